Context: an optimization exercise on an open-source flow, tuned for small area and a short achievable clock period. The choices shown serve that exercise and are no tape-out recipe. In this exercise RTL edits were held to simulation tests only and were not proved equivalent to the original. The runs stand in the order in which they began. Some may have run side by side, so a run need not build on the results above it, and the first need not be the original design. Not every run is shown, and edits may drop behaviour that the tests do not exercise. Power is estimated from default activity; no workload was simulated.

===== flow/run.sh =====
#!/bin/bash
# synth_recipe.tcl (not shown) runs the flow's synth.tcl, then flattens the netlist and writes it again
# the make line also repeats each setting of config.mk as NAME=value (left out here)
make -C /OpenROAD-flow-scripts/flow DESIGN_CONFIG=/design/flow/config.mk WORK_HOME=/design/flow/orfs CLKGATE_MAP_FILE= SYNTH_SCRIPT=/design/flow/synth_recipe.tcl finish

===== flow/config.mk =====
export PLATFORM = sky130hd
export DESIGN_NAME = minisys_cpu
export DESIGN_NICKNAME = minisys_cpu
export VERILOG_FILES = /design/flow/design.v
export SDC_FILE = /design/flow/constraint.sdc
export NUM_CORES = 4
export LEC_CHECK = 0
export CAP_MARGIN = 20
export CORE_MARGIN = 2
export CORE_UTILIZATION = 35
export SLEW_MARGIN = 20

===== flow/constraint.sdc =====
create_clock -name core_clock -period 18.0 [get_ports {clk}]
set_input_delay 3.6000 -clock core_clock [delete_from_list [all_inputs] [get_ports {clk}]]
set_output_delay 3.6000 -clock core_clock [all_outputs]
set_load 0.01 [all_outputs]

===== flow/design.v =====
`timescale 1ns / 1ps
module control32(Opcode, Function_opcode, Jr, RegDST, ALUSrc, RegWrite, MemWrite, Branch, nBranch, Jmp, Jal, I_format, Sftmd, ALUOp,
                Alu_resultHigh,MemorIOtoReg,MemRead,IORead, IOWrite);
    input[5:0]   Opcode;             
    input[5:0]   Function_opcode;  	 
    output       Jr;         	  
    output       RegDST;           
    output       ALUSrc;           
    output       RegWrite;   	   
    output       MemWrite;        
    output       Branch;         
    output       nBranch;        
    output       Jmp;             
    output       Jal;             
    output       I_format;       
    output       Sftmd;          
    output[1:0]  ALUOp;         
    input[21:0] Alu_resultHigh;  
    output MemorIOtoReg;  
    output MemRead;  
    output IORead;  
    output IOWrite;  
wire R_format;
assign R_format = (Opcode == 6'b000000)? 1'b1 : 1'b0;
assign Jmp = (Opcode == 6'b000010)? 1'b1 : 1'b0;
assign Jr = ((Opcode == 6'b000000)&&(Function_opcode == 6'b001000))? 1'b1 : 1'b0;
assign Jal = (Opcode == 6'b000011)? 1'b1 : 1'b0;
assign Branch = (Opcode == 6'b000100)? 1'b1 : 1'b0;
assign nBranch = (Opcode == 6'b000101)? 1'b1 : 1'b0;
assign RegDST = R_format;
assign I_format = (Opcode[5:3]==3'b001)? 1'b1 : 1'b0;
assign ALUSrc = I_format||Opcode == 6'b100011||Opcode == 6'b101011;  
assign Sftmd =  (((Function_opcode==6'b000000)||(Function_opcode==6'b000010)
||(Function_opcode==6'b000011)||(Function_opcode==6'b000100)
||(Function_opcode==6'b000110)||(Function_opcode==6'b000111))
&& R_format)? 1'b1:1'b0;
assign ALUOp = {(R_format||I_format),(Branch||nBranch)};
assign RegWrite = (R_format||MemorIOtoReg||Jal||I_format)&&!(Jr); 
assign MemWrite = (Opcode == 6'b101011 && (Alu_resultHigh[21:0] != 22'h3FFFFF)) ? 1'b1:1'b0;        
assign MemRead = (Opcode == 6'b100011 && Alu_resultHigh[21:0] != 22'h3FFFFF) ? 1'b1:1'b0;           
assign IORead = (Opcode == 6'b100011 && Alu_resultHigh[21:0] == 22'h3FFFFF) ? 1'b1:1'b0;            
assign IOWrite =(Opcode == 6'b101011 && Alu_resultHigh[21:0] == 22'h3FFFFF) ? 1'b1:1'b0;            
assign MemorIOtoReg = IORead || MemRead;   
endmodule
`timescale 1ns / 1ps
module decode32(read_data_1,read_data_2,Instruction,mem_data,ALU_result,
                 Jal,RegWrite,MemtoReg,RegDst,Sign_extend,clock,reset,opcplus4);
    output[31:0] read_data_1;
    output[31:0] read_data_2;
    input[31:0]  Instruction;
    input[31:0]  mem_data;               
    input[31:0]  ALU_result;
    input        Jal;
    input        RegWrite;
    input        MemtoReg;               
    input        RegDst;
    output[31:0] Sign_extend;
    input        clock,reset;
    input[31:0]  opcplus4;               
reg [31:0] register[0:31];
wire [5:0] op = Instruction[31:26];
wire [4:0]rs,rt;
assign rs = Instruction[25:21];
assign rt = Instruction[20:16];
assign read_data_1 = register[rs];
assign read_data_2 = register[rt];
wire sign;
assign sign = Instruction[15];
assign Sign_extend[31:0] = ((op==6'b001100)      
                          ||(op==6'b001101)      
                          ||(op==6'b001110)      
                          ||(op==6'b001011)      
                          ||(op==6'b001001))?{{16{1'b0}},Instruction[15:0]}:{{16{sign}},Instruction[15:0]};   
reg [4:0] write_addrass;
always @(*) begin
    if(Jal) write_addrass = 5'b11111;
    else if(RegDst) write_addrass = Instruction[15:11];
    else write_addrass = Instruction[20:16];
end
integer i;
always @(posedge clock) begin
    if(reset==1) begin
        for(i=0;i<32;i=i+1)
            register[i] <= 32'b0;
    end
    else if(RegWrite && (write_addrass != 5'b00000)) begin
        if(Jal) register[write_addrass] <= opcplus4;
        else if(MemtoReg) register[write_addrass] <= mem_data;
        else register[write_addrass] <= ALU_result;
    end
end
endmodule
`timescale 1ns / 1ps
module executs32(Read_data_1,Read_data_2,Sign_extend,Function_opcode,Exe_opcode,ALUOp,
                 Shamt,ALUSrc,I_format,Zero,Jr,Sftmd,ALU_Result,Addr_Result,PC_plus_4
                 );
    input[31:0]  Read_data_1;		 
    input[31:0]  Read_data_2;		 
    input[31:0]  Sign_extend;		 
    input[5:0]   Function_opcode;  	 
    input[5:0]   Exe_opcode;  		 
    input[1:0]   ALUOp;              
    input[4:0]   Shamt;              
    input  		 Sftmd;             
    input        ALUSrc;             
    input        I_format;           
    input        Jr;                
    output       Zero;               
    output reg [31:0] ALU_Result;         
    output[31:0] Addr_Result;		 
    input[31:0]  PC_plus_4;          
wire[31:0] Ainput,Binput;  
wire[3:0] Exe_code;  
wire[2:0] ALU_ctl;  
wire[2:0] Sftm;  
reg[31:0] Shift_Result;  
reg[31:0] ALU_output_mux;  
wire[32:0] Branch_Addr;  
assign Ainput = Read_data_1;
assign Binput = (ALUSrc == 0) ? Read_data_2 : Sign_extend[31:0];
wire signed [31:0] s_A,s_B ;
assign s_A = Ainput;
assign s_B = Binput;
assign Exe_code = (I_format==0) ? Function_opcode[3:0] :{1'b0,Exe_opcode[2:0]};
assign ALU_ctl[0] = (Exe_code[0] | Exe_code[3]) & ALUOp[1];
assign ALU_ctl[1] = ((!Exe_code[2]) | (!ALUOp[1]));
assign ALU_ctl[2] = (Exe_code[1] & ALUOp[1]) | ALUOp[0];
always @(*) begin
    case (ALU_ctl)
        3'b000: ALU_output_mux = Ainput&Binput ; 
        3'b001: ALU_output_mux = Ainput|Binput; 
        3'b010: ALU_output_mux = s_A + s_B; 
        3'b011: ALU_output_mux = Ainput+Binput; 
        3'b100: ALU_output_mux = Ainput^Binput; 
        3'b101: ALU_output_mux = ~(Ainput|Binput); 
        3'b110: ALU_output_mux = s_A-s_B; 
        3'b111: begin
            if(Function_opcode==6'b101010) ALU_output_mux = s_A-s_B;  
            else ALU_output_mux = Ainput - Binput; 
        end  
        default: ALU_output_mux = 32'h0000_0000;
    endcase
end
assign Sftm = Function_opcode[2:0];
always @* begin  
if(Sftmd)
case(Sftm[2:0])
3'b000:Shift_Result = Binput << Shamt;  
3'b010:Shift_Result = Binput >> Shamt;  
3'b100:Shift_Result = Binput << Ainput;  
3'b110:Shift_Result = Binput >> Ainput;  
3'b011:Shift_Result = s_B >>> Shamt;  
3'b111:Shift_Result = s_B >>> Ainput;  
default:Shift_Result = Binput;
endcase
else
Shift_Result = Binput;
end
always @* begin
if( ((ALU_ctl==3'b111) && (Exe_code[3]==1)) ||((ALU_ctl[2:1]==2'b11) && (I_format==1)) )
ALU_Result = {31'b0,ALU_output_mux[31]};
else if((ALU_ctl==3'b101) && (I_format==1))
ALU_Result[31:0]= {Sign_extend[15:0],16'b0};
else if(Sftmd==1)
ALU_Result = Shift_Result ;
else  
ALU_Result = ALU_output_mux[31:0];
end
assign Zero = (ALU_output_mux == 32'b0) ? 1'b1 : 1'b0;
assign Branch_Addr = PC_plus_4+(Sign_extend<<2);  
assign Addr_Result = Branch_Addr[31:0];
endmodule
`timescale 1ns / 1ps
module Ifetc32(Instruction_i,rom_adr_o,Instruction,branch_base_addr,Addr_result,Read_data_1,Branch,nBranch,Jmp,Jal,Jr,Zero,clock,reset,link_addr);
    input[31:0]  Instruction_i;          
    output[13:0] rom_adr_o;              
    output[31:0] Instruction;            
    output[31:0] branch_base_addr;       
    input[31:0]  Addr_result;            
    input[31:0]  Read_data_1;            
    input        Branch;
    input        nBranch;
    input        Jmp;
    input        Jal;
    input        Jr;
    input        Zero;
    input        clock,reset;            
    output[31:0] link_addr;              
reg[31:0] PC, Next_PC;
assign branch_base_addr = PC + 4;
assign link_addr = PC + 4;
assign rom_adr_o = PC[15:2];
assign Instruction = Instruction_i;
always @* begin
if(((Branch == 1) && (Zero == 1 )) || ((nBranch == 1) && (Zero == 0)))  
    Next_PC = Addr_result;
else if(Jr == 1)
    Next_PC = Read_data_1;
else Next_PC = PC+4;
end
always @(posedge clock) begin
    if(reset == 1)
        PC <= 32'h0000_0000;
    else begin
        if((Jal == 1) || (Jmp == 1)) PC <= {PC[31:28],Instruction[25:0],2'b00};
        else PC <= Next_PC;
    end
end
endmodule
`timescale 1ns / 1ps
module MemOrIO( mRead, mWrite, ioRead, ioWrite,addr_in, addr_out, m_rdata,
                io_rdata, r_wdata, r_rdata, write_data, LEDCtrl, SwitchCtrl,SegmentCtrl,keyboardCtrl);
input mRead;              
input mWrite;             
input ioRead;             
input ioWrite;            
input[31:0] addr_in;      
output[31:0] addr_out;    
input[31:0] m_rdata;      
input[15:0] io_rdata;     
output[31:0] r_wdata;     
input[31:0] r_rdata;      
output[31:0] write_data;  
output LEDCtrl;           
output SwitchCtrl;        
output SegmentCtrl;
output keyboardCtrl;
assign addr_out = addr_in;
assign r_wdata = (mRead ) ? m_rdata: {16'b0,io_rdata} ;
assign LEDCtrl = (ioWrite) ? 1'b1: 1'b0;
assign SwitchCtrl = (ioRead) ? 1'b1: 1'b0;
assign keyboardCtrl = (ioRead) ? 1'b1: 1'b0;
assign SegmentCtrl = LEDCtrl;
assign write_data = r_rdata;
endmodule
`timescale 1ns / 1ps
module IO(SwitchCtrl,LedCtrl,SegmentCtrl,keyboardCtrl,clk,rst,IORead,IOWrite,addr,switch,
        Led_data,keyboard_read_data,SegmentData,io_data,led,Segment_num);
    input SwitchCtrl;
    input LedCtrl;
    input SegmentCtrl;
    input keyboardCtrl;
    input clk;
    input rst;
    input IORead;
    input IOWrite;
    input[1:0] addr;
    input [23:0] switch;
    input[15:0] Led_data;
    input [15:0]keyboard_read_data;
    input [7:0] SegmentData;
    output reg [15:0] io_data;
    output reg [23:0] led;
    output reg [31:0] Segment_num;
    reg [15:0] io_data_q;
    always @(*) begin
        io_data = io_data_q;
        if(IORead) begin
            if(addr==2'b00)
                io_data = switch[15:0];
            else if(addr==2'b10)
                io_data = { 8'h00, switch[23:16] };
            else if(addr==2'b11)
                io_data = keyboard_read_data;
        end
    end
    always@(posedge clk) begin
        if(rst)
            io_data_q <= 0;
        else
            io_data_q <= io_data;
    end
     always@(posedge clk) begin
        if(rst) begin
            led <= 0;
        end
		else if(LedCtrl) begin
			if(addr == 2'b00)
				led[23:0] <= { led[23:16], Led_data[15:0] };
			else if(addr == 2'b10 )
				led[23:0] <= { Led_data[7:0], led[15:0] };
			else
				led <= led;
        end
		else begin
            led <= 0;
        end
    end
    always@(posedge clk) begin
        if(rst) begin
            Segment_num <= 0;
        end
		else if(SegmentCtrl ) begin
			if(addr == 2'b00)
                if(switch[23:21] == 3'b000) Segment_num[31:0] <= {8'b0,Segment_num[23:16],Led_data[15:0]};
                else if (switch[23:21] == 3'b001) Segment_num[31:0] <= {4'b0001,4'b0,Segment_num[23:16],Led_data[15:0]};
                else if (switch[23:21] == 3'b010) Segment_num[31:0] <= {4'b0010,4'b0,Segment_num[23:16],Led_data[15:0]};
                else if (switch[23:21] == 3'b011) Segment_num[31:0] <= {4'b0011,4'b0,Segment_num[23:16],Led_data[15:0]};
                else if (switch[23:21] == 3'b100) Segment_num[31:0] <= {4'b0100,4'b0,Segment_num[23:16],Led_data[15:0]};
                else if (switch[23:21] == 3'b101) Segment_num[31:0] <= {4'b0101,4'b0,Segment_num[23:16],Led_data[15:0]};
                else if (switch[23:21] == 3'b110) Segment_num[31:0] <= {4'b0110,4'b0,Segment_num[23:16],Led_data[15:0]};
                else if (switch[23:21] == 3'b111) Segment_num[31:0] <= {4'b0111,4'b0,Segment_num[23:16],Led_data[15:0]};
                else Segment_num[31:0] <= {8'b0,Segment_num[23:16],Led_data[15:0]};
			else if(addr == 2'b11)
				if(switch[23:21] == 3'b00) Segment_num[31:0] <= {4'b0,SegmentData[7:0],Segment_num[15:0]};
                else if (switch[23:21] == 3'b001) Segment_num[31:0] <= {4'b0001,SegmentData[7:0],Segment_num[15:0]};
                else if (switch[23:21] == 3'b010) Segment_num[31:0] <= {4'b0010,SegmentData[7:0],Segment_num[15:0]};
                else if (switch[23:21] == 3'b011) Segment_num[31:0] <= {4'b0011,SegmentData[7:0],Segment_num[15:0]};
                else if (switch[23:21] == 3'b100) Segment_num[31:0] <= {4'b0100,SegmentData[7:0],Segment_num[15:0]};
                else if (switch[23:21] == 3'b101) Segment_num[31:0] <= {4'b0101,SegmentData[7:0],Segment_num[15:0]};
                else if (switch[23:21] == 3'b110) Segment_num[31:0] <= {4'b0110,SegmentData[7:0],Segment_num[15:0]};
                else if (switch[23:21] == 3'b111) Segment_num[31:0] <= {4'b0111,SegmentData[7:0],Segment_num[15:0]};
                else Segment_num[31:0] <= {4'b0,SegmentData[7:0],Segment_num[23:0]};
        end
		else begin
            Segment_num[31:0] <= Segment_num;
        end
    end
endmodule
`timescale 1ns / 1ps
module minisys_cpu(
    input         clk,
    input         rst,           
    output [13:0] imem_addr,     
    input  [31:0] imem_data,     
    output [13:0] dmem_addr,     
    output        dmem_we,       
    output        dmem_re,       
    output [31:0] dmem_wdata,    
    input  [31:0] dmem_rdata,    
    input  [23:0] switch_i,      
    input  [15:0] kbd_i,         
    output [23:0] led,           
    output [31:0] seg_num        
);
wire [31:0] Instruction;
    wire[5:0]   Opcode = Instruction[31:26];
    wire[5:0]   Function_opcode = Instruction[5:0];
    wire       Jr;
    wire       RegDST;
    wire       ALUSrc;
    wire       RegWrite;
    wire       MemWrite;
    wire       Branch;
    wire       nBranch;
    wire       Jmp;
    wire       Jal;
    wire       I_format;
    wire       Sftmd;
    wire[1:0]  ALUOp;
    wire[31:0]  ALU_result;
    wire MemorIOtoReg;
    wire MemRead;
    wire IORead;
    wire IOWrite;
control32 contorller(.Opcode(Opcode),.Function_opcode(Function_opcode),.Jr(Jr),.RegDST(RegDST),.ALUSrc(ALUSrc),.RegWrite(RegWrite),.MemWrite(MemWrite),.Branch(Branch),.nBranch(nBranch)
                    ,.Jmp(Jmp),.Jal(Jal),.I_format(I_format),.Sftmd(Sftmd),.ALUOp(ALUOp),.Alu_resultHigh(ALU_result[31:10]),.MemorIOtoReg(MemorIOtoReg),.MemRead(MemRead)
                    ,.IORead(IORead),.IOWrite(IOWrite));
    wire[31:0] read_data_1;
    wire[31:0] read_data_2;
    wire[31:0] mem_data;
    wire[31:0] Sign_extend;
    wire[31:0] opcplus4;
    wire clock = clk;
decode32 decoder(.read_data_1(read_data_1),.read_data_2(read_data_2),.Instruction(Instruction),.mem_data(mem_data),.ALU_result(ALU_result),.Jal(Jal),.RegWrite(RegWrite)
                ,.MemtoReg(MemorIOtoReg),.RegDst(RegDST),.Sign_extend(Sign_extend),.clock(clock),.reset(rst),.opcplus4(opcplus4));
wire Zero;
wire [31:0] PC_plus_4;
wire [31:0] Addr_Result;
wire [4:0]  Shamt = Instruction[10:6];
executs32 ALU(.Read_data_1(read_data_1),.Read_data_2(read_data_2),.Sign_extend(Sign_extend),.Function_opcode(Function_opcode),.Exe_opcode(Opcode),
            .ALUOp(ALUOp),.Shamt(Shamt),.Sftmd(Sftmd),.ALUSrc(ALUSrc),.I_format(I_format),.Jr(Jr),.Zero(Zero),.ALU_Result(ALU_result),.Addr_Result(Addr_Result),
            .PC_plus_4(PC_plus_4));
Ifetc32 ifetc(.Instruction_i(imem_data),.rom_adr_o(imem_addr),.Instruction(Instruction),.branch_base_addr(PC_plus_4),.Addr_result(Addr_Result),.Read_data_1(read_data_1),.Branch(Branch),.nBranch(nBranch),.Jmp(Jmp),
            .Jal(Jal),.Jr(Jr),.Zero(Zero),.clock(clock),.reset(rst),.link_addr(opcplus4));
wire [31:0] addr_out;
wire [31:0] write_data;
wire  LEDCtrl ;
wire  SwitchCtrl;
wire  SegmentCtrl;
wire  keyboardCtrl;
wire [15:0]io_data;
MemOrIO memoryIO(
    .mRead(MemRead),
    .mWrite(MemWrite),
    .ioRead(IORead),
    .ioWrite(IOWrite),
    .addr_in(ALU_result),
    .addr_out(addr_out),
    .m_rdata(dmem_rdata),
    .io_rdata(io_data),
    .r_wdata(mem_data),
    .r_rdata(read_data_2),
    .write_data(write_data),
    .LEDCtrl(LEDCtrl),
    .SwitchCtrl(SwitchCtrl),
    .SegmentCtrl(SegmentCtrl),
    .keyboardCtrl(keyboardCtrl));
assign dmem_addr  = addr_out[15:2];
assign dmem_we    = MemWrite;
assign dmem_re    = MemRead;
assign dmem_wdata = write_data;
IO io(
    .SwitchCtrl(SwitchCtrl),
    .LedCtrl(LEDCtrl),
    .SegmentCtrl(SegmentCtrl),
    .keyboardCtrl(keyboardCtrl),
    .clk(clock),
    .rst(rst),
    .IORead(IORead),
    .IOWrite(IOWrite),
    .addr(addr_out[1:0]),
    .switch(switch_i),
    .Led_data(write_data[15:0]),
    .keyboard_read_data(kbd_i),
    .SegmentData(write_data[7:0]),
    .io_data(io_data),
    .led(led),
    .Segment_num(seg_num));
endmodule

==> key figures, run 1 <==
Run status
  • Outcome: timing/DRC/antenna clean

Timing
  • TNS Setup: 0 ns
  • Slew margin rel.: 15.5%
  • Tmin final: 16.82 ns
  • Fin. Hold Viols: 0
  • Worst-Margin Slew: 1.26 ns
  • Post-route clock period utilization: 93.4%
  • Worst Clk Skew: 0.0653 ns
  • Pins Over Slew Limit: 0
  • Final setup vio count: 0
  • Unrepaired setup endpoints after global routing: false
  • Max Fclk: 59.5 MHz

Worst setup path
  • RR Startpoint: decoder.register[31][1]
  • Worst EP required: 14.40 ns
  • Reg-to-reg critical path endpoint: decoder.register[31][2]
  • Critical-path top delay cell: clkdlybuf4s50_1
  • Crit path buf inv count: 4
  • CP endpoint: dmem_re
  • Worst Setup Start Kind: primary input
  • CP Capture Type: primary output
  • Most frequent CP cell: a21oi_1
  • Crit path launch: imem_data[18]
  • R2R depth: 30
  • Worst path depth: 25
  • Worst path top cell family by delay: compound AO/OA/AOI/OAI gates
  • Max stage delay on crit path: 0.99 ns
  • Reg-to-reg slack, setup: 7.59 ns
  • Data arrival, critical path: 13.22 ns
  • Crit-path max FO: 32
  • WS Path Type: primary input to primary output

Detailed routing
  • ANT nets after route: 0
  • Routed via count: 67400
  • # DRC: 0
  • Final WL: 372 mm
  • 1st-iter DRT viols: 10500
  • Vias per cell: 6.58
  • 1st-pass router iterations: 8
  • Wire length per cell: 36.3 um

Finish
  • # fillers: 20500
  • Layout area overhead: 13.5%
  • Commonest non-fill, non-tap cell in the layout: nor2_1
  • Fin nets: 7533
  • Fin area: 85100 um2
  • Layout cell share with drive strength beyond 1: 14.3%
  • Most frequent cells in the layout: nor2_1 (1107), edfxtp_1 (1024), mux2i_1 (945)

Synthesis
  • FFs w/ async S/R, synth: 0%
  • Syn Area/Cell: 10.3 um2
  • Seq/Total Area, Yosys: 43.8%
  • Most area-consuming cells after synthesis: edfxtp_1 (41%), mux2i_1 (13%), mux4_2 (6.1%), nor2_1 (5.6%), a22oi_1 (3.5%)
  • Dominant cell type by area after synthesis: edfxtp_1
  • Synth warn: 4
  • Prevailing post-synth register cell: edfxtp_1
  • Number of flops mapped to enable cells by yosys: 1024
  • Seq cells post-synth: 1128
  • Netlist Area Pre-Place: 75000 um2
  • Yosys cell types: 109
  • Post-synthesis cell count: 7313
  • Share of the synthesized area in the top cell type: 41.0%

Clock network
  • Clk Latency, worst-skew pair: 0.85 ns
  • Gates resized, CTS repair: 0
  • Num CTS Buffers: 131
  • Cts hold-fix bufs: 0
  • Cell chosen for the clock root: clkbuf_16
  • Setup Buffers After CTS: 0
  • Clock Sinks: 1128
  • CTS H-tree lvls: 4
  • Worst-path clk slew: 0.05 ns
  • CTS tree: yes
  • CTS Buffer Depth: 3

Pwr
  • Overall power: 7.92 mW
  • Pwr Density: 93.0 nW/um2
  • Leak: 30.8 nW
  • Max VDD drop: 0.105 mV

Floorplanning
  • Core ar.: 213000 um2
  • Die area: 218000 um2
  • Die Y: 467 um
  • Starting Density: 35.3%
  • Rows: 169
  • Chip width: 467 um
  • Ports: 224

GRT
  • Largest net degree at the start of global routing: 113
  • First-pass GRT wire length: 507 mm
  • All-Layer GR Usage: 33.0%
  • Vias in the first global route: 63600
  • Initial antenna violation count: 21
  • Grt total ovfl: 0

Worst hold path
  • Hold WC Path Type: flop to flop
  • Hold path depth: 2

Placement
  • DP HPWL: 252 mm
  • Final weighted congestion in routability-driven placement: 1.07
  • DP Area: 80800 um2
  • Buffers on Ports: 223

Run
  • Max-Cap Viols: 0
[how the worst min path moves through the flow]
stage	start	endpoint	slack (ns)
finish	io.io_data_q[8]	io.io_data_q[8]	0.45
global route	io.io_data_q[14]	io.io_data_q[14]	0.47
CTS	io.io_data_q[8]	io.io_data_q[8]	0.45
detailed placement	io.io_data_q[8]	io.io_data_q[8]	0.44
global placement	io.io_data_q[3]	io.io_data_q[3]	0.44
floorplan	io.io_data_q[10]	io.io_data_q[10]	0.43
[per-layer routing]
metal | part of all wire [%] | GRT usage [%] | up-vias
met5 | 0.10 | 0.329 | -
met2 | 43 | 48.9 | 5291
li1 | - | - | 27500
met3 | 13 | 9.64 | 1156
met4 | 7.3 | 20.7 | 18
met1 | 37 | 41.9 | 33400
[report_power, final]
part / total [mW] / switching (mW) / internal [mW]
Sequential: 3.00 / 0.0539 / 2.94
Clock: 2.72 / 1.19 / 1.54
Combinational: 2.20 / 1.50 / 0.701
[logic make-up (layout without fill, tap and decap cells)]
group / after synthesis / count (layout) / synth area share (%)
buf+inv: 835 / 893 / 5.03
mux: 1197 / 1197 / 19.4
simple gates: 2302 / 2302 / 13.9
compound gates: 1656 / 1656 / 14.9
flops: 1128 / 1128 / 43.8
fa+ha+maj: 127 / 127 / 2.14
xor+xnor: 67 / 67 / 0.782
other cells: 1 / 46 / 0.00500
[cell usage after synthesis, types with 34 or more instances]
library cell	instances
xnor2_1	50
ha_1	123
a211oi_1	87
nor2_2	92
o22ai_1	45
edfxtp_1	1024
o211ai_1	85
nor3_1	152
a21o_1	42
buf_2	84
a22oi_1	345
o21ai_0	189
inv_1	137
mux2_2	45
nand2_1	440
buf_1	62
nand3_1	141
dfxtp_1	104
mux2i_1	949
mux4_2	202
nor2b_1	64
nor2_1	1115
and3_1	34
nor4_1	40
buf_4	83
nand2b_1	43
a31oi_1	41
a21oi_1	444
clkbuf_1	426
[final cells by class]
cell class                      instances  area [um2]  area share, %
Tap cell                             2821        3530           4.15
Clock inverter                         75         796          0.935
Multi-Input combinational cell       5381       39400           46.3
Clock buffer                          159        3450           4.05
Antenna cell                           14        35.0         0.0412
Timing Repair Buffer                  510        4550           5.34
Inverter                              149         559          0.657
Sequential cell                      1128       32800           38.6
[tightest hold or removal path: stages (launching register included)]
cell and delay, ns:
dfxtp_1 0.30, nand2_1 0.05, a21oi_1 0.05
[per-stage QoR]
stage / hold slack, ns / setup slack (ns) / std cells / utilization [%]
floorplan: 0.431 / 3.20 / 7344 / -
global placement: 0.439 / 1.72 / 9986 / 38.0
detailed placement: 0.443 / 1.53 / 9986 / 38.0
CTS: 0.450 / 1.50 / 10200 / 40.0
global route: 0.468 / 1.13 / 10200 / 40.0
finish: 0.450 / 1.18 / 10200 / 40.1
[state kept, by name (all words and copies together), names as in the netlist, named ones only]
| name | count |
|---|---|
| decoder.register | 1024 |
| ifetc.PC | 30 |
| io.Segment_num | 32 |
| io.io_data_q | 16 |
| io.led | 24 |
==> inputs of run 2 (changes only) <==
==> flow/design.v (replaced) <==
`timescale 1ns / 1ps
module rf_aoi222(input a1, input a2, input b1, input b2, input c1, input c2, output y);
    assign y = ~((a1 & a2) | (b1 & b2) | (c1 & c2));
endmodule
module rf_nand2(input a, input b, output y);
    assign y = ~(a & b);
endmodule
module rf_join11(input [10:0] g, output yn);
    assign yn = &g;
endmodule
module rf_rbit(input [31:1] sel, input [31:1] d, output yn);
    wire [10:0] g;
    genvar j;
    generate for (j = 0; j < 10; j = j + 1) begin : T
        rf_aoi222 u(.a1(sel[3*j+1]), .a2(d[3*j+1]), .b1(sel[3*j+2]), .b2(d[3*j+2]),
                    .c1(sel[3*j+3]), .c2(d[3*j+3]), .y(g[j]));
    end endgenerate
    rf_nand2 u31(.a(sel[31]), .b(d[31]), .y(g[10]));
    rf_join11 uj(.g(g), .yn(yn));
endmodule
module rf_wdec(input [4:0] n, input wen, input rst, output [31:1] en);
    genvar i;
    generate for (i = 1; i < 32; i = i + 1) begin : D
        assign en[i] = (wen && n == i) || rst;
    end endgenerate
endmodule
module wb_nand4(input a, input b, input c, input d, output y);
    assign y = ~(a & b & c & d);
endmodule
module wb_bit9(input [8:0] s, input [8:0] d, input fill_n, output y);
    wire [2:0] g;
    genvar j;
    generate for (j = 0; j < 3; j = j + 1) begin : T
        rf_aoi222 u(.a1(s[3*j]), .a2(d[3*j]), .b1(s[3*j+1]), .b2(d[3*j+1]),
                    .c1(s[3*j+2]), .c2(d[3*j+2]), .y(g[j]));
    end endgenerate
    wb_nand4 uj(.a(g[0]), .b(g[1]), .c(g[2]), .d(fill_n), .y(y));
endmodule
module wb_mux(input [31:0] sum, input [31:0] g, input [31:0] p, input [31:0] pgn,
              input [31:0] shr, input [31:0] shl, input [15:0] imm, input [31:0] mem,
              input [15:0] io, input [31:0] pc4,
              input s_arith, input s_slt, input s_g, input s_p, input s_n,
              input s_srl, input s_sll, input fill_n, input s_lui,
              input s_mem, input s_io, input s_jal, output [31:0] wd);
    genvar b;
    generate for (b = 0; b < 32; b = b + 1) begin : B
        if (b == 0) begin : Z
            assign wd[0] = (s_arith & sum[0]) | (s_slt & sum[31]) | (s_g & g[0]) | (s_p & p[0])
                         | (s_n & pgn[0]) | (s_srl & shr[0]) | (s_sll & shl[0]) | ~fill_n
                         | (s_mem & mem[0]) | (s_io & io[0]) | (s_jal & pc4[0]);
        end else if (b < 16) begin : L
            wb_bit9 u(.s({s_arith, s_g, s_p, s_n, s_srl, s_sll, s_mem, s_io, s_jal}),
                      .d({sum[b], g[b], p[b], pgn[b], shr[b], shl[b], mem[b], io[b], pc4[b]}),
                      .fill_n(fill_n), .y(wd[b]));
        end else begin : H
            wb_bit9 u(.s({s_arith, s_g, s_p, s_n, s_srl, s_sll, s_mem, s_lui, s_jal}),
                      .d({sum[b], g[b], p[b], pgn[b], shr[b], shl[b], mem[b], imm[b-16], pc4[b]}),
                      .fill_n(fill_n), .y(wd[b]));
        end
    end endgenerate
endmodule
module rf_dec(input [4:0] n, output [31:1] sel);
    genvar i;
    generate for (i = 1; i < 32; i = i + 1) begin : D
        assign sel[i] = (n == i);
    end endgenerate
endmodule
module mem_addr(input [15:0] p, input [15:0] g, output [15:0] sum, output c10);
    wire [15:0] pp [0:4];
    wire [15:0] gg [0:4];
    assign gg[0] = g;
    assign pp[0] = p;
    genvar l, m;
    generate for (l = 0; l < 4; l = l + 1) begin : L
        for (m = 0; m < 16; m = m + 1) begin : M
            if ((m >> l) & 1) begin : C
                localparam integer J = ((m >> l) << l) - 1;
                assign gg[l+1][m] = gg[l][m] | (pp[l][m] & gg[l][J]);
                assign pp[l+1][m] = pp[l][m] & pp[l][J];
            end else begin : N
                assign gg[l+1][m] = gg[l][m];
                assign pp[l+1][m] = pp[l][m];
            end
        end
    end endgenerate
    assign sum = p ^ {gg[4][14:0], 1'b0};
    assign c10 = gg[4][9];
endmodule
module mem_strobe(input [21:0] rh, input [21:0] s, input [21:0] si, input c10,
                  input is_sw, input is_lw, output we, output re, output is_io);
    wire io0 = &(rh ^ s);
    wire io1 = &(rh ^ si);
    assign is_io = c10 ? io1 : io0;
    assign we = is_sw & ~is_io;
    assign re = is_lw & ~is_io;
endmodule
module sh_mux2i(input a, input b, input s, output y);
    assign y = ~(s ? b : a);
endmodule
module minisys_cpu(
    input         clk,
    input         rst,           
    output [13:0] imem_addr,     
    input  [31:0] imem_data,     
    output [13:0] dmem_addr,     
    output        dmem_we,       
    output        dmem_re,       
    output [31:0] dmem_wdata,    
    input  [31:0] dmem_rdata,    
    input  [23:0] switch_i,      
    input  [15:0] kbd_i,         
    output [23:0] led,           
    output [31:0] seg_num        
);
    wire [31:0] ins = imem_data;
    wire [5:0]  op  = ins[31:26];
    wire [5:0]  fn  = ins[5:0];
    wire [4:0]  rs  = ins[25:21];
    wire [4:0]  rt  = ins[20:16];
    wire [4:0]  rd  = ins[15:11];
    wire [4:0]  sh  = ins[10:6];
    wire [15:0] imm = ins[15:0];
    wire is_lw   = op[5] & ~op[3];
    wire is_sw   = op[5] &  op[3];
    wire is_i    = ~op[5] & op[3];                  
    wire is_r    = ~op[5] & ~op[3] & ~op[2] & ~op[1];
    wire is_br   = ~op[5] & ~op[3] &  op[2];        
    wire is_jmp  = ~op[5] & ~op[3] & ~op[2] & op[1];  
    wire is_jal  = is_jmp & op[0];
    wire is_jr   = is_r & ~fn[5] & fn[3];
    wire zext    = is_i & (op[2] | op[0]);
    wire [31:0] ext = {{16{imm[15] & ~zext}}, imm};
    wire [31:0] sext = {{16{imm[15]}}, imm};
    reg  [31:0] pc;
    reg  [15:0] io_q;
    reg  [23:0] led_q;
    reg  [15:0] seg_lo;
    reg  [7:0]  seg_mid;
    reg  [2:0]  seg_a;      
    reg  [2:0]  seg_b;      
    wire        wen;
    wire [4:0]  wa;
    wire [31:1] sel_a, sel_b, en_w;
    wire [31:0] wdr;
    wire [31:0] rbits [1:31];
    rf_dec dec_a(.n(rs), .sel(sel_a));
    rf_dec dec_b(.n(rt), .sel(sel_b));
    rf_wdec dec_w(.n(wa), .wen(wen), .rst(rst), .en(en_w));
    genvar g, b;
    generate for (g = 1; g < 32; g = g + 1) begin : R
        reg [31:0] q;
        always @(posedge clk) begin
            if (en_w[g]) q <= wdr;
        end
        assign rbits[g] = q;
    end endgenerate
    wire [31:0] ra_n, rb_n;
    wire [31:0] ra = ~ra_n;
    wire [31:0] rb = ~rb_n;
    generate for (b = 0; b < 32; b = b + 1) begin : P
        wire [31:1] col;
        for (g = 1; g < 32; g = g + 1) begin : C
            assign col[g] = rbits[g][b];
        end
        rf_rbit pa(.sel(sel_a), .d(col), .yn(ra_n[b]));
        rf_rbit pb(.sel(sel_b), .d(col), .yn(rb_n[b]));
    end endgenerate
    wire [31:0] bop   = is_r ? rb : ext;
    wire        sub   = is_r ? (fn[3] | (fn[1] & ~fn[2])) : (is_i & op[1] & ~op[2]);
    wire [31:0] bx    = bop ^ {32{sub}};
    wire [31:0] p     = ra ^ bx;
    wire [31:0] gn    = ra & bx;
    wire [31:0] pg [0:5];
    wire [31:0] gg [0:5];
    assign gg[0] = {gn[31:1], gn[0] | (p[0] & sub)};
    assign pg[0] = p;
    genvar l, m;
    generate for (l = 0; l < 5; l = l + 1) begin : L
        for (m = 0; m < 32; m = m + 1) begin : M
            if ((m >> l) & 1) begin : C
                localparam integer J = ((m >> l) << l) - 1;
                assign gg[l+1][m] = gg[l][m] | (pg[l][m] & gg[l][J]);
                assign pg[l+1][m] = pg[l][m] & pg[l][J];
            end else begin : N
                assign gg[l+1][m] = gg[l][m];
                assign pg[l+1][m] = pg[l][m];
            end
        end
    end endgenerate
    wire [31:0] cy    = gg[5];                     
    wire [31:0] sum   = p ^ {cy[30:0], sub};
    wire        sh_var   = fn[2];
    wire        sh_left  = ~fn[1];
    wire        sh_fill  = fn[0] & rb[31];
    wire [4:0]  sh_amt   = sh_var ? ra[4:0] : sh;
    wire        sh_big   = sh_var & (|ra[31:5]);
    wire [31:0] sx [0:5];
    wire [31:0] sh_r, sh_out;
    genvar q;
    generate for (q = 0; q < 32; q = q + 1) begin : SH
        sh_mux2i ui(.a(rb[q]), .b(rb[31-q]), .s(sh_left), .y(sx[0][q]));
        for (l = 0; l < 5; l = l + 1) begin : S
            if (q + (1 << l) < 32) begin : M
                sh_mux2i u(.a(sx[l][q]), .b(sx[l][q + (1 << l)]), .s(sh_amt[l]), .y(sx[l+1][q]));
            end else begin : F
                sh_mux2i u(.a(sx[l][q]), .b(l % 2 ? sh_fill : ~sh_fill), .s(sh_amt[l]), .y(sx[l+1][q]));
            end
        end
        assign sh_out[q] = sx[5][31-q];
    end endgenerate
    assign sh_r = sx[5];
    wire [15:0] ap = ra[15:0] ^ imm;
    wire [15:0] ag = ra[15:0] & imm;
    wire [15:0] addr;
    wire        c10;
    mem_addr mad(.p(ap), .g(ag), .sum(addr), .c10(c10));
    wire [21:0] inc  = sext[31:10] + 22'd1;
    wire        is_io;
    wire [1:0] ioa = addr[1:0];
    wire io_rd = is_lw & is_io;
    wire io_wr = is_sw & is_io;
    mem_strobe mst(.rh(ra[31:10]), .s(sext[31:10]), .si(inc), .c10(c10),
                   .is_sw(is_sw), .is_lw(is_lw), .we(dmem_we), .re(dmem_re), .is_io(is_io));
    wire mem_rd = is_lw & ~is_io;
    assign dmem_addr = addr[15:2];
    assign dmem_wdata = rb;
    reg [15:0] io_data;
    always @(*) begin
        io_data = io_q;
        if (io_rd) begin
            case (ioa)
                2'b00: io_data = switch_i[15:0];
                2'b10: io_data = {8'h00, switch_i[23:16]};
                2'b11: io_data = kbd_i;
                default: io_data = io_q;
            endcase
        end
    end
    wire eq = (ra == rb);
    wire taken = is_br & (eq ^ op[0]);
    wire [29:0] boff = taken ? sext[29:0] : 30'b0;
    wire [29:0] pcw  = pc[31:2] + boff + 30'd1;
    wire [31:0] pcn  = {pcw, pc[1:0]};           
    wire [31:0] pc4  = pcn;                      
    reg [31:0] npc;
    always @(*) begin
        if (is_jmp)      npc = {pc[31:28], ins[25:0], 2'b00};
        else if (is_jr)  npc = ra;
        else             npc = pcn;
    end
    assign imem_addr = pc[15:2];
    wire [1:0] lop   = is_r ? fn[1:0] : op[1:0];
    wire r_arith = is_r & fn[5] & ~fn[2] & ~fn[3];
    wire r_slt   = is_r & fn[5] & fn[3];
    wire r_logic = is_r & fn[5] & fn[2];
    wire r_shift = is_r & ~fn[5];
    wire i_arith = is_i & ~op[2] & ~op[1];
    wire i_slt   = is_i & ~op[2] & op[1];
    wire i_logic = is_i & op[2] & ~(op[1] & op[0]);
    wire i_lui   = is_i & op[2] & op[1] & op[0];
    wire is_log  = r_logic | i_logic;
    wire nr      = ~rst;
    wire s_arith = nr & (r_arith | i_arith);
    wire s_slt   = nr & (r_slt | i_slt);
    wire s_g     = nr & is_log & ~lop[1];              
    wire s_p     = nr & is_log & (lop[1] ^ lop[0]);    
    wire s_n     = nr & is_log & lop[1] & lop[0];      
    wire s_srl   = nr & r_shift & ~sh_left & ~sh_big;
    wire s_sll   = nr & r_shift & sh_left & ~sh_big;
    wire s_fill  = nr & r_shift & sh_big & sh_fill;
    wire s_lui   = nr & i_lui;
    wire s_mem   = nr & is_lw & mem_rd;
    wire s_io    = nr & is_lw & ~mem_rd;
    wire s_jal   = nr & is_jal;
    wb_mux wbm(.sum(sum), .g(gn), .p(p), .pgn(~(p | gn)), .shr(sh_r), .shl(sh_out), .imm(imm),
               .mem(dmem_rdata), .io(io_data), .pc4(pc4),
               .s_arith(s_arith), .s_slt(s_slt), .s_g(s_g), .s_p(s_p), .s_n(s_n),
               .s_srl(s_srl), .s_sll(s_sll), .fill_n(~s_fill), .s_lui(s_lui),
               .s_mem(s_mem), .s_io(s_io), .s_jal(s_jal), .wd(wdr));
    assign wen = (is_r & ~is_jr) | is_i | is_lw | is_jal;
    assign wa  = is_jal ? 5'd31 : (is_r ? rd : rt);
    always @(posedge clk) begin
        if (rst) begin
            pc    <= 32'b0;
            io_q  <= 16'b0;
            led_q <= 24'b0;
            seg_lo <= 16'b0;
            seg_mid <= 8'b0;
            seg_a <= 3'b0;
            seg_b <= 3'b0;
        end else begin
            pc <= npc;
            io_q <= io_data;
            if (io_wr) begin
                if (ioa == 2'b00) led_q[15:0] <= rb[15:0];
                else if (ioa == 2'b10) led_q[23:16] <= rb[7:0];
            end else
                led_q <= 24'b0;
            if (io_wr && ioa == 2'b00) begin
                seg_lo <= rb[15:0];
                seg_a  <= switch_i[23:21];
                seg_b  <= 3'b0;
            end else if (io_wr && ioa == 2'b11) begin
                seg_mid <= rb[7:0];
                seg_a  <= 3'b0;
                seg_b  <= switch_i[23:21];
            end
        end
    end
    assign led = led_q;
    assign seg_num = {1'b0, seg_a, 1'b0, seg_b, seg_mid, seg_lo};
endmodule
==> flow/flow/run.sh (new file) <==
#!/bin/bash
# Layout flow: the standard ORFS flow (standard.sh), with
#  - port buffers of sky130_fd_sc_hd__buf_1 instead of the default delay buffer
#  - a larger setup slack margin for ORFS's timing repair, so that it keeps
#    improving paths past the (loose) clock constraint
#  - global routing that keeps more wires off met1/met2 (flow/fastroute.tcl)
# The SDC, clock period and every other setting are the standard flow's.
set -uo pipefail
here=$(pwd)
export SETUP_SLACK_MARGIN=7
export BUFFER_PORTS_ARGS="-buffer_cell sky130_fd_sc_hd__buf_1"
export FASTROUTE_TCL="$here/flow/fastroute.tcl"
bash standard.sh > standard_flow.log 2>&1
status=$?
cp -f orfs/logs/sky130hd/minisys_cpu/base/*.log . 2>/dev/null || true
exit $status
==> flow/flow/fastroute.tcl (new file) <==
# Global routing layers for sky130hd, as the platform's fastroute.tcl, but
# with less of met1 and met2 offered to the global router so that fewer
# wires are left to fight over the cell pins there.
set_global_routing_layer_adjustment met1 0.5
set_global_routing_layer_adjustment met2 0.35
set_global_routing_layer_adjustment met3-$::env(MAX_ROUTING_LAYER) 0.2

set_routing_layers -clock $::env(MIN_CLK_ROUTING_LAYER)-$::env(MAX_ROUTING_LAYER)
set_routing_layers -signal $::env(MIN_ROUTING_LAYER)-$::env(MAX_ROUTING_LAYER)
==> flow/standard.sh (new file) <==
#!/bin/bash
# synth_recipe.tcl (not shown) runs the flow's synth.tcl, then flattens the netlist and writes it again
# the make line also repeats each setting of config.mk as NAME=value (left out here)
make -C /OpenROAD-flow-scripts/flow DESIGN_CONFIG=/design/flow/config.mk WORK_HOME=/design/flow/orfs CLKGATE_MAP_FILE= SYNTH_SCRIPT=/design/flow/synth_recipe.tcl "${@:-finish}"
--- a/flow/config.mk
+++ b/flow/config.mk
@@ -7,5 +7,9 @@
 export LEC_CHECK = 0
 export CAP_MARGIN = 20
 export CORE_MARGIN = 2
-export CORE_UTILIZATION = 35
+export CORE_UTILIZATION = 50
+export CTS_CLUSTER_DIAMETER = 100
+export CTS_CLUSTER_SIZE = 30
 export SLEW_MARGIN = 20
+export SYNTH_HIERARCHICAL = 1
+export SYNTH_MINIMUM_KEEP_SIZE = 0
removed: flow/run.sh
==> run 2 against run 1 <==
Via count fell by 36%. Maximum frequency rose by 46%. Sequential cell count fell by 34. Sequential share of layout area rose by 13 points. Setup slack improved by 5.3 ns. Final area fell by 28%. Clock skew fell by 0.023 ns. Critical endpoint is now dmem_we. Largest power group unchanged.
==> key figures, run 2 <==
Run
  • Max-Cap Viols: 0 (unchanged)

Pwr
  • Leak: 22.0 nW (was 30.8 nW)
  • Clock share of power: 23.2% (was 34.3%)
  • Overall power: 5.80 mW (was 7.92 mW)
  • Pint: 3.97 mW (was 5.18 mW)
  • Combinational Power Share: 23.0% (was 27.8%)
  • Pwr Density: 93.9 nW/um2 (was 93.0 nW/um2)
  • Net switching power: 1.83 mW (was 2.74 mW)
  • Reg power frac: 53.7% (was 37.8%)
  • Sw frac: 31.6% (was 34.6%)
  • Max VDD drop: 0.0813 mV (was 0.105 mV)

Worst setup path
  • CP endpoint: dmem_we (was dmem_re)
  • R2R depth: 29 (was 30)
  • CP Capture Type: primary output (unchanged)
  • Critical-path top delay cell: nand4_1 (was clkdlybuf4s50_1)
  • WS Path Type: primary input to primary output (unchanged)
  • Crit path buf inv count: 6 (was 4)
  • Worst path depth: 21 (was 25)
  • Reg-to-reg slack, setup: 10.32 ns (was 7.59 ns)
  • Worst Setup Start Kind: primary input (unchanged)
  • Reg-to-reg critical path endpoint: R[19].q[28] (was decoder.register[31][2])
  • Worst path top cell family by delay: simple AND/OR/NAND/NOR gates (was compound AO/OA/AOI/OAI gates)
  • CP Cell Sequence: buf_1, buf_6, nand2b_4, nor2_4, buf_12, a222oi_1, nand4_1, nor3_2, buf_4, inv_4, ha_4, ha_4, o211a_4, o211ai_4, a31o_4, nand2b_4, nand4_1, nor2_1, a22oi_2, and2_4, buf_6
  • Worst EP required: 14.40 ns (about the same)
  • Crit path launch: imem_data[24] (was imem_data[18])
  • Crit-path max FO: 9 (was 32)
  • RR Startpoint: R[13].q[4] (was decoder.register[31][1])
  • Data arrival, critical path: 7.93 ns (was 13.22 ns)
  • Max stage delay on crit path: 0.60 ns (was 0.99 ns)

Placement
  • DP Area: 56900 um2 (was 80800 um2)
  • Final weighted congestion in routability-driven placement: 1.02 (was 1.07)
  • DP HPWL: 136 mm (was 252 mm)
  • Pre-CTS setup slack: 5.03 ns (was 1.53 ns)
  • Buffers on Ports: 220 (was 223)

Finish
  • Layout cell share with drive strength beyond 1: 17.3% (was 14.3%)
  • Largest register by flop count: R.q (was decoder.register)
  • Final core utilization: 58.9% (was 40.1%)
  • Largest register FFs: 992 (was 1024)
  • Most frequent cells in the layout: edfxtp_1 (992), a222oi_1 (742), buf_4 (273) (was nor2_1 (1107), edfxtp_1 (1024), mux2i_1 (945))
  • Fin nets: 4602 (was 7533)
  • # fillers: 8500 (was 20500)
  • Layout area overhead: 17.2% (was 13.5%)
  • Fin area: 61700 um2 (was 85100 um2)
  • Largest regs: R.q (992), pc (32), led_q (24) (was decoder.register (1024), io.Segment_num (32), ifetc.PC (30))
  • Commonest non-fill, non-tap cell in the layout: edfxtp_1 (was nor2_1)

Synthesis
  • Most area-consuming cells after synthesis: edfxtp_1 (57%), a222oi_1 (14%), mux2i_1 (3.9%), dfxtp_1 (3.9%), ha_1 (2.7%) (was edfxtp_1 (41%), mux2i_1 (13%), mux4_2 (6.1%), nor2_1 (5.6%), a22oi_1 (3.5%))
  • Synth warn: 8 (was 4)
  • Share of the synthesized area in the top cell type: 56.6% (was 41.0%)
  • Dominant cell type by area after synthesis: edfxtp_1 (unchanged)
  • FFs w/ async S/R, synth: 0% (unchanged)
  • List of most frequent post-synthesis cells: edfxtp_1 (992), a222oi_1 (742), nor2_1 (208), mux2i_1 (207), nand4_1 (182) (was nor2_1 (1115), edfxtp_1 (1024), mux2i_1 (949), a21oi_1 (444), nand2_1 (440))
  • Yosys cell types: 81 (was 109)
  • Seq/Total Area, Yosys: 60.4% (was 43.8%)
  • Prevailing post-synth register cell: edfxtp_1 (unchanged)
  • Seq cells post-synth: 1094 (was 1128)
  • Post-synthesis cell count: 3828 (was 7313)
  • Syn Area/Cell: 13.8 um2 (was 10.3 um2)
  • Count leader, synth: edfxtp_1 (was nor2_1)
  • Number of flops mapped to enable cells by yosys: 992 (was 1024)
  • Netlist Area Pre-Place: 52700 um2 (was 75000 um2)

Detailed routing
  • # DRC: 0 (unchanged)
  • ANT nets after route: 0 (unchanged)
  • Vias per cell: 7.40 (was 6.58)
  • 1st-pass router iterations: 10 (was 8)
  • Final WL: 223 mm (was 372 mm)
  • Wire length per cell: 38.6 um (was 36.3 um)
  • 1st-iter DRT viols: 6536 (was 10500)
  • Routed via count: 42800 (was 67400)

Floorplanning
  • Core ar.: 105000 um2 (was 213000 um2)
  • Starting Density: 50.2% (was 35.3%)
  • Chip width: 329 um (was 467 um)
  • Die Y: 329 um (was 467 um)
  • Rows: 119 (was 169)
  • Die area: 108000 um2 (was 218000 um2)
  • Ports: 224 (unchanged)

Clock network
  • CTS tree: yes (unchanged)
  • CTS H-tree lvls: 2 (was 4)
  • Clk Latency, worst-skew pair: 0.70 ns (was 0.85 ns)
  • Worst-path clk slew: 0.11 ns (was 0.05 ns)
  • Cell chosen for the clock root: clkbuf_16 (unchanged)
  • CTS Buffer Depth: 3 (unchanged)
  • Clock Sinks: 1094 (was 1128)
  • Num CTS Buffers: 47 (was 131)

Worst hold path
  • Hold WC Path Type: flop to flop (unchanged)

Timing
  • Pins Over Slew Limit: 0 (unchanged)
  • Slew margin rel.: 23.1% (was 15.5%)
  • Worst Clk Skew: 0.0421 ns (was 0.0653 ns)
  • Max Fclk: 86.7 MHz (was 59.5 MHz)
  • Worst-Margin Slew: 1.15 ns (was 1.26 ns)
  • Post-route clock period utilization: 64.1% (was 93.4%)
  • TNS Setup: 0 ns (unchanged)
  • Tmin final: 11.53 ns (was 16.82 ns)
  • Unrepaired setup endpoints after global routing: true (was false)
  • Fin. Hold Viols: 0 (unchanged)
  • PnR worst setup slack: 6.47 ns (was 1.18 ns)
  • Final setup vio count: 0 (unchanged)

GRT
  • Grt total ovfl: 0 (unchanged)
  • Initial antenna violation count: 6 (was 21)
  • Largest net degree at the start of global routing: 59 (was 113)
  • First-pass GRT wire length: 300 mm (was 507 mm)
  • All-Layer GR Usage: 47.9% (was 33.0%)
  • Vias in the first global route: 42100 (was 63600)

Run status
  • Outcome: timing/DRC/antenna clean (unchanged)
run 2: cell count changes after synthesis, moves of 282 or more:
cell | previous run | this run
a21oi_1 | 444 | 92
a22oi_1 | 345 | 8
a222oi_1 | 7 | 742
nand2_1 | 440 | 158
clkbuf_1 | 426 | 72
nor2_1 | 1115 | 208
mux2i_1 | 949 | 207
run 2: stage by stage:
stage	hold WS (ns)	cells
floorplan	0.473	3829
detailed placement	0.446	5523
finish	0.469	5787
global route	0.493	5782
global placement	0.437	5523
CTS	0.471	5686
run 2: power groups by stage:
| stage | Sequential, mW | Clock (mW) | Combinational, mW |
|---|---|---|---|
| floorplan | 3.15 | 0 | 0.675 |
| global placement | 3.15 | 0 | 1.15 |
| detailed placement | 3.17 | 0 | 1.15 |
| CTS | 3.11 | 1.35 | 1.23 |
| global route | 3.14 | 1.43 | 1.39 |
| finish | 3.11 | 1.35 | 1.33 |
run 2: final cells by class:
cell class / instances / area, um2 / share of cell area [%]
sequential: 1094 / 31800 / 51.6
inverter: 138 / 524 / 0.850
clock buffer: 53 / 1240 / 2.01
antenna: 6 / 15.0 / 0.0243
clock inverter: 10 / 221 / 0.359
multi-input combinational: 2495 / 21300 / 34.5
tap: 1391 / 1740 / 2.82
timing repair buffer: 600 / 4820 / 7.81
run 2: worst register-to-register path, delay by kind of cell (launching register included):
kind | cells | cell delay, ns
AOI/OAI and AO/OA | 6 | 1.89
DFF | 1 | 0.40
buffers and inverters | 8 | 1.32
xor gates and xnor gates | 2 | 0.20
adders and majority gates | 2 | 0.56
and+or+nand+nor | 11 | 3.07
run 2: cell families (layout without fill, tap and decap cells):
logic type	after synthesis	count (layout)	synth area share (%)
xor+xnor	171	171	2.86
other cells	1	8	0.00712
buf+inv	240	801	1.91
fa+ha+maj	120	120	2.94
flops	1094	1094	60.4
mux	216	216	4.13
simple gates	879	879	9.07
compound gates	1107	1107	18.7
run 2: worst min-delay path by stage:
stage | start | endpoint | depth (start not counted)
after floorplan | pc[29] | pc[29] | 2
after global placement | seg_lo[2] | seg_lo[2] | 2
after detailed placement | seg_lo[2] | seg_lo[2] | 2
after CTS | seg_lo[2] | seg_lo[2] | 2
after global routing | seg_lo[11] | seg_lo[11] | 2
final | seg_lo[2] | seg_lo[2] | 2
run 2: timing repair:
| item | in CTS | in global routing |
|---|---|---|
| setup buffers | 92 | 77 |
| hold buffers | 0 | 0 |
| endpoints found under the setup margin | 899 | 477 |
| gates cloned | 8 | 18 |
| pin swaps | 106 | 120 |
| resized for setup | 162 | 145 |
run 2: routing by layer:
layer | routed length [um] | global-route usage (%) | share of wire, % | up-vias
li1 | - | - | - | 17900
met1 | 72600 | 66.8 | 33 | 20800
met2 | 89000 | 66.3 | 40 | 3314
met3 | 40800 | 26.7 | 18 | 816
met4 | 20900 | 32.6 | 9.3 | 10
met5 | 60 | 0 | 0.027 | -
run 2: modules after synthesis (local to each module, per instance), a selection:
module,area (um2),cells,times used,flops+latches
rf_dec,218,46,2,0
mem_strobe,508,64,1,0
rf_join11,27.5,4,64,0
wb_nand4,6.26,1,31,0
sh_mux2i,10.0,1,192,0
rf_aoi222,10.0,1,733,0
==> inputs of run 3 (changes only) <==
--- a/flow/design.v
+++ b/flow/design.v
@@ -5,8 +5,11 @@
 module rf_nand2(input a, input b, output y);
     assign y = ~(a & b);
 endmodule
-module rf_join11(input [10:0] g, output yn);
-    assign yn = &g;
+module rf_join11(input [10:0] g, output [2:0] h);
+    assign h = {~&g[10:8], ~&g[7:4], ~&g[3:0]};
+endmodule
+module rf_nor3(input [2:0] h, output yn);
+    assign yn = ~|h;
 endmodule
 module rf_rbit(input [31:1] sel, input [31:1] d, output yn);
     wire [10:0] g;
@@ -16,7 +19,22 @@
                     .c1(sel[3*j+3]), .c2(d[3*j+3]), .y(g[j]));
     end endgenerate
     rf_nand2 u31(.a(sel[31]), .b(d[31]), .y(g[10]));
-    rf_join11 uj(.g(g), .yn(yn));
+    wire [2:0] h;
+    rf_join11 uj(.g(g), .h(h));
+    rf_nor3 un(.h(h), .yn(yn));
+endmodule
+module rf_rbit2(input [31:1] sel, input [31:1] d, output yn, output yn2);
+    wire [10:0] g;
+    genvar j;
+    generate for (j = 0; j < 10; j = j + 1) begin : T
+        rf_aoi222 u(.a1(sel[3*j+1]), .a2(d[3*j+1]), .b1(sel[3*j+2]), .b2(d[3*j+2]),
+                    .c1(sel[3*j+3]), .c2(d[3*j+3]), .y(g[j]));
+    end endgenerate
+    rf_nand2 u31(.a(sel[31]), .b(d[31]), .y(g[10]));
+    wire [2:0] h;
+    rf_join11 uj(.g(g), .h(h));
+    rf_nor3 un(.h(h), .yn(yn));
+    rf_nor3 un2(.h(h), .yn(yn2));
 endmodule
 module rf_wdec(input [4:0] n, input wen, input rst, output [31:1] en);
     genvar i;
@@ -65,34 +83,179 @@
         assign sel[i] = (n == i);
     end endgenerate
 endmodule
-module mem_addr(input [15:0] p, input [15:0] g, output [15:0] sum, output c10);
-    wire [15:0] pp [0:4];
-    wire [15:0] gg [0:4];
-    assign gg[0] = g;
-    assign pp[0] = p;
-    genvar l, m;
-    generate for (l = 0; l < 4; l = l + 1) begin : L
-        for (m = 0; m < 16; m = m + 1) begin : M
-            if ((m >> l) & 1) begin : C
-                localparam integer J = ((m >> l) << l) - 1;
-                assign gg[l+1][m] = gg[l][m] | (pp[l][m] & gg[l][J]);
-                assign pp[l+1][m] = pp[l][m] & pp[l][J];
-            end else begin : N
-                assign gg[l+1][m] = gg[l][m];
-                assign pp[l+1][m] = pp[l][m];
-            end
-        end
-    end endgenerate
-    assign sum = p ^ {gg[4][14:0], 1'b0};
-    assign c10 = gg[4][9];
-endmodule
+module mem_addr(input [15:0] rn, input [15:0] imm, output [15:0] sum, output c10);
+    wire [15:0] G0, P0;
+    wire [15:0] G1, P1;
+    wire [15:0] G2, P2;
+    wire [15:0] G3, P3;
+    wire [15:0] G4, P4;
+    ma_xnor2 x0(.a(rn[0]), .b(imm[0]), .y(P0[0]));
+    ma_andn a0(.an(rn[0]), .b(imm[0]), .y(G0[0]));
+    ma_xnor2 x1(.a(rn[1]), .b(imm[1]), .y(P0[1]));
+    ma_andn a1(.an(rn[1]), .b(imm[1]), .y(G0[1]));
+    ma_xnor2 x2(.a(rn[2]), .b(imm[2]), .y(P0[2]));
+    ma_andn a2(.an(rn[2]), .b(imm[2]), .y(G0[2]));
+    ma_xnor2 x3(.a(rn[3]), .b(imm[3]), .y(P0[3]));
+    ma_andn a3(.an(rn[3]), .b(imm[3]), .y(G0[3]));
+    ma_xnor2 x4(.a(rn[4]), .b(imm[4]), .y(P0[4]));
+    ma_andn a4(.an(rn[4]), .b(imm[4]), .y(G0[4]));
+    ma_xnor2 x5(.a(rn[5]), .b(imm[5]), .y(P0[5]));
+    ma_andn a5(.an(rn[5]), .b(imm[5]), .y(G0[5]));
+    ma_xnor2 x6(.a(rn[6]), .b(imm[6]), .y(P0[6]));
+    ma_andn a6(.an(rn[6]), .b(imm[6]), .y(G0[6]));
+    ma_xnor2 x7(.a(rn[7]), .b(imm[7]), .y(P0[7]));
+    ma_andn a7(.an(rn[7]), .b(imm[7]), .y(G0[7]));
+    ma_xnor2 x8(.a(rn[8]), .b(imm[8]), .y(P0[8]));
+    ma_andn a8(.an(rn[8]), .b(imm[8]), .y(G0[8]));
+    ma_xnor2 x9(.a(rn[9]), .b(imm[9]), .y(P0[9]));
+    ma_andn a9(.an(rn[9]), .b(imm[9]), .y(G0[9]));
+    ma_xnor2 x10(.a(rn[10]), .b(imm[10]), .y(P0[10]));
+    ma_andn a10(.an(rn[10]), .b(imm[10]), .y(G0[10]));
+    ma_xnor2 x11(.a(rn[11]), .b(imm[11]), .y(P0[11]));
+    ma_andn a11(.an(rn[11]), .b(imm[11]), .y(G0[11]));
+    ma_xnor2 x12(.a(rn[12]), .b(imm[12]), .y(P0[12]));
+    ma_andn a12(.an(rn[12]), .b(imm[12]), .y(G0[12]));
+    ma_xnor2 x13(.a(rn[13]), .b(imm[13]), .y(P0[13]));
+    ma_andn a13(.an(rn[13]), .b(imm[13]), .y(G0[13]));
+    ma_xnor2 x14(.a(rn[14]), .b(imm[14]), .y(P0[14]));
+    ma_andn a14(.an(rn[14]), .b(imm[14]), .y(G0[14]));
+    ma_xnor2 x15(.a(rn[15]), .b(imm[15]), .y(P0[15]));
+    ma_andn a15(.an(rn[15]), .b(imm[15]), .y(G0[15]));
+    ma_inv gi0_0(.a(G0[0]), .y(G1[0]));
+    ma_a21oi g0_1(.a1(P0[1]), .a2(G0[0]), .b1(G0[1]), .y(G1[1]));
+    ma_inv gi0_2(.a(G0[2]), .y(G1[2]));
+    ma_inv pi0_2(.a(P0[2]), .y(P1[2]));
+    ma_a21oi g0_3(.a1(P0[3]), .a2(G0[2]), .b1(G0[3]), .y(G1[3]));
+    ma_nand2 p0_3(.a(P0[3]), .b(P0[2]), .y(P1[3]));
+    ma_inv gi0_4(.a(G0[4]), .y(G1[4]));
+    ma_inv pi0_4(.a(P0[4]), .y(P1[4]));
+    ma_a21oi g0_5(.a1(P0[5]), .a2(G0[4]), .b1(G0[5]), .y(G1[5]));
+    ma_nand2 p0_5(.a(P0[5]), .b(P0[4]), .y(P1[5]));
+    ma_inv gi0_6(.a(G0[6]), .y(G1[6]));
+    ma_inv pi0_6(.a(P0[6]), .y(P1[6]));
+    ma_a21oi g0_7(.a1(P0[7]), .a2(G0[6]), .b1(G0[7]), .y(G1[7]));
+    ma_nand2 p0_7(.a(P0[7]), .b(P0[6]), .y(P1[7]));
+    ma_inv gi0_8(.a(G0[8]), .y(G1[8]));
+    ma_inv pi0_8(.a(P0[8]), .y(P1[8]));
+    ma_a21oi g0_9(.a1(P0[9]), .a2(G0[8]), .b1(G0[9]), .y(G1[9]));
+    ma_nand2 p0_9(.a(P0[9]), .b(P0[8]), .y(P1[9]));
+    ma_inv gi0_10(.a(G0[10]), .y(G1[10]));
+    ma_inv pi0_10(.a(P0[10]), .y(P1[10]));
+    ma_a21oi g0_11(.a1(P0[11]), .a2(G0[10]), .b1(G0[11]), .y(G1[11]));
+    ma_nand2 p0_11(.a(P0[11]), .b(P0[10]), .y(P1[11]));
+    ma_inv gi0_12(.a(G0[12]), .y(G1[12]));
+    ma_inv pi0_12(.a(P0[12]), .y(P1[12]));
+    ma_a21oi g0_13(.a1(P0[13]), .a2(G0[12]), .b1(G0[13]), .y(G1[13]));
+    ma_nand2 p0_13(.a(P0[13]), .b(P0[12]), .y(P1[13]));
+    ma_inv gi0_14(.a(G0[14]), .y(G1[14]));
+    ma_inv pi0_14(.a(P0[14]), .y(P1[14]));
+    ma_a21oi g0_15(.a1(P0[15]), .a2(G0[14]), .b1(G0[15]), .y(G1[15]));
+    ma_nand2 p0_15(.a(P0[15]), .b(P0[14]), .y(P1[15]));
+    ma_inv gi1_0(.a(G1[0]), .y(G2[0]));
+    ma_inv gi1_1(.a(G1[1]), .y(G2[1]));
+    ma_o21ai g1_2(.a1(P1[2]), .a2(G1[1]), .b1(G1[2]), .y(G2[2]));
+    ma_o21ai g1_3(.a1(P1[3]), .a2(G1[1]), .b1(G1[3]), .y(G2[3]));
+    ma_inv gi1_4(.a(G1[4]), .y(G2[4]));
+    ma_inv pi1_4(.a(P1[4]), .y(P2[4]));
+    ma_inv gi1_5(.a(G1[5]), .y(G2[5]));
+    ma_inv pi1_5(.a(P1[5]), .y(P2[5]));
+    ma_o21ai g1_6(.a1(P1[6]), .a2(G1[5]), .b1(G1[6]), .y(G2[6]));
+    ma_nor2 p1_6(.a(P1[6]), .b(P1[5]), .y(P2[6]));
+    ma_o21ai g1_7(.a1(P1[7]), .a2(G1[5]), .b1(G1[7]), .y(G2[7]));
+    ma_nor2 p1_7(.a(P1[7]), .b(P1[5]), .y(P2[7]));
+    ma_inv gi1_8(.a(G1[8]), .y(G2[8]));
+    ma_inv pi1_8(.a(P1[8]), .y(P2[8]));
+    ma_inv gi1_9(.a(G1[9]), .y(G2[9]));
+    ma_inv pi1_9(.a(P1[9]), .y(P2[9]));
+    ma_o21ai g1_10(.a1(P1[10]), .a2(G1[9]), .b1(G1[10]), .y(G2[10]));
+    ma_nor2 p1_10(.a(P1[10]), .b(P1[9]), .y(P2[10]));
+    ma_o21ai g1_11(.a1(P1[11]), .a2(G1[9]), .b1(G1[11]), .y(G2[11]));
+    ma_nor2 p1_11(.a(P1[11]), .b(P1[9]), .y(P2[11]));
+    ma_inv gi1_12(.a(G1[12]), .y(G2[12]));
+    ma_inv pi1_12(.a(P1[12]), .y(P2[12]));
+    ma_inv gi1_13(.a(G1[13]), .y(G2[13]));
+    ma_inv pi1_13(.a(P1[13]), .y(P2[13]));
+    ma_o21ai g1_14(.a1(P1[14]), .a2(G1[13]), .b1(G1[14]), .y(G2[14]));
+    ma_nor2 p1_14(.a(P1[14]), .b(P1[13]), .y(P2[14]));
+    ma_o21ai g1_15(.a1(P1[15]), .a2(G1[13]), .b1(G1[15]), .y(G2[15]));
+    ma_nor2 p1_15(.a(P1[15]), .b(P1[13]), .y(P2[15]));
+    ma_inv gi2_0(.a(G2[0]), .y(G3[0]));
+    ma_inv gi2_1(.a(G2[1]), .y(G3[1]));
+    ma_inv gi2_2(.a(G2[2]), .y(G3[2]));
+    ma_inv gi2_3(.a(G2[3]), .y(G3[3]));
+    ma_a21oi g2_4(.a1(P2[4]), .a2(G2[3]), .b1(G2[4]), .y(G3[4]));
+    ma_a21oi g2_5(.a1(P2[5]), .a2(G2[3]), .b1(G2[5]), .y(G3[5]));
+    ma_a21oi g2_6(.a1(P2[6]), .a2(G2[3]), .b1(G2[6]), .y(G3[6]));
+    ma_a21oi g2_7(.a1(P2[7]), .a2(G2[3]), .b1(G2[7]), .y(G3[7]));
+    ma_inv gi2_8(.a(G2[8]), .y(G3[8]));
+    ma_inv pi2_8(.a(P2[8]), .y(P3[8]));
+    ma_inv gi2_9(.a(G2[9]), .y(G3[9]));
+    ma_inv pi2_9(.a(P2[9]), .y(P3[9]));
+    ma_inv gi2_10(.a(G2[10]), .y(G3[10]));
+    ma_inv pi2_10(.a(P2[10]), .y(P3[10]));
+    ma_inv gi2_11(.a(G2[11]), .y(G3[11]));
+    ma_inv pi2_11(.a(P2[11]), .y(P3[11]));
+    ma_a21oi g2_12(.a1(P2[12]), .a2(G2[11]), .b1(G2[12]), .y(G3[12]));
+    ma_nand2 p2_12(.a(P2[12]), .b(P2[11]), .y(P3[12]));
+    ma_a21oi g2_13(.a1(P2[13]), .a2(G2[11]), .b1(G2[13]), .y(G3[13]));
+    ma_nand2 p2_13(.a(P2[13]), .b(P2[11]), .y(P3[13]));
+    ma_a21oi g2_14(.a1(P2[14]), .a2(G2[11]), .b1(G2[14]), .y(G3[14]));
+    ma_nand2 p2_14(.a(P2[14]), .b(P2[11]), .y(P3[14]));
+    ma_a21oi g2_15(.a1(P2[15]), .a2(G2[11]), .b1(G2[15]), .y(G3[15]));
+    ma_nand2 p2_15(.a(P2[15]), .b(P2[11]), .y(P3[15]));
+    ma_inv gi3_0(.a(G3[0]), .y(G4[0]));
+    ma_inv gi3_1(.a(G3[1]), .y(G4[1]));
+    ma_inv gi3_2(.a(G3[2]), .y(G4[2]));
+    ma_inv gi3_3(.a(G3[3]), .y(G4[3]));
+    ma_inv gi3_4(.a(G3[4]), .y(G4[4]));
+    ma_inv gi3_5(.a(G3[5]), .y(G4[5]));
+    ma_inv gi3_6(.a(G3[6]), .y(G4[6]));
+    ma_inv gi3_7(.a(G3[7]), .y(G4[7]));
+    ma_o21ai g3_8(.a1(P3[8]), .a2(G3[7]), .b1(G3[8]), .y(G4[8]));
+    ma_o21ai g3_9(.a1(P3[9]), .a2(G3[7]), .b1(G3[9]), .y(G4[9]));
+    ma_o21ai g3_10(.a1(P3[10]), .a2(G3[7]), .b1(G3[10]), .y(G4[10]));
+    ma_o21ai g3_11(.a1(P3[11]), .a2(G3[7]), .b1(G3[11]), .y(G4[11]));
+    ma_o21ai g3_12(.a1(P3[12]), .a2(G3[7]), .b1(G3[12]), .y(G4[12]));
+    ma_o21ai g3_13(.a1(P3[13]), .a2(G3[7]), .b1(G3[13]), .y(G4[13]));
+    ma_o21ai g3_14(.a1(P3[14]), .a2(G3[7]), .b1(G3[14]), .y(G4[14]));
+    ma_o21ai g3_15(.a1(P3[15]), .a2(G3[7]), .b1(G3[15]), .y(G4[15]));
+    assign sum[0] = P0[0];
+    ma_xor2 s1(.a(P0[1]), .b(G4[0]), .y(sum[1]));
+    ma_xor2 s2(.a(P0[2]), .b(G4[1]), .y(sum[2]));
+    ma_xor2 s3(.a(P0[3]), .b(G4[2]), .y(sum[3]));
+    ma_xor2 s4(.a(P0[4]), .b(G4[3]), .y(sum[4]));
+    ma_xor2 s5(.a(P0[5]), .b(G4[4]), .y(sum[5]));
+    ma_xor2 s6(.a(P0[6]), .b(G4[5]), .y(sum[6]));
+    ma_xor2 s7(.a(P0[7]), .b(G4[6]), .y(sum[7]));
+    ma_xor2 s8(.a(P0[8]), .b(G4[7]), .y(sum[8]));
+    ma_xor2 s9(.a(P0[9]), .b(G4[8]), .y(sum[9]));
+    ma_xor2 s10(.a(P0[10]), .b(G4[9]), .y(sum[10]));
+    ma_xor2 s11(.a(P0[11]), .b(G4[10]), .y(sum[11]));
+    ma_xor2 s12(.a(P0[12]), .b(G4[11]), .y(sum[12]));
+    ma_xor2 s13(.a(P0[13]), .b(G4[12]), .y(sum[13]));
+    ma_xor2 s14(.a(P0[14]), .b(G4[13]), .y(sum[14]));
+    ma_xor2 s15(.a(P0[15]), .b(G4[14]), .y(sum[15]));
+    assign c10 = G4[9];
+endmodule
+module ma_xnor2(input a, input b, output y);  assign y = ~(a ^ b);        endmodule
+module ma_xor2(input a, input b, output y);   assign y = a ^ b;           endmodule
+module ma_andn(input an, input b, output y);  assign y = ~an & b;         endmodule
+module ma_a21oi(input a1, input a2, input b1, output y); assign y = ~((a1 & a2) | b1); endmodule
+module ma_o21ai(input a1, input a2, input b1, output y); assign y = ~((a1 | a2) & b1); endmodule
+module ma_nand2(input a, input b, output y);  assign y = ~(a & b);        endmodule
+module ma_nor2(input a, input b, output y);   assign y = ~(a | b);        endmodule
+module ma_inv(input a, output y);             assign y = ~a;              endmodule
 module mem_strobe(input [21:0] rh, input [21:0] s, input [21:0] si, input c10,
                   input is_sw, input is_lw, output we, output re, output is_io);
     wire io0 = &(rh ^ s);
     wire io1 = &(rh ^ si);
+    wire we0_n = ~(is_sw & ~io0);
+    wire we1_n = ~(is_sw & ~io1);
+    wire re0_n = ~(is_lw & ~io0);
+    wire re1_n = ~(is_lw & ~io1);
+    sh_mux2i mw(.a(we0_n), .b(we1_n), .s(c10), .y(we));
+    sh_mux2i mr(.a(re0_n), .b(re1_n), .s(c10), .y(re));
     assign is_io = c10 ? io1 : io0;
-    assign we = is_sw & ~is_io;
-    assign re = is_lw & ~is_io;
 endmodule
 module sh_mux2i(input a, input b, input s, output y);
     assign y = ~(s ? b : a);
@@ -154,18 +317,19 @@
         end
         assign rbits[g] = q;
     end endgenerate
-    wire [31:0] ra_n, rb_n;
+    wire [31:0] ra_n, rb_n, rm_n;
     wire [31:0] ra = ~ra_n;
+    wire [31:0] rm = ~rm_n;                     
     wire [31:0] rb = ~rb_n;
     generate for (b = 0; b < 32; b = b + 1) begin : P
         wire [31:1] col;
         for (g = 1; g < 32; g = g + 1) begin : C
             assign col[g] = rbits[g][b];
         end
-        rf_rbit pa(.sel(sel_a), .d(col), .yn(ra_n[b]));
+        rf_rbit2 pa(.sel(sel_a), .d(col), .yn(ra_n[b]), .yn2(rm_n[b]));
         rf_rbit pb(.sel(sel_b), .d(col), .yn(rb_n[b]));
     end endgenerate
-    wire [31:0] bop   = is_r ? rb : ext;
+    wire [31:0] bop   = (is_r | is_br) ? rb : ext;    
     wire        sub   = is_r ? (fn[3] | (fn[1] & ~fn[2])) : (is_i & op[1] & ~op[2]);
     wire [31:0] bx    = bop ^ {32{sub}};
     wire [31:0] p     = ra ^ bx;
@@ -209,17 +373,15 @@
         assign sh_out[q] = sx[5][31-q];
     end endgenerate
     assign sh_r = sx[5];
-    wire [15:0] ap = ra[15:0] ^ imm;
-    wire [15:0] ag = ra[15:0] & imm;
     wire [15:0] addr;
     wire        c10;
-    mem_addr mad(.p(ap), .g(ag), .sum(addr), .c10(c10));
+    mem_addr mad(.rn(rm_n[15:0]), .imm(imm), .sum(addr), .c10(c10));
     wire [21:0] inc  = sext[31:10] + 22'd1;
     wire        is_io;
     wire [1:0] ioa = addr[1:0];
     wire io_rd = is_lw & is_io;
     wire io_wr = is_sw & is_io;
-    mem_strobe mst(.rh(ra[31:10]), .s(sext[31:10]), .si(inc), .c10(c10),
+    mem_strobe mst(.rh(rm[31:10]), .s(sext[31:10]), .si(inc), .c10(c10),
                    .is_sw(is_sw), .is_lw(is_lw), .we(dmem_we), .re(dmem_re), .is_io(is_io));
     wire mem_rd = is_lw & ~is_io;
     assign dmem_addr = addr[15:2];
@@ -236,12 +398,12 @@
             endcase
         end
     end
-    wire eq = (ra == rb);
+    wire eq = ~|p;                                  
     wire taken = is_br & (eq ^ op[0]);
-    wire [29:0] boff = taken ? sext[29:0] : 30'b0;
-    wire [29:0] pcw  = pc[31:2] + boff + 30'd1;
-    wire [31:0] pcn  = {pcw, pc[1:0]};           
-    wire [31:0] pc4  = pcn;                      
+    wire [29:0] pc4w = pc[31:2] + 30'd1;
+    wire [29:0] pcbw = pc4w + sext[29:0];
+    wire [31:0] pc4  = {pc4w, pc[1:0]};
+    wire [31:0] pcn  = taken ? {pcbw, pc[1:0]} : pc4;
     reg [31:0] npc;
     always @(*) begin
         if (is_jmp)      npc = {pc[31:28], ins[25:0], 2'b00};
--- a/flow/config.mk
+++ b/flow/config.mk
@@ -6,10 +6,13 @@
 export NUM_CORES = 4
 export LEC_CHECK = 0
 export CAP_MARGIN = 20
+export CELL_PAD_IN_SITES_DETAIL_PLACEMENT = 1
+export CELL_PAD_IN_SITES_GLOBAL_PLACEMENT = 1
 export CORE_MARGIN = 2
-export CORE_UTILIZATION = 50
+export CORE_UTILIZATION = 45
 export CTS_CLUSTER_DIAMETER = 100
 export CTS_CLUSTER_SIZE = 30
 export SLEW_MARGIN = 20
 export SYNTH_HIERARCHICAL = 1
 export SYNTH_MINIMUM_KEEP_SIZE = 0
+export TNS_END_PERCENT = 5
==> run 3 against run 2 <==
Still clean on timing, DRC and antenna. Register-to-register slack improved by 0.92 ns. Non-clock buffer count fell by 134. Count of clock-buffer cells in the layout rose by 6. Critical path type unchanged. Critical endpoint is now dmem_wdata[2]. Largest cell class unchanged.
==> key figures, run 3 <==
Clock network
  • Worst-path clk slew: 0.11 ns (about the same)
  • Num CTS Buffers: 48 (was 47)
  • Cts hold-fix bufs: 0 (unchanged)
  • Clk Latency, worst-skew pair: 0.72 ns (was 0.70 ns)
  • CTS Buffer Depth: 3 (unchanged)
  • CTS tree: yes (unchanged)
  • Clock Sinks: 1094 (unchanged)
  • CTS H-tree lvls: 2 (unchanged)
  • Cell chosen for the clock root: clkbuf_16 (unchanged)

Pwr
  • Reg power frac: 53.1% (was 53.7%)
  • Leak: 21.6 nW (was 22.0 nW)
  • Clock share of power: 23.9% (was 23.2%)
  • Max VDD drop: 0.0864 mV (was 0.0813 mV)
  • Sw frac: 32.4% (was 31.6%)
  • Pint: 3.97 mW (about the same)
  • Combinational Power Share: 23.0% (about the same)
  • Pwr Density: 96.7 nW/um2 (was 93.9 nW/um2)
  • Net switching power: 1.90 mW (was 1.83 mW)

GRT
  • Largest net degree at the start of global routing: 48 (was 59)
  • Grt met1 use: 65.2% (was 66.8%)
  • GRT met2 Usage: 67.1% (was 66.3%)
  • Gr busiest metal: met2 (was met1)
  • Vias in the first global route: 44400 (was 42100)
  • Grt total ovfl: 0 (unchanged)
  • Routing usage on met3: 21.4% (was 26.7%)
  • First-pass GRT wire length: 328 mm (was 300 mm)
  • Initial antenna violation count: 3 (was 6)
  • All-Layer GR Usage: 46.5% (was 47.9%)

Detailed routing
  • 1st-iter DRT viols: 5815 (was 6536)
  • Vias per cell: 7.23 (was 7.40)
  • ANT nets after route: 0 (unchanged)
  • 1st-pass router iterations: 12 (was 10)
  • Wire length per cell: 39.9 um (was 38.6 um)
  • # DRC: 0 (unchanged)
  • Final WL: 238 mm (was 223 mm)
  • Routed via count: 43100 (was 42800)

Timing
  • Smallest hold slack: 0.469 ns (about the same)
  • Worst Clk Skew: 0.0524 ns (was 0.0421 ns)
  • TNS Setup: 0 ns (unchanged)
  • Max Fclk: 89.3 MHz (was 86.7 MHz)
  • Pins Over Slew Limit: 0 (unchanged)
  • Final setup vio count: 0 (unchanged)
  • Unrepaired setup endpoints after global routing: true (unchanged)
  • Tmin final: 11.20 ns (was 11.53 ns)
  • Fin. Hold Viols: 0 (unchanged)
  • Post-route clock period utilization: 62.2% (was 64.1%)
  • Slew margin rel.: 18.2% (was 23.1%)
  • PnR worst setup slack: 6.80 ns (was 6.47 ns)
  • Worst-Margin Slew: 1.22 ns (was 1.15 ns)

Floorplanning
  • Chip width: 350 um (was 329 um)
  • Starting Density: 45.5% (was 50.2%)
  • Ports: 224 (unchanged)
  • Die area: 122000 um2 (was 108000 um2)
  • Rows: 126 (was 119)
  • Core ar.: 118000 um2 (was 105000 um2)
  • Die Y: 350 um (was 329 um)

Worst setup path
  • RR Startpoint: R[4].q[0] (was R[13].q[4])
  • Crit path buf inv count: 4 (was 6)
  • Max stage delay on crit path: 0.81 ns (was 0.60 ns)
  • WS Path Type: primary input to primary output (unchanged)
  • Worst EP required: 14.40 ns (about the same)
  • CP Cell Sequence: buf_1, nand2b_1, nor2_4, buf_4, a222oi_1, nand4_1, nor3_4, inv_1, buf_1 (was buf_1, buf_6, nand2b_4, nor2_4, buf_12, a222oi_1, nand4_1, nor3_2, buf_4, inv_4, ha_4, ha_4, o211a_4, o211ai_4, a31o_4, nand2b_4, nand4_1, nor2_1, a22oi_2, and2_4, buf_6)
  • Critical-path top delay cell: nor3_4 (was nand4_1)
  • CP Capture Type: primary output (unchanged)
  • Crit-path max FO: 17 (was 9)
  • Worst Setup Start Kind: primary input (unchanged)
  • Worst path top cell family by delay: simple AND/OR/NAND/NOR gates (unchanged)
  • Data arrival, critical path: 7.60 ns (was 7.93 ns)
  • Most frequent CP cell: buf_1
  • Crit path launch: imem_data[19] (was imem_data[24])

Placement
  • Final weighted congestion in routability-driven placement: 1.03 (was 1.02)
  • Buffers on Ports: 220 (unchanged)
  • Pre-CTS setup slack: 5.26 ns (was 5.03 ns)
  • DP HPWL: 156 mm (was 136 mm)

Synthesis
  • Dominant cell type by area after synthesis: edfxtp_1 (unchanged)
  • Seq/Total Area, Yosys: 59.2% (was 60.4%)
  • Synth warn: 7 (was 8)
  • Post-synthesis cell count: 3969 (was 3828)
  • Number of flops mapped to enable cells by yosys: 992 (unchanged)
  • Count leader, synth: edfxtp_1 (unchanged)
  • Most area-consuming cells after synthesis: edfxtp_1 (55%), a222oi_1 (14%), mux2i_1 (3.9%), dfxtp_1 (3.8%), ha_1 (2.3%) (was edfxtp_1 (57%), a222oi_1 (14%), mux2i_1 (3.9%), dfxtp_1 (3.9%), ha_1 (2.7%))
  • FFs w/ async S/R, synth: 0% (unchanged)
  • List of most frequent post-synthesis cells: edfxtp_1 (992), a222oi_1 (742), mux2i_1 (212), inv_1 (200), nor2_1 (196) (was edfxtp_1 (992), a222oi_1 (742), nor2_1 (208), mux2i_1 (207), nand4_1 (182))
  • Share of the synthesized area in the top cell type: 55.4% (was 56.6%)
  • Seq cells post-synth: 1094 (unchanged)
  • Netlist Area Pre-Place: 53800 um2 (was 52700 um2)
  • Prevailing post-synth register cell: edfxtp_1 (unchanged)
  • Yosys cell types: 88 (was 81)
  • Syn Area/Cell: 13.5 um2 (was 13.8 um2)

Finish
  • Fin nets: 4605 (was 4602)
  • Commonest non-fill, non-tap cell in the layout: edfxtp_1 (unchanged)
  • Largest regs: R.q (992), pc (32), led_q (24) (unchanged)
  • Most frequent cells in the layout: edfxtp_1 (992), a222oi_1 (742), buf_4 (236) (was edfxtp_1 (992), a222oi_1 (742), buf_4 (273))
  • Layout cell share with drive strength beyond 1: 13.8% (was 17.3%)
  • Largest register by flop count: R.q (unchanged)
  • Largest register FFs: 992 (unchanged)
  • Layout area overhead: 12.8% (was 17.2%)
  • # fillers: 11800 (was 8500)

Worst hold path
  • Hold WC Path Type: flop to flop (unchanged)
  • Worst Hold Launch: seg_lo[6] (was seg_lo[2])

Run status
  • Outcome: timing/DRC/antenna clean (unchanged)

Run
  • Max-Cap Viols: 0 (unchanged)
==> run 3: worst register-to-register path, cell delays in order (launching register included) <==
cell,delay (ns)
edfxtp_1,0.39
a222oi_1,0.43
nand4_1,0.59
nor3_2,0.72
inv_1,0.27
mux2i_1,0.50
mux2i_1,0.18
fa_1,0.50
a211oi_1,0.38
o21ai_1,0.20
nand3_1,0.21
nand3_1,0.20
a32oi_1,0.39
o211ai_1,0.20
a31oi_1,0.25
xnor2_1,0.13
a222oi_1,0.24
and3_1,0.21
nand4_1,0.11
buf_4,0.31
==> run 3: repair_timing <==
item | in CTS | in global routing
endpoints found under the setup margin | 516 | 28
pin swaps | 49 | 1
endpoints found under the hold margin | 0 | 0
buffers inserted | 73 | 1
gates resized for setup | 46 | 2
==> run 3: cells by family after synthesis <==
| logic type | after synthesis | synth area share, % |
|---|---|---|
| AO/OA/AOI/OAI | 1157 | 19.1 |
| flip-flops | 1094 | 59.2 |
| AND/OR/NAND/NOR | 917 | 9.82 |
| buffers and inverters | 293 | 2.26 |
| multiplexers | 220 | 4.11 |
| XOR/XNOR | 183 | 2.98 |
| adder cells (fa/ha/maj) | 104 | 2.50 |
| other | 1 | 0.00697 |
==> run 3: power groups by stage <==
stage | registers [mW] | clock network, mW | logic, mW
final | 3.11 | 1.40 | 1.35
after global routing | 3.14 | 1.49 | 1.42
after CTS | 3.11 | 1.42 | 1.31
after detailed placement | 3.17 | 0 | 1.27
after global placement | 3.15 | 0 | 1.27
after floorplan | 3.14 | 0 | 0.732
==> run 3: metal layers <==
| layer | share of wire [%] | vias up |
|---|---|---|
| met1 | 34 | 21300 |
| met4 | 9.8 | 0 |
| met5 | 0 | - |
| met2 | 41 | 2814 |
| met3 | 15 | 831 |
| li1 | - | 18200 |
==> run 3: worst paths after layout <==
kind,endpoint,depth (start not counted),slack (ns)
max,dmem_wdata[2],9,6.80
min,seg_lo[6],2,0.47
max reg2reg,R[25].q[0],19,11.24
min reg2reg,seg_lo[6],2,0.47
==> run 3: through the flow <==
| step | instance area, um2 | util [%] | std cells | power [mW] |
|---|---|---|---|---|
| floorplan | 53800 | - | 3970 | 3.88 |
| global placement | 58100 | 49.2 | 5807 | 4.42 |
| detailed placement | 58100 | 49.2 | 5807 | 4.44 |
| CTS | 60600 | 51.2 | 5951 | 5.85 |
| global route | 60600 | 51.3 | 5952 | 6.05 |
| finish | 60600 | 51.3 | 5960 | 5.87 |
==> run 3: area by class of cell <==
type	instances	area, um2	area share, %
Timing Repair Buffer	466	2800	4.62
Inverter	202	758	1.25
Clock buffer	59	1260	2.08
Clock inverter	12	313	0.516
Tap cell	1536	1920	3.17
Sequential cell	1094	31800	52.5
Antenna cell	8	20.0	0.0330
Multi-Input combinational cell	2583	21700	35.8
==> run 3: per-module statistics from Yosys (local to each module, per instance), a selection <==
module	area (um2)	flip-flops and latches	copies in the design
ma_nand2	3.75	0	9
ma_xnor2	8.76	0	16
mem_strobe	513	0	1
wb_nand4	6.26	0	31
ma_a21oi	8.76	0	14
rf_nand2	3.75	0	64
ma_nor2	3.75	0	5
ma_xor2	8.76	0	15
mem_addr	7.51	0	1
rf_nor3	10.0	0	96
==> inputs of run 4 (changes only) <==
--- a/flow/design.v
+++ b/flow/design.v
@@ -317,7 +317,7 @@
         end
         assign rbits[g] = q;
     end endgenerate
-    wire [31:0] ra_n, rb_n, rm_n;
+    wire [31:0] ra_n, rb_n, rm_n, ro_n;
     wire [31:0] ra = ~ra_n;
     wire [31:0] rm = ~rm_n;                     
     wire [31:0] rb = ~rb_n;
@@ -327,7 +327,7 @@
             assign col[g] = rbits[g][b];
         end
         rf_rbit2 pa(.sel(sel_a), .d(col), .yn(ra_n[b]), .yn2(rm_n[b]));
-        rf_rbit pb(.sel(sel_b), .d(col), .yn(rb_n[b]));
+        rf_rbit2 pb(.sel(sel_b), .d(col), .yn(rb_n[b]), .yn2(ro_n[b]));
     end endgenerate
     wire [31:0] bop   = (is_r | is_br) ? rb : ext;    
     wire        sub   = is_r ? (fn[3] | (fn[1] & ~fn[2])) : (is_i & op[1] & ~op[2]);
@@ -385,7 +385,7 @@
                    .is_sw(is_sw), .is_lw(is_lw), .we(dmem_we), .re(dmem_re), .is_io(is_io));
     wire mem_rd = is_lw & ~is_io;
     assign dmem_addr = addr[15:2];
-    assign dmem_wdata = rb;
+    assign dmem_wdata = ~ro_n;                   
     reg [15:0] io_data;
     always @(*) begin
         io_data = io_q;
==> flow/flow/run.sh (replaced) <==
#!/bin/bash
# Layout flow: the standard ORFS flow (standard.sh), with
#  - port buffers of sky130_fd_sc_hd__buf_2 instead of the default delay buffer
#  - a larger setup slack margin for ORFS's timing repair, so that it keeps
#    improving paths past the (loose) clock constraint
#  - the resizer free to change a cell's footprint (MATCH_CELL_FOOTPRINT=0),
#    not used in synthesis
#  - global routing that keeps more wires off met1/met2 (flow/fastroute.tcl)
# The synthesis, SDC, clock period and every other setting are the standard flow's.
set -uo pipefail
here=$(pwd)
export SETUP_SLACK_MARGIN=7
export BUFFER_PORTS_ARGS="-buffer_cell sky130_fd_sc_hd__buf_2"
export FASTROUTE_TCL="$here/flow/fastroute.tcl"
bash standard.sh synth > standard_synth.log 2>&1 || exit 1
bash standard.sh MATCH_CELL_FOOTPRINT=0 finish > standard_flow.log 2>&1
status=$?
cp -f orfs/logs/sky130hd/minisys_cpu/base/*.log . 2>/dev/null || true
exit $status
==> run 4 against run 3 <==
Cell count grew 1.9%. Worst hold slack lost 0.0021 ns. Global-route usage grew 1.1 points. Setup slack gained 0.036 ns. Register-to-register slack lost 0.26 ns. Sequential power is essentially flat. Critical endpoint is now dmem_we. Largest power group unchanged. Highest routed layer is now met5.
==> key figures, run 4 <==
Floorplanning
  • Die area: 123000 um2 (was 122000 um2)
  • Ports: 224 (unchanged)
  • Starting Density: 45.2% (was 45.5%)
  • Chip width: 351 um (was 350 um)
  • Core ar.: 120000 um2 (was 118000 um2)
  • Die Y: 351 um (was 350 um)
  • Rows: 127 (was 126)

Worst setup path
  • Worst path top cell family by delay: simple AND/OR/NAND/NOR gates (unchanged)
  • Data arrival, critical path: 7.57 ns (was 7.60 ns)
  • Worst Setup Start Kind: primary input (unchanged)
  • CP Capture Type: primary output (unchanged)
  • Crit path buf inv count: 5 (was 4)
  • CP Cell Sequence: buf_2, or3_4, nor2_4, buf_4, buf_4, a222oi_1, nand4_1, nor3_2, inv_1, xnor2_1, nor4_1, nand4_1, o21ai_0, mux2i_4, buf_2 (was buf_1, nand2b_1, nor2_4, buf_4, a222oi_1, nand4_1, nor3_4, inv_1, buf_1)
  • Critical-path top delay cell: nand4_1 (was nor3_4)
  • Crit-path max FO: 18 (was 17)
  • WS Path Type: primary input to primary output (unchanged)
  • Worst EP required: 14.40 ns (about the same)
  • Max stage delay on crit path: 0.46 ns (was 0.81 ns)

Finish
  • Sequential cell area: 31800 um2 (unchanged)
  • # fillers: 12000 (was 11800)
  • Commonest non-fill, non-tap cell in the layout: edfxtp_1 (unchanged)
  • Layout cell share with drive strength beyond 1: 19.4% (was 13.8%)
  • Layout area overhead: 13.1% (was 12.8%)
  • Final core utilization: 51.1% (was 51.3%)
  • Largest register by flop count: R.q (unchanged)
  • Multi-input combinational cell area: 22000 um2 (was 21700 um2)
  • Non-filler cells, final: 6074 (was 5960)
  • Most frequent cells in the layout: edfxtp_1 (992), a222oi_1 (742), inv_1 (231) (was edfxtp_1 (992), a222oi_1 (742), buf_4 (236))
  • Largest register FFs: 992 (unchanged)
  • Fin area: 61200 um2 (was 60600 um2)
  • Fin nets: 4646 (was 4605)
  • Largest regs: R.q (992), pc (32), led_q (24) (unchanged)

Timing
  • Post-route clock period utilization: 62.0% (was 62.2%)
  • Unrepaired setup endpoints after global routing: true (unchanged)
  • Final setup vio count: 0 (unchanged)
  • Smallest hold slack: 0.467 ns (was 0.469 ns)
  • Fin. Hold Viols: 0 (unchanged)
  • TNS Setup: 0 ns (unchanged)
  • Worst Clk Skew: 0.0436 ns (was 0.0524 ns)
  • Pins Over Slew Limit: 0 (unchanged)
  • Max Fclk: 89.6 MHz (was 89.3 MHz)
  • Tmin final: 11.17 ns (was 11.20 ns)
  • Slew margin rel.: 24.6% (was 18.2%)
  • Worst-Margin Slew: 1.12 ns (was 1.22 ns)

Placement
  • Cells after DPL: 5925 (was 5807)
  • DP HPWL: 164 mm (was 156 mm)
  • Final weighted congestion in routability-driven placement: 1.04 (was 1.03)
  • DP Area: 58800 um2 (was 58100 um2)
  • Buffers on Ports: 220 (unchanged)

Pwr
  • Leak: 22.5 nW (was 21.6 nW)
  • Pwr Density: 95.7 nW/um2 (was 96.7 nW/um2)
  • Max VDD drop: 0.0965 mV (was 0.0864 mV)

Synthesis
  • Combinational family with the most area after synthesis: compound AO/OA/AOI/OAI gates (unchanged)
  • Prevailing post-synth register cell: edfxtp_1 (unchanged)
  • Xor/xnor share of the synthesized area: 2.98% (about the same)
  • Syn Area/Cell: 13.5 um2 (about the same)
  • Post-synthesis cell count: 4010 (was 3969)
  • Mux share of post-synthesis cell area: 4.19% (was 4.11%)
  • Compound-Gate Fraction of Synth Area: 18.9% (was 19.1%)
  • Post-Synth Adder-Cell Area: 2.49% (was 2.50%)
  • Most area-consuming cells after synthesis: edfxtp_1 (55%), a222oi_1 (14%), mux2i_1 (4.0%), dfxtp_1 (3.8%), nor3_2 (2.4%) (was edfxtp_1 (55%), a222oi_1 (14%), mux2i_1 (3.9%), dfxtp_1 (3.8%), ha_1 (2.3%))
  • Seq/Total Area, Yosys: 58.8% (was 59.2%)
  • Count leader, synth: edfxtp_1 (unchanged)
  • FFs w/ async S/R, synth: 0% (unchanged)
  • Yosys cell types: 99 (was 88)
  • Netlist Area Pre-Place: 54100 um2 (was 53800 um2)
  • Dominant cell type by area after synthesis: edfxtp_1 (unchanged)
  • Share of the synthesized area in the top cell type: 55.0% (was 55.4%)
  • Seq cells post-synth: 1094 (unchanged)
  • List of most frequent post-synthesis cells: edfxtp_1 (992), a222oi_1 (742), inv_1 (231), mux2i_1 (215), nor2_1 (196) (was edfxtp_1 (992), a222oi_1 (742), mux2i_1 (212), inv_1 (200), nor2_1 (196))
  • Simple-gate share of the synthesized area: 10.2% (was 9.82%)
  • Number of flops mapped to enable cells by yosys: 992 (unchanged)
  • Synth warn: 7 (unchanged)

Clock network
  • CTS tree: yes (unchanged)
  • Cell chosen for the clock root: clkbuf_16 (unchanged)
  • Clk Latency, worst-skew pair: 0.71 ns (was 0.72 ns)
  • Worst-path clk slew: 0.11 ns (about the same)
  • CTS H-tree lvls: 2 (unchanged)
  • CTS Buffer Depth: 3 (unchanged)
  • Cts hold-fix bufs: 0 (unchanged)
  • Clock Sinks: 1094 (unchanged)
  • Num CTS Buffers: 47 (was 48)

Detailed routing
  • 1st-iter DRT viols: 5679 (was 5815)
  • 1st-pass router iterations: 10 (was 12)
  • Vias per cell: 7.14 (was 7.23)
  • ANT nets after route: 0 (unchanged)
  • # DRC: 0 (unchanged)
  • Routed via count: 43400 (was 43100)
  • Wire length per cell: 40.1 um (was 39.9 um)
  • Final WL: 244 mm (was 238 mm)

GRT
  • Initial antenna violation count: 10 (was 3)
  • Grt total ovfl: 0 (unchanged)
  • Largest net degree at the start of global routing: 48 (unchanged)
  • First-pass GRT wire length: 336 mm (was 328 mm)
  • Vias in the first global route: 45300 (was 44400)
  • All-Layer GR Usage: 47.6% (was 46.5%)

Worst hold path
  • Hold WC Path Type: flop to flop (unchanged)

Run
  • Max-Cap Viols: 0 (unchanged)

Run status
  • Outcome: timing/DRC/antenna clean (unchanged)
-- run 4: final timing paths --
| path | startpoint | endpoint | slack, ns | depth (start not counted) |
|---|---|---|---|---|
| worst max register to register | R[4].q[0] | R[4].q[0] | 10.98 | 20 |
| worst max-delay path | imem_data[22] | dmem_we | 6.83 | 15 |
| worst min-delay path | seg_lo[10] | seg_lo[10] | 0.47 | 2 |
| worst min register to register | seg_lo[10] | seg_lo[10] | 0.47 | 2 |
-- run 4: through the flow --
stage | worst slack [ns] | total power, mW
global route | 6.66 | 6.04
floorplan | 7.20 | 3.89
CTS | 7.01 | 5.84
global placement | 5.16 | 4.46
detailed placement | 4.95 | 4.49
finish | 6.83 | 5.86
-- run 4: layer usage --
| metal | wire (um) | global-route usage (%) |
|---|---|---|
| met5 | 193 | 0.903 |
| met4 | 23300 | 33.5 |
| met3 | 36700 | 23.2 |
| met2 | 102000 | 69.2 |
| met1 | 81900 | 65.2 |
-- run 4: area by class of cell --
class	instances	area share, %
flip-flops and latches	1094	52.0
repair buffers	464	4.92
inverters	233	1.43
clock inverters	15	0.360
multi-input cells	2596	35.9
clock buffers	52	2.02
diodes	8	0.0327
well taps	1612	3.30
-- run 4: worst register-to-register path, stage by stage (launching register included) --
cell      delay, ns
edfxtp_1       0.41
a222oi_1       0.46
nand4_1        0.68
nor3_2         0.64
inv_1          0.18
mux2i_1        0.60
mux2i_1        0.21
fa_1           0.51
a211oi_1       0.39
o21ai_1        0.19
or4b_4         0.27
a21oi_1        0.09
o21ai_0        0.21
nand3b_1       0.19
o31ai_1        0.39
o21bai_1       0.13
xor2_1         0.36
a222oi_1       0.12
and3_1         0.18
nand4_1        0.08
buf_4          0.46
-- run 4: cell families (layout without fill, tap and decap cells) --
group	after synthesis	in the layout
AO/OA/AOI/OAI	1154	1154
XOR/XNOR	183	183
adder cells (fa/ha/maj)	104	104
buffers and inverters	321	764
flip-flops	1094	1094
multiplexers	225	225
other	1	10
AND/OR/NAND/NOR	928	928
-- run 4: power breakdown --
part	internal [mW]	switching [mW]
combinational	0.416	0.971
sequential	3.01	0.102
clock	0.519	0.837
total	3.95	1.91
-- run 4: timing repair --
item	4_1_cts	5_1_grt
setup endpoints to repair	510	70
resized for setup	54	0
pin swaps	41	1
buffers inserted	72	2
-- run 4: per-module statistics from Yosys, one instance, submodules excluded, a selection --
module	area, um2	copies in the design	flip-flops and latches	cells inside
ma_a21oi	8.76	14	0	1
ma_o21ai	5.00	14	0	1
minisys_cpu	39700	1	1094	2308
ma_nand2	3.75	9	0	1
rf_aoi222	10.0	733	0	1
mem_strobe	513	1	0	64
ma_xor2	8.76	15	0	1
rf_wdec	395	1	0	59
ma_nor2	3.75	5	0	1
==> inputs of run 5 (changes only) <==
--- a/flow/flow/run.sh
+++ b/flow/flow/run.sh
@@ -1,6 +1,6 @@
 #!/bin/bash
 # Layout flow: the standard ORFS flow (standard.sh), with
-#  - port buffers of sky130_fd_sc_hd__buf_2 instead of the default delay buffer
+#  - port buffers of sky130_fd_sc_hd__buf_1 instead of the default delay buffer
 #  - a larger setup slack margin for ORFS's timing repair, so that it keeps
 #    improving paths past the (loose) clock constraint
 #  - the resizer free to change a cell's footprint (MATCH_CELL_FOOTPRINT=0),
@@ -10,7 +10,7 @@
 set -uo pipefail
 here=$(pwd)
 export SETUP_SLACK_MARGIN=7
-export BUFFER_PORTS_ARGS="-buffer_cell sky130_fd_sc_hd__buf_2"
+export BUFFER_PORTS_ARGS="-buffer_cell sky130_fd_sc_hd__buf_1"
 export FASTROUTE_TCL="$here/flow/fastroute.tcl"
 bash standard.sh synth > standard_synth.log 2>&1 || exit 1
 bash standard.sh MATCH_CELL_FOOTPRINT=0 finish > standard_flow.log 2>&1
--- a/flow/config.mk
+++ b/flow/config.mk
@@ -9,7 +9,7 @@
 export CELL_PAD_IN_SITES_DETAIL_PLACEMENT = 1
 export CELL_PAD_IN_SITES_GLOBAL_PLACEMENT = 1
 export CORE_MARGIN = 2
-export CORE_UTILIZATION = 45
+export CORE_UTILIZATION = 50
 export CTS_CLUSTER_DIAMETER = 100
 export CTS_CLUSTER_SIZE = 30
 export SLEW_MARGIN = 20
==> run 5 against run 4 <==
Combinational power about the same. Synthesized cell count unchanged. Die area down 9.9%. Power up 0.23%. Highest routed layer unchanged. Sequential share of layout area up 0.15 points. Worst hold slack better by 0.012 ns. Largest power group unchanged. Utilization up 5.8 points. Global-route usage up 3.5 points. Register-to-register slack worse by 0.30 ns. First-iteration DRC count up 7.1%. Maximum frequency up 1.4%. Critical endpoint unchanged.
==> key figures, run 5 <==
Run status
  • Outcome: timing/DRC/antenna clean (unchanged)

Clock network
  • Worst-path clk slew: 0.11 ns (about the same)
  • CTS Buffer Depth: 3 (unchanged)
  • CTS tree: yes (unchanged)
  • CTS H-tree lvls: 2 (unchanged)
  • Num CTS Buffers: 47 (unchanged)
  • Clk Latency, worst-skew pair: 0.72 ns (was 0.71 ns)
  • Cell chosen for the clock root: clkbuf_16 (unchanged)
  • Clock Sinks: 1094 (unchanged)

Synthesis
  • Synth warn: 7 (unchanged)
  • Most area-consuming cells after synthesis: edfxtp_1 (55%), a222oi_1 (14%), mux2i_1 (4.0%), dfxtp_1 (3.8%), nor3_2 (2.4%) (unchanged)
  • List of most frequent post-synthesis cells: edfxtp_1 (992), a222oi_1 (742), inv_1 (231), mux2i_1 (215), nor2_1 (196) (unchanged)
  • Share of the synthesized area in the top cell type: 55.0% (unchanged)
  • FFs w/ async S/R, synth: 0% (unchanged)
  • Syn Area/Cell: 13.5 um2 (unchanged)
  • Yosys cell types: 99 (unchanged)
  • Prevailing post-synth register cell: edfxtp_1 (unchanged)
  • Seq cells post-synth: 1094 (unchanged)
  • Count leader, synth: edfxtp_1 (unchanged)
  • Number of flops mapped to enable cells by yosys: 992 (unchanged)
  • Netlist Area Pre-Place: 54100 um2 (unchanged)
  • Seq/Total Area, Yosys: 58.8% (unchanged)
  • Post-synthesis cell count: 4010 (unchanged)
  • Dominant cell type by area after synthesis: edfxtp_1 (unchanged)

Detailed routing
  • 1st-iter DRT viols: 6082 (was 5679)
  • # DRC: 0 (unchanged)
  • Final WL: 237 mm (was 244 mm)
  • ANT nets after route: 0 (unchanged)
  • Routed via count: 44100 (was 43400)
  • Wire length per cell: 40.3 um (was 40.1 um)
  • Vias per cell: 7.49 (was 7.14)
  • 1st-pass router iterations: 13 (was 10)

Timing
  • Max Fclk: 90.8 MHz (was 89.6 MHz)
  • Fin. Hold Viols: 0 (unchanged)
  • TNS Setup: 0 ns (unchanged)
  • Worst Clk Skew: 0.0413 ns (was 0.0436 ns)
  • Smallest hold slack: 0.480 ns (was 0.467 ns)
  • Pins Over Slew Limit: 0 (unchanged)
  • Worst-Margin Slew: 1.15 ns (was 1.12 ns)
  • PnR worst setup slack: 6.99 ns (was 6.83 ns)
  • Unrepaired setup endpoints after global routing: false (was true)
  • Slew margin rel.: 23.1% (was 24.6%)
  • Tmin final: 11.01 ns (was 11.17 ns)
  • Post-route clock period utilization: 61.2% (was 62.0%)
  • Final setup vio count: 0 (unchanged)

GRT
  • Initial antenna violation count: 14 (was 10)
  • First-pass GRT wire length: 331 mm (was 336 mm)
  • GRT met2 Usage: 72.6% (was 69.2%)
  • Routing usage on met3: 27.1% (was 23.2%)
  • Grt met1 use: 68.2% (was 65.2%)
  • Grt total ovfl: 0 (unchanged)
  • Vias in the first global route: 46400 (was 45300)
  • All-Layer GR Usage: 51.1% (was 47.6%)
  • Gr busiest metal: met2 (unchanged)
  • Largest net degree at the start of global routing: 48 (unchanged)

Floorplanning
  • Core ar.: 107000 um2 (was 120000 um2)
  • Ports: 224 (unchanged)
  • Die area: 111000 um2 (was 123000 um2)
  • Rows: 120 (was 127)
  • Chip width: 333 um (was 351 um)
  • Die Y: 333 um (was 351 um)
  • Starting Density: 50.5% (was 45.2%)

Worst setup path
  • CP Capture Type: primary output (unchanged)
  • Worst path top cell family by delay: buffers and inverters (was simple AND/OR/NAND/NOR gates)
  • Data arrival, critical path: 7.41 ns (was 7.57 ns)
  • Most frequent CP cell: buf_4
  • Worst EP required: 14.40 ns (about the same)
  • Max stage delay on crit path: 0.42 ns (was 0.46 ns)
  • Worst Setup Start Kind: primary input (unchanged)
  • Critical-path top delay cell: mux2i_4 (was nand4_1)
  • Crit path buf inv count: 8 (was 5)
  • WS Path Type: primary input to primary output (unchanged)
  • CP Cell Sequence: clkbuf_4, nand3b_1, buf_4, buf_4, nor2_4, buf_12, a222oi_1, nand4_1, buf_4, nor3_4, buf_6, xnor2_2, nand2_2, nor2_4, a21oi_4, buf_12, o21ai_4, mux2i_4, buf_2 (was buf_2, or3_4, nor2_4, buf_4, buf_4, a222oi_1, nand4_1, nor3_2, inv_1, xnor2_1, nor4_1, nand4_1, o21ai_0, mux2i_4, buf_2)
  • Crit-path max FO: 32 (was 18)

Run
  • Max-Cap Viols: 0 (unchanged)

Finish
  • Commonest non-fill, non-tap cell in the layout: edfxtp_1 (unchanged)
  • Largest register by flop count: R.q (unchanged)
  • Largest register FFs: 992 (unchanged)
  • Layout cell share with drive strength beyond 1: 15.6% (was 19.4%)
  • Fin nets: 4675 (was 4646)
  • Layout area overhead: 12.7% (was 13.1%)
  • Final core utilization: 56.9% (was 51.1%)
  • Most frequent cells in the layout: edfxtp_1 (992), a222oi_1 (742), buf_4 (242) (was edfxtp_1 (992), a222oi_1 (742), inv_1 (231))
  • Largest regs: R.q (992), pc (32), led_q (24) (unchanged)

Pwr
  • Pwr Density: 96.3 nW/um2 (was 95.7 nW/um2)
  • Max VDD drop: 0.135 mV (was 0.0965 mV)
  • Overall power: 5.87 mW (was 5.86 mW)
  • Leak: 22.0 nW (was 22.5 nW)

Worst hold path
  • Hold WC Path Type: flop to flop (unchanged)

Placement
  • Final weighted congestion in routability-driven placement: 1.04 (about the same)
  • DP HPWL: 155 mm (was 164 mm)
  • Buffers on Ports: 220 (unchanged)
  • Pre-CTS setup slack: 4.89 ns (was 4.95 ns)
==> run 5: cell counts after synthesis <==
Identical to the previous run, type by type.
==> run 5: final cells by class <==
cell class,instances,area (um2)
Antenna cell,4,10.0
Clock buffer,56,1250
Clock inverter,14,215
Fill cell,10500,46200
Inverter,233,875
Multi-Input combinational cell,2596,22000
Sequential cell,1094,31800
Tap cell,1403,1760
Timing Repair Buffer,493,3110
==> run 5: stage by stage <==
step           instance area (um2)  std cells
4_1_cts                      60400       5856
2_1_floorplan                54100       4011
3_3_place_gp                 58300       5727
5_1_grt                      61000       5890
3_5_place_dp                 58300       5727
6_report                     61000       5893
==> run 5: worst paths after layout <==
| path | to | depth (start not counted) | start | slack (ns) |
|---|---|---|---|---|
| setup / recovery | dmem_we | 19 | imem_data[21] | 6.99 |
| hold / removal | seg_lo[1] | 2 | seg_lo[1] | 0.48 |
| setup reg to reg | R[28].q[3] | 19 | R[13].q[5] | 10.68 |
| hold reg to reg | seg_lo[1] | 2 | seg_lo[1] | 0.48 |
==> run 5: power by group <==
part / total, mW / internal, mW / switching [mW]
combinational: 1.39 / 0.420 / 0.974
clock: 1.36 / 0.523 / 0.835
sequential: 3.12 / 3.01 / 0.106
==> run 5: per-layer routing <==
| metal | vias up | wire length (um) |
|---|---|---|
| met5 | - | 92 |
| met4 | 12 | 24400 |
| met3 | 973 | 37700 |
| met2 | 3086 | 97800 |
| met1 | 21800 | 77200 |
| li1 | 18300 | - |
==> run 5: what timing repair did <==
| action | in CTS | in global routing |
|---|---|---|
| pin swaps | 41 | 43 |
| buffers inserted | 59 | 31 |
| resized for setup | 51 | 80 |
| setup endpoints to repair | 512 | 103 |
| hold buffers | 0 | 0 |
==> run 5: worst min-delay path, cell delays in order (launching register included) <==
cell and delay (ns):
dfxtp_1 0.35, nand2_1 0.05, o21ai_0 0.06
==> run 5: Yosys stat by module (local to each module, per instance), excerpt <==
module,cells inside,times used,flops+latches,cell area (um2)
mem_addr,1,1,0,7.51
wb_nand4,1,31,0,6.26
rf_wdec,59,1,0,395
ma_xnor2,1,16,0,8.76
ma_xor2,1,15,0,8.76
ma_nor2,1,5,0,3.75
ma_andn,1,15,0,13.8
sh_mux2i,1,194,0,10.0
ma_o21ai,1,14,0,5.00
rf_nor3,1,128,0,10.0
minisys_cpu,2308,1,1094,39700
ma_a21oi,1,14,0,8.76
mem_strobe,64,1,0,513
==> run 5: cell families (layout without fill, tap and decap cells) <==
kind of cell	count (synthesis)	count (layout)	synth area share, %
xor+xnor	183	183	2.98
simple gates	928	928	10.2
buf+inv	321	796	2.41
compound gates	1154	1154	18.9
other cells	1	6	0.00693
mux	225	225	4.19
fa+ha+maj	104	104	2.49
flops	1094	1094	58.8
==> inputs of run 6 (changes only) <==
--- a/flow/flow/run.sh
+++ b/flow/flow/run.sh
@@ -9,7 +9,7 @@
 # The synthesis, SDC, clock period and every other setting are the standard flow's.
 set -uo pipefail
 here=$(pwd)
-export SETUP_SLACK_MARGIN=7
+export SETUP_SLACK_MARGIN=7.5
 export BUFFER_PORTS_ARGS="-buffer_cell sky130_fd_sc_hd__buf_1"
 export FASTROUTE_TCL="$here/flow/fastroute.tcl"
 bash standard.sh synth > standard_synth.log 2>&1 || exit 1
--- a/flow/config.mk
+++ b/flow/config.mk
@@ -9,7 +9,7 @@
 export CELL_PAD_IN_SITES_DETAIL_PLACEMENT = 1
 export CELL_PAD_IN_SITES_GLOBAL_PLACEMENT = 1
 export CORE_MARGIN = 2
-export CORE_UTILIZATION = 50
+export CORE_UTILIZATION = 40
 export CTS_CLUSTER_DIAMETER = 100
 export CTS_CLUSTER_SIZE = 30
 export SLEW_MARGIN = 20
==> run 6 against run 5 <==
Setup slack better by 0.26 ns. Clock skew is 0.013 ns higher. Register-to-register slack better by 0.32 ns. Maximum frequency is 2.4% higher. Cell count is 8.2% higher. Via count is 0.92% lower. Final area is 3.9% higher. Synthesized area stayed put. Wire length is 3.6% higher. Worst hold slack worse by 0.0081 ns. Clock power is 3% higher. Sequential cell count stayed put. Largest power group unchanged.
==> key figures, run 6 <==
Detailed routing
  • ANT nets after route: 0 (unchanged)
  • 1st-iter DRT viols: 5849 (was 6082)
  • # DRC: 0 (unchanged)
  • Routed via count: 43700 (was 44100)
  • Final WL: 246 mm (was 237 mm)
  • Vias per cell: 6.86 (was 7.49)
  • 1st-pass router iterations: 10 (was 13)
  • Wire length per cell: 38.6 um (was 40.3 um)

Synthesis
  • Number of flops mapped to enable cells by yosys: 992 (unchanged)
  • Yosys cell types: 99 (unchanged)
  • FFs w/ async S/R, synth: 0% (unchanged)
  • Seq cells post-synth: 1094 (unchanged)
  • Prevailing post-synth register cell: edfxtp_1 (unchanged)
  • Seq/Total Area, Yosys: 58.8% (unchanged)
  • Count leader, synth: edfxtp_1 (unchanged)
  • List of most frequent post-synthesis cells: edfxtp_1 (992), a222oi_1 (742), inv_1 (231), mux2i_1 (215), nor2_1 (196) (unchanged)
  • Syn Area/Cell: 13.5 um2 (unchanged)
  • Dominant cell type by area after synthesis: edfxtp_1 (unchanged)
  • Synth warn: 7 (unchanged)
  • Most area-consuming cells after synthesis: edfxtp_1 (55%), a222oi_1 (14%), mux2i_1 (4.0%), dfxtp_1 (3.8%), nor3_2 (2.4%) (unchanged)
  • Post-synthesis cell count: 4010 (unchanged)
  • Share of the synthesized area in the top cell type: 55.0% (unchanged)
  • Netlist Area Pre-Place: 54100 um2 (unchanged)

Timing
  • Worst Clk Skew: 0.0548 ns (was 0.0413 ns)
  • Smallest hold slack: 0.472 ns (was 0.480 ns)
  • Tmin final: 10.75 ns (was 11.01 ns)
  • Final setup vio count: 0 (unchanged)
  • Unrepaired setup endpoints after global routing: true (was false)
  • TNS Setup: 0 ns (unchanged)
  • Worst-Margin Slew: 1.26 ns (was 1.15 ns)
  • Slew margin rel.: 15.3% (was 23.1%)
  • Post-route clock period utilization: 59.7% (was 61.2%)
  • Max Fclk: 93.0 MHz (was 90.8 MHz)
  • Pins Over Slew Limit: 0 (unchanged)
  • Fin. Hold Viols: 0 (unchanged)
  • PnR worst setup slack: 7.25 ns (was 6.99 ns)

Clock network
  • Clock Sinks: 1094 (unchanged)
  • Worst-path clk slew: 0.12 ns (was 0.11 ns)
  • Cell chosen for the clock root: clkbuf_16 (unchanged)
  • Clk Latency, worst-skew pair: 0.72 ns (about the same)
  • CTS Buffer Depth: 3 (unchanged)
  • CTS tree: yes (unchanged)
  • CTS H-tree lvls: 2 (unchanged)
  • Num CTS Buffers: 48 (was 47)

Worst setup path
  • WS Path Type: primary input to primary output (unchanged)
  • Reg-to-reg critical path endpoint: R[18].q[1] (was R[28].q[3])
  • Data arrival, critical path: 7.15 ns (was 7.41 ns)
  • Reg-to-reg slack, setup: 11.00 ns (was 10.68 ns)
  • CP Capture Type: primary output (unchanged)
  • Worst EP required: 14.40 ns (about the same)
  • Worst Setup Start Kind: primary input (unchanged)
  • RR Startpoint: R[22].q[20] (was R[13].q[5])
  • Crit-path max FO: 13 (was 32)
  • R2R depth: 16 (was 19)

Finish
  • Commonest non-fill, non-tap cell in the layout: edfxtp_1 (unchanged)
  • Layout cell share with drive strength beyond 1: 18.4% (was 15.6%)
  • Largest register by flop count: R.q (unchanged)
  • Fin nets: 4795 (was 4675)
  • Fin area: 63400 um2 (was 61000 um2)
  • Largest regs: R.q (992), pc (32), led_q (24) (unchanged)
  • Final core utilization: 47.4% (was 56.9%)
  • Layout area overhead: 17.1% (was 12.7%)
  • Largest register FFs: 992 (unchanged)
  • Most frequent cells in the layout: edfxtp_1 (992), a222oi_1 (742), buf_4 (323) (was edfxtp_1 (992), a222oi_1 (742), buf_4 (242))

Worst hold path
  • Hold WC Path Type: flop to flop (unchanged)
  • Worst Hold Launch: seg_lo[5] (was seg_lo[1])
  • Min-Delay Endpoint: seg_lo[5] (was seg_lo[1])
  • Hold path depth: 2 (unchanged)

GRT
  • All-Layer GR Usage: 42.5% (was 51.1%)
  • Initial antenna violation count: 4 (was 14)
  • Grt total ovfl: 0 (unchanged)
  • Largest net degree at the start of global routing: 48 (unchanged)
  • First-pass GRT wire length: 340 mm (was 331 mm)
  • Vias in the first global route: 45600 (was 46400)

Run status
  • Outcome: timing/DRC/antenna clean (unchanged)

Floorplanning
  • Starting Density: 40.4% (was 50.5%)
  • Rows: 134 (was 120)
  • Core ar.: 134000 um2 (was 107000 um2)
  • Die area: 138000 um2 (was 111000 um2)
  • Die Y: 372 um (was 333 um)
  • Chip width: 372 um (was 333 um)
  • Ports: 224 (unchanged)

Pwr
  • Leak: 23.0 nW (was 22.0 nW)
  • Max VDD drop: 0.0843 mV (was 0.135 mV)
  • Pwr Density: 94.1 nW/um2 (was 96.3 nW/um2)

Placement
  • DP HPWL: 163 mm (was 155 mm)
  • DP Area: 58900 um2 (was 58300 um2)
  • Pre-CTS setup slack: 5.05 ns (was 4.89 ns)
  • Buffers on Ports: 220 (unchanged)
  • Final weighted congestion in routability-driven placement: 1.03 (was 1.04)

Run
  • Max-Cap Viols: 0 (unchanged)
-- run 6: cell counts after synthesis --
No cell type changed its count.
-- run 6: per-module statistics from Yosys, one instance, submodules excluded, a selection --
| module | cells inside | area [um2] | flops+latches |
|---|---|---|---|
| minisys_cpu | 2308 | 39700 | 1094 |
| rf_wdec | 59 | 395 | 0 |
| rf_aoi222 | 1 | 10.0 | 0 |
| sh_mux2i | 1 | 10.0 | 0 |
| ma_xnor2 | 1 | 8.76 | 0 |
| ma_xor2 | 1 | 8.76 | 0 |
| mem_addr | 1 | 7.51 | 0 |
| wb_nand4 | 1 | 6.26 | 0 |
| rf_nand2 | 1 | 3.75 | 0 |
-- run 6: repair_timing --
item / in CTS / in global routing
pin swaps: 135 / 39
gates resized for setup: 210 / 46
endpoints found under the setup margin: 948 / 573
cloned: 9 / 2
setup buffers: 169 / 21
hold buffers: 0 / 0
-- run 6: logic make-up (layout without fill, tap and decap cells) --
group / Yosys count / in the layout / synth area share (%)
AO/OA/AOI/OAI: 1154 / 1154 / 18.9
other: 1 / 5 / 0.00693
XOR/XNOR: 183 / 183 / 2.98
adder cells (fa/ha/maj): 104 / 104 / 2.49
buffers and inverters: 321 / 914 / 2.41
AND/OR/NAND/NOR: 928 / 929 / 10.2
multiplexers: 225 / 225 / 4.19
flip-flops: 1094 / 1094 / 58.8
-- run 6: how the worst max path moves through the flow --
| stage | start | endpoint | slack, ns | cells after the start |
|---|---|---|---|---|
| floorplan | imem_data[25] | dmem_re | 7.54 | 12 |
| global placement | imem_data[24] | R[14].q[1] | 5.09 | 19 |
| detailed placement | imem_data[22] | R[14].q[1] | 5.05 | 20 |
| CTS | imem_data[25] | dmem_we | 7.31 | 19 |
| global route | imem_data[25] | dmem_re | 7.12 | 19 |
| finish | imem_data[22] | dmem_we | 7.25 | 20 |
-- run 6: through the flow --
| step | power [mW] | instances |
|---|---|---|
| after floorplan | 3.89 | 4011 |
| after global placement | 4.44 | 6102 |
| after detailed placement | 4.46 | 6102 |
| after CTS | 5.94 | 6350 |
| after global routing | 6.17 | 6373 |
| final | 5.96 | 6376 |
-- run 6: power by group --
part | total (mW) | leakage, nW | switching [mW] | internal, mW
Combinational | 1.45 | 11.2 | 0.989 | 0.461
Sequential | 3.11 | 11.0 | 0.101 | 3.01
Clock | 1.40 | 0.744 | 0.851 | 0.549
Total | 5.96 | 23.0 | 1.94 | 4.02
-- run 6: routing by layer --
layer | wire [um] | GRT usage (%) | vias up
met5 | 184 | 0.874 | -
met4 | 22600 | 27.2 | 6
met3 | 37100 | 21.2 | 718
met2 | 102000 | 62.3 | 2608
met1 | 84200 | 58.7 | 21900
li1 | - | - | 18500
-- run 6: critical path: stages --
cell and delay (ns):
buf_6 0.16, or3b_4 0.48, buf_4 0.17, nor2_4 0.20
buf_12 0.20, a222oi_1 0.10, nand4_1 0.14, buf_6 0.19
nor3_4 0.06, buf_6 0.14, buf_4 0.13, buf_4 0.13
nor2b_4 0.12, a21oi_2 0.06, o21ai_2 0.07, a21oi_4 0.05
buf_12 0.15, o21ai_4 0.38, mux2i_4 0.42, buf_6 0.15
-- run 6: area by class of cell --
cell class                      count  area (um2)
Clock inverter                     16         278
Clock buffer                       54        1270
Fill cell                       13600       70400
Timing Repair Buffer              611        4490
Antenna cell                        3        7.51
Sequential cell                  1094       31800
Tap cell                         1768        2210
Multi-Input combinational cell   2597       22400
Inverter                          233         875
==> inputs of run 7 (changes only) <==
--- a/flow/flow/run.sh
+++ b/flow/flow/run.sh
@@ -9,7 +9,7 @@
 # The synthesis, SDC, clock period and every other setting are the standard flow's.
 set -uo pipefail
 here=$(pwd)
-export SETUP_SLACK_MARGIN=7.5
+export SETUP_SLACK_MARGIN=7
 export BUFFER_PORTS_ARGS="-buffer_cell sky130_fd_sc_hd__buf_1"
 export FASTROUTE_TCL="$here/flow/fastroute.tcl"
 bash standard.sh synth > standard_synth.log 2>&1 || exit 1
==> run 7 against run 6 <==
Synthesized area is the same. Final area down 2.5%. Die area is the same. Worst hold slack gained 0.0027 ns. Sequential power about the same. Combinational power shrank 4%. Count of clock-buffer cells in the layout shrank 2. Utilization is 1.2 points lower. Still clean on timing, DRC and antenna.
==> key figures, run 7 <==
Timing
  • TNS Setup: 0 ns (unchanged)
  • Tmin final: 11.01 ns (was 10.75 ns)
  • Final setup vio count: 0 (unchanged)
  • PnR worst setup slack: 6.99 ns (was 7.25 ns)
  • Post-route clock period utilization: 61.1% (was 59.7%)
  • Unrepaired setup endpoints after global routing: true (unchanged)
  • Worst Clk Skew: 0.0419 ns (was 0.0548 ns)
  • Pins Over Slew Limit: 0 (unchanged)
  • Worst-Margin Slew: 1.14 ns (was 1.26 ns)
  • Fin. Hold Viols: 0 (unchanged)
  • Slew margin rel.: 23.5% (was 15.3%)
  • Max Fclk: 90.9 MHz (was 93.0 MHz)
  • Smallest hold slack: 0.474 ns (was 0.472 ns)

Worst setup path
  • Most frequent CP cell: buf_4 (was buf_6)
  • Critical-path top delay cell: a222oi_1 (was or3b_4)
  • Worst Setup Start Kind: primary input (unchanged)
  • Data arrival, critical path: 7.41 ns (was 7.15 ns)
  • WS Path Type: primary input to primary output (unchanged)
  • CP Cell Sequence: clkbuf_4, nand3b_1, buf_4, nor2_4, buf_4, buf_6, a222oi_1, nand4_1, buf_4, nor3_2, xnor2_2, nand2_2, inv_1, inv_1, o21ai_4, mux2i_4, clkbuf_2 (was buf_6, or3b_4, buf_4, nor2_4, buf_12, a222oi_1, nand4_1, buf_6, nor3_4, buf_6, buf_4, buf_4, nor2b_4, a21oi_2, o21ai_2, a21oi_4, buf_12, o21ai_4, mux2i_4, buf_6)
  • Crit-path max FO: 18 (was 13)
  • CP Capture Type: primary output (unchanged)
  • Max stage delay on crit path: 0.47 ns (was 0.48 ns)
  • Worst EP required: 14.40 ns (about the same)

Finish
  • Largest register by flop count: R.q (unchanged)
  • Most frequent cells in the layout: edfxtp_1 (992), a222oi_1 (742), buf_4 (264) (was edfxtp_1 (992), a222oi_1 (742), buf_4 (323))
  • Fin nets: 4698 (was 4795)
  • Fin area: 61800 um2 (was 63400 um2)
  • Largest regs: R.q (992), pc (32), led_q (24) (unchanged)
  • Commonest non-fill, non-tap cell in the layout: edfxtp_1 (unchanged)
  • Largest register FFs: 992 (unchanged)
  • Layout area overhead: 14.2% (was 17.1%)
  • Layout cell share with drive strength beyond 1: 16.0% (was 18.4%)

Placement
  • Final weighted congestion in routability-driven placement: 1.00 (was 1.03)
  • DP Area: 58800 um2 (was 58900 um2)
  • DP HPWL: 163 mm (about the same)
  • Buffers on Ports: 220 (unchanged)
  • Pre-CTS setup slack: 5.12 ns (was 5.05 ns)

Floorplanning
  • Chip width: 372 um (unchanged)
  • Starting Density: 40.4% (unchanged)
  • Die area: 138000 um2 (unchanged)
  • Ports: 224 (unchanged)
  • Rows: 134 (unchanged)
  • Die Y: 372 um (unchanged)
  • Core ar.: 134000 um2 (unchanged)

Clock network
  • CTS H-tree lvls: 2 (unchanged)
  • Cell chosen for the clock root: clkbuf_16 (unchanged)
  • CTS tree: yes (unchanged)
  • Cts hold-fix bufs: 0 (unchanged)
  • Clk Latency, worst-skew pair: 0.72 ns (about the same)
  • Worst-path clk slew: 0.11 ns (was 0.12 ns)
  • Clock Sinks: 1094 (unchanged)
  • CTS Buffer Depth: 3 (unchanged)
  • Num CTS Buffers: 47 (was 48)

Detailed routing
  • Wire length per cell: 39.0 um (was 38.6 um)
  • # DRC: 0 (unchanged)
  • ANT nets after route: 0 (unchanged)
  • 1st-pass router iterations: 13 (was 10)
  • 1st-iter DRT viols: 6120 (was 5849)
  • Final WL: 245 mm (was 246 mm)
  • Vias per cell: 6.93 (was 6.86)
  • Routed via count: 43500 (was 43700)

Synthesis
  • FFs w/ async S/R, synth: 0% (unchanged)
  • Number of flops mapped to enable cells by yosys: 992 (unchanged)
  • Post-synthesis cell count: 4010 (unchanged)
  • Prevailing post-synth register cell: edfxtp_1 (unchanged)
  • Dominant cell type by area after synthesis: edfxtp_1 (unchanged)
  • Seq/Total Area, Yosys: 58.8% (unchanged)
  • Share of the synthesized area in the top cell type: 55.0% (unchanged)
  • Netlist Area Pre-Place: 54100 um2 (unchanged)
  • Syn Area/Cell: 13.5 um2 (unchanged)
  • Synth warn: 7 (unchanged)
  • Count leader, synth: edfxtp_1 (unchanged)
  • Yosys cell types: 99 (unchanged)
  • Seq cells post-synth: 1094 (unchanged)
  • Most area-consuming cells after synthesis: edfxtp_1 (55%), a222oi_1 (14%), mux2i_1 (4.0%), dfxtp_1 (3.8%), nor3_2 (2.4%) (unchanged)
  • List of most frequent post-synthesis cells: edfxtp_1 (992), a222oi_1 (742), inv_1 (231), mux2i_1 (215), nor2_1 (196) (unchanged)

GRT
  • Grt total ovfl: 0 (unchanged)
  • Vias in the first global route: 45400 (was 45600)
  • Largest net degree at the start of global routing: 48 (unchanged)
  • All-Layer GR Usage: 42.2% (was 42.5%)
  • First-pass GRT wire length: 337 mm (was 340 mm)
  • Initial antenna violation count: 5 (was 4)

Pwr
  • Max VDD drop: 0.0852 mV (was 0.0843 mV)
  • Overall power: 5.88 mW (was 5.96 mW)
  • Pwr Density: 95.2 nW/um2 (was 94.1 nW/um2)
  • Leak: 22.2 nW (was 23.0 nW)

Run
  • Max-Cap Viols: 0 (unchanged)

Run status
  • Outcome: timing/DRC/antenna clean (unchanged)

Worst hold path
  • Hold WC Path Type: flop to flop (unchanged)
## run 7: cell counts after synthesis
No cell type changed its count.
## run 7: kinds of logic (layout without fill, tap and decap cells)
| group | count (synthesis) | after routing | share of synthesized area, % |
|---|---|---|---|
| buf+inv | 321 | 815 | 2.41 |
| flops | 1094 | 1094 | 58.8 |
| other cells | 1 | 3 | 0.00693 |
| simple gates | 928 | 930 | 10.2 |
| xor+xnor | 183 | 183 | 2.98 |
| compound gates | 1154 | 1154 | 18.9 |
| mux | 225 | 225 | 4.19 |
| fa+ha+maj | 104 | 104 | 2.49 |
## run 7: through the flow
| step | utilization (%) | instances |
|---|---|---|
| 3_3_place_gp | 44.0 | 6094 |
| 4_1_cts | 45.7 | 6239 |
| 2_1_floorplan | - | 4011 |
| 3_5_place_dp | 44.0 | 6094 |
| 5_1_grt | 46.2 | 6275 |
| 6_report | 46.2 | 6276 |
## run 7: final timing paths
path | from | to | slack (ns) | cells after the start
max | imem_data[23] | dmem_we | 6.99 | 17
min | seg_lo[1] | seg_lo[1] | 0.47 | 2
max reg2reg | R[4].q[0] | R[10].q[0] | 11.07 | 20
min reg2reg | seg_lo[1] | seg_lo[1] | 0.47 | 2
## run 7: worst max-delay path: cells and delay by family
kind / cells / cell delay [ns]
AOI/OAI and AO/OA: 2 / 0.83
xor gates and xnor gates: 1 / 0.21
buffers and inverters: 8 / 1.41
muxes: 1 / 0.44
and+or+nand+nor: 5 / 0.87
## run 7: final cells by class
cell class              count  area [um2]
fillers                 13700       72000
flip-flops and latches   1094       31800
multi-input cells        2598       22100
repair buffers            514        3260
well taps                1768        2210
clock buffers              52        1240
inverters                 233         875
clock inverters            16         239
diodes                      1        2.50
## run 7: where the power goes
part	internal, mW	switching, mW
sequential	3.01	0.101
combinational	0.419	0.973
clock	0.535	0.841
## run 7: per-module statistics from Yosys, one instance, submodules excluded, excerpt
module,flip-flops and latches,cells
ma_a21oi,0,1
ma_xor2,0,1
rf_aoi222,0,1
rf_nand2,0,1
rf_nor3,0,1
rf_wdec,0,59
sh_mux2i,0,1
wb_mux,0,7
## run 7: per-layer routing
layer | vias to the layer above | GRT usage, % | share of wire, %
li1 | 18400 | - | -
met1 | 21700 | 59.6 | 35
met2 | 2731 | 62.0 | 42
met3 | 690 | 19.7 | 14
met4 | 12 | 26.6 | 8.7
met5 | - | 1.05 | 0.13
## run 7: repair_timing
item / CTS / global route
cloned: 0 / 2
endpoints found under the setup margin: 574 / 196
pin swaps: 63 / 48
setup buffers: 77 / 33
resized for setup: 64 / 59

-- re-timing with driven ports --
Ports are ideal in the flow. The routed layouts listed here were re-timed in OpenROAD. Step 1 assumes that a clkbuf_16 drives the clock port and a buf_2 every other input. Step 2 adds t to the input delays and takes it off the output delays; t is the mean of the earliest and latest rising clock arrival at the registers after step 1. Input paths then give back, and output paths get back, about the clock's delay inside the block. Three values: no drivers, after step 1, after step 2; two values: the first two.
run	shift t [ns]	setup slack, ns	latest minus earliest clock arrival (ns)	worst register clock-pin slew, ns	pins driven straight from the clock port
run 1	0.899	1.184 / 1.162 / 1.162	0.067 / 0.067	0.10 / 0.10	1
run 2	0.751	6.467 / 6.431 / 6.034	0.042 / 0.042	0.12 / 0.12	1
run 3	0.774	6.797 / 6.767 / 6.413	0.053 / 0.053	0.12 / 0.12	1
run 4	0.763	6.833 / 6.789 / 6.479	0.043 / 0.044	0.12 / 0.12	1
run 5	0.772	6.988 / 6.934 / 6.564	0.041 / 0.042	0.12 / 0.12	1
run 6	0.764	7.247 / 7.205 / 6.832	0.055 / 0.055	0.12 / 0.12	1
run 7	0.774	6.994 / 6.967 / 6.606	0.042 / 0.042	0.12 / 0.12	1
After both steps setup and hold are still met in every run listed. The setup slack of run 2, which loses most, moves by -0.036 ns with the drivers and by -0.433 ns with both steps.
